Context: an optimization exercise on an open-source flow, tuned for small area. The choices shown serve that exercise and are no tape-out recipe.
Where RTL was checked, it was by simulation tests only, not by an equivalence proof against the original.
The runs stand in the order in which they began. Some may have run side by side, so a run need not build on the results above it, and the first need not be the original design.
The series may have gaps, and a smaller design here may also do less where the tests do not look.
Only the layout flow was run in runs 2 and 3; the RTL was not checked for function there.
Power and IR drop assume default switching activity.

### design/flow/config.mk
export PLATFORM = sky130hd
export DESIGN_NAME = datapath
export DESIGN_NICKNAME = datapath
export VERILOG_FILES = /design/flow/design.v
export SDC_FILE = /design/flow/constraint.sdc
export NUM_CORES = 4
export LEC_CHECK = 0
export CAP_MARGIN = 20
export CORE_MARGIN = 2
export CORE_UTILIZATION = 40
export SLEW_MARGIN = 20
### design/flow/constraint.sdc
create_clock -name core_clock -period 11.5 [get_ports {clk}]
set_input_delay 2.3000 -clock core_clock [delete_from_list [all_inputs] [get_ports {clk}]]
set_output_delay 2.3000 -clock core_clock [all_outputs]
set_load 0.01 [all_outputs]
### design/flow/design.v
module mux2 #(parameter Width=8)
    (input wire [Width-1:0] d0,d1,
    input wire s,
    output wire [Width-1:0] y);
    assign y=s? d1:d0;
endmodule
module flop (
    input  wire clk, 
    input  wire reset,
    input  wire [31:0] d,
    output reg  [31:0] q  
);
    always @(posedge clk or posedge reset) begin
        if (reset) 
            q <= 32'b0;
        else 
            q <= d;
    end
endmodule
module Extender(
    input [23:0] Instruction, 
    input [1:0] ImmSrc,
    output reg [31:0] ExtImm  
);
always @(*) begin  
    case (ImmSrc)
        2'b00:ExtImm={24'b0 , Instruction[7:0]};  
        2'b01:ExtImm={20'b0 , Instruction[11:0]};  
        2'b10:ExtImm={{6{Instruction[23]}} , Instruction[23:0] , 2'b00};  
        default: ExtImm=32'bx;
    endcase
end
endmodule
module ALU (
    input [31:0] SrcA,
    input [31:0] SrcB,
    input [1:0] AluControl,
    output reg [31:0] AluOutput,
    output reg ZeroFlag,
    output reg CarryFlag,
    output reg OverflowFlag,
    output reg NegativeFlag
);
always @(*) begin
    AluOutput = 32'b0;
    CarryFlag = 0;
    OverflowFlag = 0;
    ZeroFlag = 0;
    NegativeFlag = 0;
    case (AluControl)
        2'b00: begin   
            AluOutput = SrcA & SrcB;
            CarryFlag = 0;
            OverflowFlag = 0;
        end
        2'b01: begin   
            AluOutput = SrcA | SrcB;
            CarryFlag = 0;
            OverflowFlag = 0;
        end
        2'b10: begin   
            {CarryFlag, AluOutput} = {1'b0, SrcA} + {1'b0, SrcB};
            OverflowFlag = (SrcA[31] == SrcB[31]) && (SrcA[31] != AluOutput[31]);
        end
        2'b11: begin   
            {CarryFlag, AluOutput} = {1'b0, SrcA} - {1'b0, SrcB};
            CarryFlag = (SrcA >= SrcB) ? 1 : 0;   
            OverflowFlag = (SrcA[31] != SrcB[31]) && (SrcA[31] != AluOutput[31]);
        end
        default: begin
            AluOutput = 32'b0;
            CarryFlag = 0;
            OverflowFlag = 0;
        end
    endcase
    ZeroFlag = (AluOutput == 32'b0);
    NegativeFlag = AluOutput[31];
end
endmodule
module adder (input [31:0] a,b,
    output [31:0] y);
    assign y = a + b;
endmodule
module GPR(
    input [31:0] R15, 
    input [3:0] A1,A2, 
    input clk,
    input [3:0] A3,  
    input [31:0] WD3,  
    output reg [31:0] RD1,RD2, 
    input WE3 
);
    reg [31:0] register[14:0];
    always@(*) begin  
        RD1=(A1==4'b1111)? R15 : register[A1];
        RD2=(A2==4'b1111)? R15 : register[A2];
    end
    always@(posedge clk) begin  
        if(WE3) begin
            register[A3]<=WD3; 
        end 
    end
endmodule
module datapath(
    input clk,
    input reset,
    input [1:0] RegSrc,
    input RegWrite,
    input [1:0] ImmSrc,
    input ALUSrc,
    input [1:0] ALUControl,
    input MemToReg,
    input PCSrc,
    output [3:0] ALUFlags,
    output [31:0] PC,
    input [31:0] Instr,
    output [31:0] ALUOutput, WriteData,
    input [31:0] ReadData
);
    wire [31:0] PCNext, PCReg, PCplus4, PCplus8;
    wire [31:0] ExtImm, SrcA, SrcB, Result;
    wire [3:0] A1, A2, A3;
    wire ZeroFlag, CarryFlag, OverflowFlag, NegativeFlag;
    assign ALUFlags = {NegativeFlag, ZeroFlag, CarryFlag, OverflowFlag};
    mux2 #(32) pcmux(
        .y(PCNext),
        .d0(PCplus4),
        .d1(Result),
        .s(PCSrc)
    );
    flop pcreg(
        .clk(clk),
        .reset(reset),
        .d(PCNext),
        .q(PCReg)
    );
    assign PC = PCReg;
    adder pcadd1(
        .a(PCReg),
        .b(32'b100),
        .y(PCplus4)
    );
    adder pcadd2(
        .a(PCplus4),
        .b(32'b100),
        .y(PCplus8)
    );
    mux2 #(4) ra1mux(
        .d0(Instr[19:16]),
        .d1(4'b1111),
        .s(RegSrc[0]),
        .y(A1)
    );
    mux2 #(4) ra2mux(
        .d0(Instr[3:0]),
        .d1(Instr[15:12]),
        .s(RegSrc[1]),
        .y(A2)
    );
    GPR rf(
        .clk(clk),
        .WE3(RegWrite),
        .A1(A1),
        .A2(A2),
        .A3(Instr[15:12]),
        .WD3(Result),
        .R15(PCplus8),
        .RD1(SrcA),
        .RD2(WriteData)
    );
    Extender ext(
        .Instruction(Instr[23:0]),
        .ImmSrc(ImmSrc),
        .ExtImm(ExtImm)
    );
    mux2 #(32) srcbmux(
        .d0(WriteData),
        .d1(ExtImm),
        .s(ALUSrc),
        .y(SrcB)
    );
    ALU alu(
        .SrcA(SrcA),
        .SrcB(SrcB),
        .AluControl(ALUControl),
        .AluOutput(ALUOutput),
        .ZeroFlag(ZeroFlag),
        .CarryFlag(CarryFlag),
        .OverflowFlag(OverflowFlag),
        .NegativeFlag(NegativeFlag)
    );
    mux2 #(32) resmux(
        .d0(ALUOutput),
        .d1(ReadData),
        .s(MemToReg),
        .y(Result)
    );
endmodule
### design/flow/run.sh
#!/bin/bash
# synth_recipe.tcl (not shown) runs the flow's synth.tcl, then flattens the netlist and writes it again
# the make line also repeats each setting of config.mk as NAME=value (left out here)
make -C /OpenROAD-flow-scripts/flow DESIGN_CONFIG=/design/flow/config.mk WORK_HOME=/design/flow/orfs CLKGATE_MAP_FILE= SYNTH_SCRIPT=/design/flow/synth_recipe.tcl finish
==> results of run 1 <==
[metal layers]
metal | vias up | GRT usage
met5 | - | 0
met2 | 1890 | 0.495
li1 | 13400 | -
met4 | 0 | 0.144
met1 | 15000 | 0.455
met3 | 318 | 0.0505
[cells by family (layout without fill, tap and decap cells)]
logic type | count (synthesis) | in the layout | synth area share
buffers and inverters | 390 | 857 | 0.0489
multiplexers | 170 | 170 | 0.0629
flip-flops | 512 | 512 | 0.471
AND/OR/NAND/NOR | 1328 | 1328 | 0.188
adder cells (fa/ha/maj) | 103 | 103 | 0.0403
XOR/XNOR | 76 | 76 | 0.0206
AO/OA/AOI/OAI | 846 | 846 | 0.168
[flip-flops by register name, indices dropped and copies added, names as in the netlist]
register	cells
pcreg.q	32
rf.register	480
[worst max-delay path, stage by stage]
cell,delay [ns]
clkdlybuf4s50_1,0.51
buf_12,0.15
mux2_8,0.44
nor3_2,0.26
nand2_1,0.14
buf_12,0.18
o22ai_1,0.17
a221oi_1,0.07
a21oi_1,0.40
o21ai_0,0.17
a21o_1,0.20
ha_1,0.35
nand2b_4,0.17
a221oi_4,0.34
nor2_2,0.10
a2111oi_4,0.54
o21ai_2,0.12
nor3b_2,0.18
o311a_1,0.35
or4_1,0.50
or4_1,0.46
or4_1,0.50
nor4_2,0.14
dlygate4sd1_1,0.30
[area by class of cell]
class	count	share of cell area
clock inverters	30	0.00819
flip-flops and latches	512	0.379
inverters	137	0.0128
repair buffers	619	0.137
clock buffers	71	0.0368
well taps	1060	0.0330
multi-input cells	2523	0.393
[where the power goes]
part | total [µW] | switching (µW) | internal [µW]
clock network | 1800 | 765 | 1040
registers | 2270 | 85.0 | 2190
logic | 2440 | 1450 | 997
[timing repair]
action | in CTS | in global routing
gates cloned | 1 | 0
resized for setup | 4 | 19
setup buffers | 3 | 1
pin swaps | 1 | 1
endpoints found under the setup margin | 1 | 1
endpoints found under the hold margin | 0 | 0
[synth_stat cells (all sizes together), types with 6 or more instances]
| library cell | number | area (µm²) |
|---|---|---|
| nand4 | 19 | 146 |
| xnor2 | 51 | 447 |
| and3 | 26 | 163 |
| or3 | 13 | 81.3 |
| a311oi | 26 | 228 |
| o21ai | 223 | 1120 |
| or4 | 8 | 63.8 |
| a22oi | 23 | 178 |
| nor2b | 26 | 163 |
| o31ai | 12 | 95.1 |
| mux2 | 103 | 1160 |
| or2 | 31 | 196 |
| a21oi | 211 | 1070 |
| edfxtp | 480 | 14400 |
| o21a | 19 | 143 |
| nand3b | 8 | 60.1 |
| o211ai | 13 | 97.6 |
| a31oi | 75 | 469 |
| a221oi | 47 | 429 |
| dfrtp | 32 | 801 |
| o21bai | 10 | 75.1 |
| xor2 | 25 | 219 |
| a32oi | 9 | 78.8 |
| mux2i | 51 | 510 |
| ha | 100 | 1250 |
| and4 | 6 | 55.1 |
| and2 | 13 | 81.3 |
| a21o | 36 | 270 |
| inv | 136 | 510 |
| nor2 | 174 | 656 |
| a211oi | 19 | 143 |
| o22ai | 37 | 231 |
| nor4 | 26 | 205 |
| o221ai | 6 | 52.6 |
| nand2b | 24 | 158 |
| nor3 | 42 | 210 |
| a31o | 7 | 61.3 |
| buf | 76 | 398 |
| nand2 | 664 | 2490 |
| o32ai | 20 | 175 |
| nand3 | 230 | 1150 |
| clkbuf | 177 | 666 |
| mux4 | 16 | 360 |
[worst max path at each step]
stage / start / to / cells past startpoint
after floorplan: RegSrc[1] / ALUFlags[2] / 23
after global placement: RegSrc[1] / ALUFlags[2] / 27
after detailed placement: RegSrc[1] / ALUFlags[2] / 27
after CTS: RegSrc[1] / ALUFlags[2] / 26
after global routing: RegSrc[1] / ALUFlags[2] / 27
final: RegSrc[1] / ALUFlags[2] / 24
[cell usage in the layout, fill, tap and decap left out, drive strengths merged, types with 9 or more instances in the layout]
cell type and count:
xnor2 51, a21oi 211, nand4 19, o21a 19, or3 13, buf 457, mux4 16, and2 13
a211oi 19, o32ai 20, clkdlybuf4s50 160, a221oi 47, o22ai 37, clkinv 23, nor2b 26, mux2i 51
a22oi 23, mux2 103, xor2 25, o211ai 13, a32oi 9, dfrtp 32, nand2 664, nand2b 24
o31ai 12, nand3 230, or2 31, a21o 36, nor3 42, ha 100, o21bai 10, a31oi 75
o21ai 223, inv 137, a311oi 26, nor4 26, edfxtp 480, clkbuf 71, nor2 174, and3 26
[metrics by stage]
step	setup WS [ns]	total power [µW]	utilization
6_report	0.144	6520	0.501
5_1_grt	0.00217	6750	0.501
4_1_cts	0.187	6460	0.500
3_5_place_dp	-0.216	4670	0.476
3_3_place_gp	-0.170	4660	0.476
2_1_floorplan	0.988	3470	-
==> results.ini, run 1 <==
[timing]
tightestPinTransition_ns=1.23
timing.hold.ws_ns=0.708
period_share=0.987
fin_tns_setup_ns=0
timing.slew.headroom=0.177
skew_ns=0.0391
layout_min_cycle_time_ns=11.36
rsz0062_at_grt=no
hold_viol_final=0
setup_viol=0
drv_slew=0
max_freq_mhz=88.1

[clocking]
clk_pin_slew_ns=0.06
clkLatencyLatePin_ns=0.64
cts_tree=built
cts_buffers=55
htreeDepth=2
clock-root-buffer=clkbuf_16
cts_sinks=512
ctsHoldBuffers=0
ctsLongestPathBuffers=3

[route]
viasPerCell=6.18
ant_nets=0
routed_wl_mm=137
wl_met1_mm=56.0
top_layer_used=met4
first_pass_iters=6
drc_errors=0
num_vias=30600
route.met2.wl_mm=60.0
wire_per_inst_um=27.6
drt_first_iter_violations=3585
wl_met3_mm=13.9

[hold_path]
holdPathEnd=pcreg.q[1]
hp-start=pcreg.q[1]
hp-class=reg2reg
holdPathStages=1

[critical_path]
r2r_end=rf.register[0][24]
crit_fanout=12
worstReg2RegStart=pcreg.q[3]
crit_path_start_kind=input pin
worstSetupPathType=in2out
cp-end-kind=output port
critPathArrivalTime_ns=9.06
crit_required_ns=9.20
worstRegToRegCells=28
r2r_slack_ns=3.17

[cells_and_area]
fin_cells=4952
drive_gt1_frac=0.197
diodes=0
multiInputGateArea_um2=15800
final_area_um2=40200
synthToLayoutAreaGrowth_pct=24.4
seq_area_um2=15200
final_net_count=4026
fill_cells=7552

[power_and_ir_drop]
vdd_ir_drop_max_v=0.000129
power_density_nw_per_um2=162
cellLeakagePower_uw=0.0154

[synth]
yosys.cell_types.count=102
syn_inst=3425
syn_area_per_cell_um2=9.42
synth.net_count=3603
synth-seq-area-share=0.471
synth_edf_count=480
syn_area_um2=32300
async_flop_share=0.0625
synth_seq_cells=512
ys_warn_count=4
ys.flop_type=edfxtp_1

[floorplanning]
dieArea_um2=83000
io_pins=176
dieHeight_um=288
start_util=0.403
core_um2=80200
rows=104
die_x_um=288

[grt]
grt_pass1_vias=29000
grt_pass1_wl_mm=197
grt_max_degree=58
antenna_found_initial=3
grtUsageTotal=0.324
overflow=0

[run_status]
status=complete, no violations

[place]
port-buffer-count=167
dp_hpwl_mm=98.2
place_area_um2=38200
dp.cells=4846
place.gp.congestion=0.979

[job]
drv_cap=0

==> inputs of run 2 (changes only) <==
==> design/flow/design.v (replaced) <==
module datapath(
    input clk,
    input reset,
    input [1:0] RegSrc,
    input RegWrite,
    input [1:0] ImmSrc,
    input ALUSrc,
    input [1:0] ALUControl,
    input MemToReg,
    input PCSrc,
    output [3:0] ALUFlags,
    output [31:0] PC,
    input [31:0] Instr,
    output [31:0] ALUOutput, WriteData,
    input [31:0] ReadData
);
    reg  [31:0] PCReg;
    wire [28:0] pc_inc = PCReg[31:3] + 29'd1;
    wire [31:0] PCplus8 = {pc_inc, PCReg[2:0]};
    wire [31:0] PCplus4 = PCReg[2] ? {pc_inc, 1'b0, PCReg[1:0]}
                                   : {PCReg[31:3], 1'b1, PCReg[1:0]};
    assign PC = PCReg;
    wire [31:0] Result = MemToReg ? ReadData : ALUOutput;
    always @(posedge clk or posedge reset) begin
        if (reset) PCReg <= 32'b0;
        else       PCReg <= PCSrc ? Result : PCplus4;
    end
    reg [31:0] r [0:14];
    wire [3:0] A3 = Instr[15:12];
    integer k;
    always @(posedge clk) begin
        for (k = 0; k < 15; k = k + 1)
            if (RegWrite && A3 == k) r[k] <= Result;
    end
    wire [3:0] A1 = RegSrc[0] ? 4'hF : Instr[19:16];
    wire [3:0] A2 = RegSrc[1] ? Instr[15:12] : Instr[3:0];
    reg [31:0] SrcA, RD2;
    integer j;
    always @(*) begin
        SrcA = {32{A1 == 4'hF}} & PCplus8;
        RD2  = {32{A2 == 4'hF}} & PCplus8;
        for (j = 0; j < 15; j = j + 1) begin
            SrcA = SrcA | ({32{A1 == j}} & r[j]);
            RD2  = RD2  | ({32{A2 == j}} & r[j]);
        end
    end
    assign WriteData = RD2;
    wire [31:0] ExtImm = ImmSrc[1] ? {{6{Instr[23]}}, Instr[23:0], 2'b00}
                       : ImmSrc[0] ? {20'b0, Instr[11:0]}
                       :             {24'b0, Instr[7:0]};
    wire [31:0] SrcB = ALUSrc ? ExtImm : RD2;
    wire sub = ALUControl[1] & ALUControl[0];
    wire [31:0] Bx = SrcB ^ {32{sub}};
    wire [32:0] sum = {1'b0, SrcA} + {1'b0, Bx} + {32'b0, sub};
    wire [31:0] logic_out = ALUControl[0] ? (SrcA | SrcB) : (SrcA & SrcB);
    assign ALUOutput = ALUControl[1] ? sum[31:0] : logic_out;
    wire N = ALUOutput[31];
    wire Z = ~|ALUOutput;
    wire C = ALUControl[1] & sum[32];
    wire V = ALUControl[1] & (SrcA[31] == Bx[31]) & (sum[31] != SrcA[31]);
    assign ALUFlags = {N, Z, C, V};
endmodule
==> run 2 against run 1 <==
Non-clock buffer count up 3. First-iteration DRC count up 44%. Via count down 10%. Utilization up 1.4 points. Setup slack better by 0.22 ns. Power down 6.5%. Largest power group is now registers.
==> results.ini, run 2 <==
[place]
port-buffer-count=167  ; unchanged
place.gp.congestion=1.00  ; +2.5%
dp_hpwl_mm=104  ; +5.8%

[synth]
synth_top_area_frac=0.509  ; +0.0623
syn_area_per_cell_um2=11.2  ; +19%
synth_area_leaders=edfxtp_1 (51%), a22oi_1 (5.5%), nand3_1 (2.9%)
synth_common_cells=edfxtp_1 (480), nand2_1 (213), a22oi_1 (207), nand3_1 (162), clkbuf_1 (138)
synth_fa_ha_area_frac=0.0212  ; -0.0191
synth_edf_count=480  ; unchanged
synth_seq_cells=512  ; unchanged
synth_compound_area_frac=0.219  ; +0.0509
ys_warn_count=2  ; -2
ys.flop_type=edfxtp_1
synth_top_family_by_area=compound AO/OA/AOI/OAI gates
synthXorXnorAreaFrac=0.0288  ; +0.00814
synth.most_common_cell=edfxtp_1
async_flop_share=0.0625  ; unchanged
synth.net_count=2633  ; -27%
syn_area_um2=28300  ; -12%
yosysTopAreaCell=edfxtp_1
yosys.area_share.simple=0.129  ; -0.0591
muxShareOfSynthArea=0.0292  ; -0.0338
yosys.cell_types.count=102  ; unchanged
syn_inst=2524  ; -26%
synth-seq-area-share=0.537  ; +0.0658

[critical_path]
cp-startpoint=RegSrc[1]
r2r_slack_ns=4.31  ; +1.14 ns
cp-endpoint=ALUFlags[2]
critPathArrivalTime_ns=8.84  ; -0.22 ns
crit_fanout=18  ; +6
r2r_end=PCReg[30]
cp-end-kind=output port
worstRegToRegCells=21  ; -25%
crit_path_start_kind=input pin
worstReg2RegStart=PCReg[3]
worstSetupPathType=in2out
crit_required_ns=9.20  ; about the same

[timing]
timing.hold.ws_ns=0.657  ; -0.0515 ns
timing.slew.headroom=0.283  ; +0.106
rsz0062_at_grt=no
drv_slew=0  ; unchanged
skew_ns=0.0311  ; -0.00798 ns
fin_tns_setup_ns=0  ; unchanged
hold_viol_final=0  ; unchanged
layout_min_cycle_time_ns=11.14  ; -0.215 ns
max_freq_mhz=89.8  ; +1.9%
setup_viol=0  ; unchanged
period_share=0.969  ; -0.0187
tightestPinTransition_ns=1.07  ; -0.157 ns

[cells_and_area]
drive_gt1_frac=0.222  ; +0.0252
final_net_count=3104  ; -23%
post-route-util=0.515  ; +0.0140
reg.largest.list=r x480, PCReg x32
mostFrequentLayoutCells=edfxtp_1 (480), buf_4 (430), nand2_1 (211)
final_common_cell=edfxtp_1
regMostFlops=r
synthToLayoutAreaGrowth_pct=27.3
largest_reg_flops=480  ; unchanged

[route]
ant_nets=0  ; unchanged
viasPerCell=6.92  ; +12%
routed_wl_mm=146  ; +6.5%
first_pass_iters=11  ; +5
drc_errors=0  ; unchanged
wire_per_inst_um=36.6  ; +33%
num_vias=27500  ; -10%
drt_first_iter_violations=5176  ; +44%

[power_and_ir_drop]
power_density_nw_per_um2=169  ; +4.1%
vdd_ir_drop_max_v=0.000119  ; -7.9%
cellLeakagePower_uw=0.0129  ; -16%

[job]
drv_cap=0  ; unchanged

[clocking]
clk_pin_slew_ns=0.06  ; about the same
ctsHoldBuffers=0  ; unchanged
clkLatencyLatePin_ns=0.64  ; about the same
htreeDepth=2  ; unchanged
cts_sinks=512  ; unchanged
ctsLongestPathBuffers=3  ; unchanged
cts_tree=built
cts_buffers=53  ; -3.6%
clock-root-buffer=clkbuf_16

[grt]
grtUsageTotal=0.385  ; +0.0603
grt_max_degree=50  ; -14%
grt_pass1_vias=26300  ; -9.2%
antenna_found_initial=3  ; unchanged
grt_pass1_wl_mm=200  ; +1.6%
overflow=0  ; unchanged

[floorplanning]
die_x_um=270  ; -6.2%
dieArea_um2=73000  ; -12%
core_um2=70000  ; -13%
start_util=0.404  ; +0.00178
io_pins=176  ; unchanged
rows=97  ; -6.7%
dieHeight_um=270  ; -6.2%

[hold_path]
hp-class=reg2reg

[run_status]
status=complete, no violations

==> run 2: cell type report <==
class	count	area [µm²]
Sequential cell	512	15200
Timing Repair Buffer	622	5380
Antenna cell	3	7.51
Fill cell	6172	34000
Multi-Input combinational cell	1772	12400
Clock buffer	63	1360
Inverter	34	128
Tap cell	940	1180
Clock inverter	32	370
==> run 2: worst min path at each step <==
stage	from	to	slack (ns)	cells past startpoint
after floorplan	PCReg[0]	PCReg[0]	0.59	1
after global placement	PCReg[31]	PCReg[31]	0.61	2
after detailed placement	PCReg[31]	PCReg[31]	0.64	2
after CTS	PCReg[31]	PCReg[31]	0.65	2
after global routing	PCReg[30]	PCReg[30]	0.71	2
final	PCReg[31]	PCReg[31]	0.66	2
==> run 2: repair_timing <==
action                     in CTS  in global routing
setup endpoints to repair       2                  1
pin swaps                       0                  7
setup buffers                   0                  3
gates resized for setup         7                 15
==> run 2: worst max-delay path, cell delays in order <==
cell             delay [ns]
clkdlybuf4s50_1        0.45
buf_12                 0.18
and3b_1                0.20
or2_2                  0.37
buf_4                  0.21
a22oi_1                0.20
o22ai_1                0.12
or4_1                  0.68
buf_4                  0.23
o21a_1                 0.19
xnor2_1                0.13
ha_1                   0.33
a21oi_1                0.15
o21ai_0                0.09
buf_4                  0.15
a211oi_2               0.38
buf_4                  0.23
a21oi_1                0.06
or2_2                  0.29
a31oi_1                0.32
o21ai_0                0.18
xnor2_1                0.15
o21ai_0                0.17
nor4_1                 0.40
nand4_1                0.23
nor4_2                 0.24
dlymetal6s2s_1         0.19
==> run 2: kinds of logic after synthesis <==
logic type,count (synthesis)
muxes,73
AOI/OAI and AO/OA,836
DFF,512
buffers and inverters,240
adders and majority gates,51
and+or+nand+nor,719
xor gates and xnor gates,93
==> run 2: layer usage <==
| metal | vias up | part of all wire | GRT usage | wire length, µm |
|---|---|---|---|---|
| met4 | 0 | 0.056 | 0.173 | 8190 |
| met2 | 2362 | 0.43 | 0.584 | 62500 |
| met5 | - | 0 | 0 | 0 |
| met3 | 522 | 0.15 | 0.138 | 21200 |
| met1 | 13500 | 0.37 | 0.492 | 53600 |
| li1 | 11100 | - | - | - |
==> run 2: power by group <==
part	internal (µW)	switching, µW
combinational	816	1190
sequential	2210	92.1
clock	1010	779
==> run 2: through the flow <==
| step | area (µm²) | cells | power, µW | setup WS, ns |
|---|---|---|---|---|
| 6_report | 36100 | 3978 | 6100 | 0.359 |
| 5_1_grt | 36100 | 3975 | 6240 | 0.171 |
| 4_1_cts | 36000 | 3972 | 6010 | 0.00249 |
| 3_5_place_dp | 34200 | 3877 | 4260 | -0.433 |
| 3_3_place_gp | 34200 | 3877 | 4250 | -0.468 |
| 2_1_floorplan | 28300 | 2524 | 3210 | 1.52 |
==> inputs of run 3 (changes only) <==
--- a/design/flow/config.mk
+++ b/design/flow/config.mk
@@ -9,3 +9,4 @@
 export CORE_MARGIN = 2
 export CORE_UTILIZATION = 40
+export GPL_TIMING_DRIVEN = 0
 export SLEW_MARGIN = 20
==> run 3 against run 2 <==
Now fails the layout checks on setup timing. Synthesized cell count unchanged. Worst hold slack improved by 0.016 ns. Routed wire length is 10% higher. Largest power group unchanged. Largest cell class unchanged. First-iteration DRC count up 7.6%. Register-to-register slack got worse by 0.86 ns. Cell area is 1.0% lower. Maximum frequency shrank 3.2%.
==> results.ini, run 3 <==
[clocking]
cts_sinks=512  ; unchanged
ctsHoldBuffers=0  ; unchanged
htreeDepth=2  ; unchanged
cts_buffers=54  ; +1.9%
clkLatencyLatePin_ns=0.65  ; about the same
clk_pin_slew_ns=0.07  ; about the same
cts_tree=built
clock-root-buffer=clkbuf_16
ctsLongestPathBuffers=3  ; unchanged

[job]
drv_cap=0  ; unchanged

[route]
routed_wl_mm=160  ; +10%
num_vias=27900  ; +1.5%
drc_errors=0  ; unchanged
first_pass_iters=8  ; -3
viasPerCell=7.29  ; +5.4%
wire_per_inst_um=41.8  ; +14%
drt_first_iter_violations=5570  ; +7.6%
ant_nets=0  ; unchanged

[place]
dp_hpwl_mm=117  ; +12%
place.gp.congestion=1.01  ; +0.73%
port-buffer-count=159  ; -4.8%
place_area_um2=32400  ; -5.4%

[synth]
yosys.cell_types.count=102  ; unchanged
synth-seq-area-share=0.537  ; unchanged
yosysTopAreaCell=edfxtp_1
syn_area_um2=28300  ; unchanged
ys.flop_type=edfxtp_1
synth_top_area_frac=0.509  ; unchanged
syn_inst=2524  ; unchanged
synth_area_leaders=edfxtp_1 (51%), a22oi_1 (5.5%), nand3_1 (2.9%)
async_flop_share=0.0625  ; unchanged
synth_edf_count=480  ; unchanged
synth_common_cells=edfxtp_1 (480), nand2_1 (213), a22oi_1 (207), nand3_1 (162), clkbuf_1 (138)
ys_warn_count=2  ; unchanged
synth.net_count=2633  ; unchanged
syn_area_per_cell_um2=11.2  ; unchanged
synth.most_common_cell=edfxtp_1
synth_seq_cells=512  ; unchanged

[power_and_ir_drop]
combPwrFrac=0.323  ; -0.006
clock_power_share=0.309  ; +0.016
seq_power_share=0.369  ; -0.009
switchingPower_uw=2180  ; +5.6%
p_sw_frac=0.349  ; +0.0111
p_total_uw=6240  ; +2.3%
p_int_uw=4060  ; +0.57%
cellLeakagePower_uw=0.0122  ; -5.6%
power_density_nw_per_um2=175  ; +3.3%
vdd_ir_drop_max_v=0.000113  ; -4.5%

[grt]
grt_pass1_wl_mm=215  ; +7.7%
busiest_layer=met2
use_met3=0.163  ; +0.0256
antenna_found_initial=7  ; +4
grtUsageTotal=0.424  ; +0.0397
grtUsageMet1=0.521  ; +0.0283
overflow=0  ; unchanged
grt_max_degree=33  ; -34%
grt_util_met2=0.626  ; +0.0423
grt_pass1_vias=26400  ; +0.32%

[critical_path]
cp-end-kind=output port
cp_num_buf_inv=5  ; -2
cp_slowest_stage_delay_ns=0.64  ; -0.04 ns
path_cells=clkdlybuf4s50_1 -> buf_6 -> and3b_1 -> buf_6 -> a22o_1 -> a22o_1 -> nor4_4 -> a41oi_1 -> xnor2_1 -> ha_1 -> and3_1 -> a221oi_2 -> o21ai_1 -> or3_1 -> a21oi_4 -> o31ai_1 -> nor4_4 -> nand4b_1 -> nor3_4 -> nand4_1 -> nor4_2 -> buf_4 -> clkbuf_2
crit_family=simple AND/OR/NAND/NOR gates
crit_fanout=8  ; -10
crit_path_start_kind=input pin
r2r_slack_ns=3.45  ; -0.86 ns
slowest_stage=a22o_1
crit_required_ns=9.20  ; about the same
worstSetupPathType=in2out
critPathArrivalTime_ns=9.21  ; +0.37 ns

[floorplanning]
io_pins=176  ; unchanged
die_x_um=270  ; unchanged
dieArea_um2=73000  ; unchanged
start_util=0.404  ; unchanged
core_um2=70000  ; unchanged
dieHeight_um=270  ; unchanged
rows=97  ; unchanged

[timing]
layout_min_cycle_time_ns=11.51  ; +0.372 ns
period_share=1.00  ; +0.0324
timing.slew.headroom=0.136  ; -0.147
skew_ns=0.0307  ; -0.000388 ns
setup_viol=1  ; +1
max_freq_mhz=86.9  ; -3.2%
worst_slack_ns=-0.0132  ; -0.372 ns
tightestPinTransition_ns=1.30  ; +0.227 ns
hold_viol_final=0  ; unchanged
drv_slew=0  ; unchanged

[cells_and_area]
reg.largest.list=r x480, PCReg x32
final_area_um2=35700  ; -1.0%
synthToLayoutAreaGrowth_pct=26.1
regMostFlops=r
largest_reg_flops=480  ; unchanged
mostFrequentLayoutCells=edfxtp_1 (480), nand2_1 (210), a22oi_1 (207)
drive_gt1_frac=0.189  ; -0.0326
final_net_count=2952  ; -4.9%
final_common_cell=edfxtp_1

[run_status]
status=finished with violations
check.faults=setup timing

[hold_path]
hp-class=reg2reg

run 3: final timing paths:
| path | startpoint | endpoint | cells past startpoint |
|---|---|---|---|
| setup / recovery | Instr[12] | ALUFlags[2] | 23 |
| setup reg to reg | PCReg[3] | r[13][31] | 18 |
| min in group asynchronous | reset | PCReg[23] | 2 |
| hold reg to reg | PCReg[31] | PCReg[31] | 2 |
| hold / removal | PCReg[31] | PCReg[31] | 2 |
| max in group asynchronous | reset | PCReg[3] | 2 |
run 3: layout make-up:
type                    count  area [µm²]
repair buffers            276        2930
diodes                      5        12.5
fillers                  6248       34300
flip-flops and latches    512       15200
well taps                 940        1180
plain buffers             193        1340
clock buffers              62        1400
clock inverters            38         499
inverters                  34         128
multi-input cells        1772       13000
run 3: timing repair:
item | 4_1_cts | 5_1_grt
setup buffers | 38 | 9
gates resized for setup | 332 | 31
pin swaps | 38 | 24
setup endpoints to repair | 32 | 4
cloned | 0 | 0
run 3: logic make-up (layout without fill, tap and decap cells):
family	after synthesis	in the layout	share of synthesized area
and+or+nand+nor	719	719	0.129
buffers and inverters	240	603	0.0360
DFF	512	512	0.537
adders and majority gates	51	51	0.0212
AOI/OAI and AO/OA	836	836	0.219
xor gates and xnor gates	93	93	0.0288
muxes	73	73	0.0292
other	0	5	0
run 3: metrics by stage:
step                hold slack [ns]  worst slack [ns]  setup TNS (ns)  cells   util
floorplan                     0.586              1.52               0   2524      -
global route                  0.699           -0.0916         -0.0916   3827  0.510
detailed placement            0.656             -3.21          -33.88   3693  0.462
finish                        0.673           -0.0132         -0.0132   3832  0.510
CTS                           0.676             0.151               0   3819  0.507
global placement              0.646             -3.72         -151.09   3623  0.444
run 3: routing by layer:
metal	routed length [µm]	share of wire
met1	55500	0.35
met2	67400	0.42
met3	24900	0.16
met4	12500	0.078
met5	19	0.00012
run 3: worst reg2reg max path: stages (launching register included):
cell and delay, ns:
dfrtp_1 0.63, nand4_1 0.44, or3_1 0.47, clkbuf_1 0.24, o21ai_0 0.89, a21oi_1 0.32
or4b_4 0.74, a21o_1 0.31, xnor2_1 0.16, ha_1 0.44, and3_1 0.31, and4_1 0.38
a221o_1 0.50, a22o_1 0.26, a211o_1 0.32, and4_1 0.25, a211oi_4 0.30, nor2_1 0.12
a21oi_2 0.66
run 3: power groups by stage:
stage | combinational (µW) | clock [µW] | sequential [µW]
floorplan | 899 | 0 | 2310
global placement | 1730 | 0 | 2340
detailed placement | 1770 | 0 | 2330
CTS | 1890 | 1910 | 2290
global route | 2060 | 1980 | 2300
finish | 2010 | 1920 | 2300
==> inputs of run 4 (changes only) <==
--- a/design/flow/design.v
+++ b/design/flow/design.v
@@ -52,11 +52,30 @@
     wire sub = ALUControl[1] & ALUControl[0];
     wire [31:0] Bx = SrcB ^ {32{sub}};
-    wire [32:0] sum = {1'b0, SrcA} + {1'b0, Bx} + {32'b0, sub};
-    wire [31:0] logic_out = ALUControl[0] ? (SrcA | SrcB) : (SrcA & SrcB);
-    assign ALUOutput = ALUControl[1] ? sum[31:0] : logic_out;
+    wire [31:0] p = SrcA ^ Bx;
+    wire [31:0] g = SrcA & Bx;
+    reg [31:0] G, P;
+    integer lvl, q;
+    always @(*) begin
+        G = {g[31:1], g[0] | (p[0] & sub)};
+        P = p;
+        for (lvl = 1; lvl < 32; lvl = lvl * 2)
+            for (q = 2 * lvl - 1; q < 32; q = q + 2 * lvl) begin
+                G[q] = G[q] | (P[q] & G[q - lvl]);
+                P[q] = P[q] & P[q - lvl];
+            end
+        for (lvl = 8; lvl >= 1; lvl = lvl / 2)
+            for (q = 3 * lvl - 1; q < 32; q = q + 2 * lvl) begin
+                G[q] = G[q] | (P[q] & G[q - lvl]);
+                P[q] = P[q] & P[q - lvl];
+            end
+    end
+    wire [32:0] c = {G, sub};
+    wire [31:0] s = p ^ c[31:0];
+    wire [31:0] logic_out = g | (p & {32{ALUControl[0]}});
+    assign ALUOutput = ALUControl[1] ? s : logic_out;
     wire N = ALUOutput[31];
     wire Z = ~|ALUOutput;
-    wire C = ALUControl[1] & sum[32];
-    wire V = ALUControl[1] & (SrcA[31] == Bx[31]) & (sum[31] != SrcA[31]);
+    wire C = ALUControl[1] & c[32];
+    wire V = ALUControl[1] & (SrcA[31] == Bx[31]) & (s[31] != SrcA[31]);
     assign ALUFlags = {N, Z, C, V};
 endmodule
==> design/flow/flow/run.sh (new file) <==
#!/bin/bash
# Own layout flow: the standard ORFS flow (standard.sh, unchanged synthesis script and
# register mapping), with these changes:
#  - ABC maps the combinational logic with an area-oriented script (flow/abc.script);
#    registers are mapped by dfflibmap before ABC, exactly as in the standard synthesis.
#  - port buffers use the smallest buffer cell (repair may still upsize them).
#  - CTS without dummy loads, with smaller sink clusters.
#
set -euo pipefail
W=$PWD
rm -rf "$W/own_scripts"
cp -r "$FLOW_HOME/scripts" "$W/own_scripts"
cp "$W/flow/abc.script" "$W/own_scripts/abc_area.script"
cp "$W/flow/abc.script" "$W/own_scripts/abc_speed.script"
CTS="-sink_clustering_enable -repair_clock_nets -dont_use_dummy_load"
CTS="$CTS -sink_clustering_size 12 -sink_clustering_max_diameter 60"
CTS="$CTS -buf_list sky130_fd_sc_hd__clkbuf_8"
bash "$W/standard.sh" \
  "SCRIPTS_DIR=$W/own_scripts" \
  "BUFFER_PORTS_ARGS=-buffer_cell sky130_fd_sc_hd__buf_1" \
  "CTS_ARGS=$CTS" \
  finish > "$W/own_flow_make.log" 2>&1
==> design/flow/flow/abc.script (new file) <==
&get -n
&st
&dch -f
&nf -a -p
&put
buffer -c
upsize -c
dnsize -c
topo
stime -c
==> design/flow/standard.sh (new file) <==
#!/bin/bash
# synth_recipe.tcl (not shown) runs the flow's synth.tcl, then flattens the netlist and writes it again
# the make line also repeats each setting of config.mk as NAME=value (left out here)
make -C /OpenROAD-flow-scripts/flow DESIGN_CONFIG=/design/flow/config.mk WORK_HOME=/design/flow/orfs CLKGATE_MAP_FILE= SYNTH_SCRIPT=/design/flow/synth_recipe.tcl "${@:-finish}"
--- a/design/flow/config.mk
+++ b/design/flow/config.mk
@@ -6,7 +6,9 @@
 export NUM_CORES = 4
 export LEC_CHECK = 0
-export CAP_MARGIN = 20
+export ABC_AREA = 1
+export CAP_MARGIN = 10
 export CORE_MARGIN = 2
-export CORE_UTILIZATION = 40
+export CORE_UTILIZATION = 50
 export GPL_TIMING_DRIVEN = 0
-export SLEW_MARGIN = 20
+export SETUP_SLACK_MARGIN = 0.2
+export SLEW_MARGIN = 10
removed: design/flow/run.sh
==> run 4 against run 3 <==
Now clean on timing, DRC and antenna. Die area shrank 29%. First-iteration DRC count shrank 6.5%. Register-to-register slack gained 1.1 ns. Sequential share of layout area grew 9.8 points. Final cell count shrank 24%. Global-route usage grew 4.2 points. Sequential cell count is the same. Routed wire length shrank 22%. Setup slack gained 0.16 ns. Utilization grew 7.3 points. Non-clock buffer count shrank 78. Clock power shrank 48%. Critical endpoint unchanged. Largest cell class unchanged. Largest power group unchanged.
==> results.ini, run 4 <==
[run_status]
status=complete, no violations

[synth]
yosys.cell_types.count=70  ; -31%
syn_area_um2=25100  ; -12%
synth.net_count=2062  ; -22%
syn_inst=1937  ; -23%
yosysTopAreaCell=edfxtp_1
synth_edf_count=480  ; unchanged
ys.flop_type=edfxtp_1
syn_area_per_cell_um2=12.9  ; +15%
synth_common_cells=edfxtp_1 (480), a22oi_1 (225), nand2_1 (188), a222oi_1 (126), clkbuf_1 (89)
synth_top_area_frac=0.575  ; +0.0662
synth_seq_cells=512  ; unchanged
ys_warn_count=2  ; unchanged
async_flop_share=0.0625  ; unchanged
synth.most_common_cell=edfxtp_1
synth_area_leaders=edfxtp_1 (58%), a22oi_1 (6.7%), a222oi_1 (5.0%)
synth-seq-area-share=0.607  ; +0.0698

[route]
drt_first_iter_violations=5206  ; -6.5%
drc_errors=0  ; unchanged
ant_nets=0  ; unchanged
num_vias=22600  ; -19%
first_pass_iters=11  ; +3
wire_per_inst_um=42.7  ; +2.0%
viasPerCell=7.75  ; +6.3%
routed_wl_mm=124  ; -22%

[grt]
use_met3=0.231  ; +0.0676
grt_pass1_wl_mm=166  ; -23%
grt_util_met2=0.657  ; +0.0309
antenna_found_initial=4  ; -3
grt_pass1_vias=21200  ; -20%
overflow=0  ; unchanged
grtUsageMet1=0.564  ; +0.0428
grtUsageTotal=0.466  ; +0.0416
grt_max_degree=33  ; unchanged
busiest_layer=met2

[cells_and_area]
mostFrequentLayoutCells=edfxtp_1 (480), a22oi_1 (225), nand2_1 (186)
fill_cells=4072  ; -35%
reg.largest.list=r x480, PCReg x32
synthToLayoutAreaGrowth_pct=15.9
final_common_cell=edfxtp_1
drive_gt1_frac=0.166  ; -0.0233
final_area_um2=29100  ; -19%
multiInputGateArea_um2=9650  ; -26%
final_net_count=2364  ; -20%
largest_reg_flops=480  ; unchanged
seq_area_um2=15200  ; unchanged
regMostFlops=r

[place]
port-buffer-count=161  ; +1.3%
dp_hpwl_mm=84.7  ; -27%
place_area_um2=27200  ; -16%
place.gp.congestion=1.09  ; +7.4%

[floorplanning]
die_x_um=228  ; -16%
rows=82  ; -15%
dieArea_um2=51900  ; -29%
dieHeight_um=228  ; -16%
core_um2=49900  ; -29%
start_util=0.503  ; +0.0982
io_pins=176  ; unchanged

[power_and_ir_drop]
vdd_ir_drop_max_v=0.0000928  ; -18%
p_total_uw=4780  ; -23%
cellLeakagePower_uw=0.00947  ; -22%
power_density_nw_per_um2=164  ; -5.8%

[critical_path]
crit_path_start_kind=input pin
worstSetupPathType=in2out
critPathArrivalTime_ns=9.05  ; -0.16 ns
cp-end-kind=output port
crit_required_ns=9.20  ; about the same
crit_fanout=10  ; +2

[clocking]
ctsLongestPathBuffers=3  ; unchanged
clock-root-buffer=clkbuf_8
cts_tree=built
cts_sinks=512  ; unchanged
clkLatencyLatePin_ns=0.68  ; +0.03 ns
htreeDepth=2  ; unchanged
clk_pin_slew_ns=0.09  ; +0.02 ns
cts_buffers=50  ; -7.4%

[timing]
skew_ns=0.0473  ; +0.0167 ns
layout_min_cycle_time_ns=11.35  ; -0.165 ns
timing.hold.ws_ns=0.613  ; -0.0599 ns
setup_viol=0  ; -1
tightestPinTransition_ns=1.42  ; +0.120 ns
max_freq_mhz=88.1  ; +1.5%
drv_slew=0  ; unchanged
rsz0062_at_grt=no
period_share=0.987  ; -0.0143
timing.slew.headroom=0.0492  ; -0.0868
hold_viol_final=0  ; unchanged

[hold_path]
hp-class=reg2reg

[job]
drv_cap=0  ; unchanged

-- run 4: changes by cell type after synthesis, moves of 25 or more --
| cell | previous run | this run |
|---|---|---|
| a222oi_1 | 49 | 126 |
| o21ai_0 | 125 | 46 |
| a21oi_1 | 87 | 62 |
| nor3_1 | 40 | 9 |
| nand3_1 | 162 | 44 |
| clkbuf_1 | 138 | 89 |
| nand2_1 | 213 | 188 |
| a221oi_1 | 22 | 47 |
-- run 4: cells by family (layout without fill, tap and decap cells) --
| kind of cell | Yosys count | in the layout | share of synthesized area |
|---|---|---|---|
| compound gates | 623 | 623 | 0.193 |
| flops | 512 | 512 | 0.607 |
| simple gates | 470 | 470 | 0.0955 |
| buf+inv | 164 | 462 | 0.0273 |
| xor+xnor | 80 | 80 | 0.0280 |
| fa+ha+maj | 49 | 49 | 0.0293 |
| mux | 39 | 41 | 0.0197 |
| other cells | 0 | 8 | 0 |
-- run 4: worst paths after layout --
path                            slack (ns)  depth (start not counted)  startpoint          end
worst min-delay path                  0.61                          2    PCReg[6]     PCReg[6]
worst max register to register        4.51                         20    PCReg[3]    PCReg[23]
worst max-delay path                  0.15                         24   Instr[16]  ALUFlags[2]
max in group asynchronous             9.23                          2       reset    PCReg[28]
worst min register to register        0.61                          2    PCReg[6]     PCReg[6]
min in group asynchronous             1.76                          2       reset    PCReg[19]
-- run 4: where the power goes --
group          switching [µW]  internal [µW]  total (µW)
Combinational            1050            421        1470
Clock                     616            386        1000
Sequential               80.3           2220        2300
Total                    1750           3030        4780
-- run 4: repair_timing --
| action | 4_1_cts | 5_1_grt |
|---|---|---|
| pin swaps | 17 | 13 |
| setup buffers | 44 | 8 |
| hold buffers | 0 | 0 |
| setup endpoints to repair | 21 | 1 |
| gates cloned | 2 | 0 |
| resized for setup | 209 | 33 |
-- run 4: metrics by stage --
step	util	setup TNS [ns]	setup slack, ns	instances
detailed placement	0.545	-15.06	-2.15	2805
CTS	0.579	0	0.257	2901
global route	0.582	0	0.175	2909
finish	0.583	0	0.151	2917
global placement	0.532	-37.41	-2.14	2770
floorplan	-	0	1.52	1937
-- run 4: layer usage --
layer | vias to the layer above | wire length, µm
met5 | - | 38
met4 | 6 | 10600
met3 | 603 | 22800
met2 | 2492 | 50300
met1 | 10900 | 40700
li1 | 8575 | -
-- run 4: final cells by class --
class                      instances  area share
sequential                       512       0.524
multi-input combinational       1263       0.332
timing repair buffer             248      0.0562
buffer                           143      0.0319
tap                              672      0.0289
clock buffer                      50      0.0237
inverter                          21     0.00271
antenna                            8    0.000689
-- run 4: worst max-delay path, cell delays in order --
cell and delay [ns]:
buf_1 0.33, or3b_2 0.55, nor2_1 0.45, clkdlybuf4s15_1 0.92
a22oi_1 0.21, nand3_1 0.13, nor2_1 0.14, o21ai_1 0.53
ha_1 0.43, a21oi_1 0.14, o21ai_0 0.12, a21oi_2 0.26
inv_2 0.13, a21oi_4 0.22, o31ai_4 0.12, a31o_2 0.29
fa_2 0.45, nand2_1 0.08, o21ai_0 0.16, nor4_1 0.41
nand4_1 0.25, nor2_1 0.16, buf_4 0.12, buf_1 0.14
==> inputs of run 5 (changes only) <==
--- a/design/flow/config.mk
+++ b/design/flow/config.mk
@@ -7,8 +7,8 @@
 export LEC_CHECK = 0
 export ABC_AREA = 1
-export CAP_MARGIN = 10
+export CAP_MARGIN = 0
 export CORE_MARGIN = 2
 export CORE_UTILIZATION = 50
 export GPL_TIMING_DRIVEN = 0
 export SETUP_SLACK_MARGIN = 0.2
-export SLEW_MARGIN = 10
+export SLEW_MARGIN = 0
==> run 5 against run 4 <==
Critical path depth grew 3. Via count is 0.73% higher. Die area stayed put. Area after synthesis unchanged. Count of clock-buffer cells in the layout is the same.
==> results.ini, run 5 <==
[power_and_ir_drop]
clock_power_share=0.210  ; about the same
seq_power_share=0.483  ; about the same
p_sw_frac=0.367  ; +0.000800
switchingPower_uw=1750  ; about the same
cellLeakagePower_uw=0.00938  ; -1.0%
power_density_nw_per_um2=165  ; +0.42%
p_int_uw=3020  ; -0.31%
vdd_ir_drop_max_v=0.000109  ; +17%
combPwrFrac=0.307  ; about the same

[cells_and_area]
drive_gt1_frac=0.158  ; -0.00750
mostFrequentLayoutCells=edfxtp_1 (480), a22oi_1 (225), nand2_1 (186)
fill_cells=4104  ; +0.79%
final_common_cell=edfxtp_1
regMostFlops=r
final_net_count=2350  ; -0.59%
reg.largest.list=r x480, PCReg x32
largest_reg_flops=480  ; unchanged
synthToLayoutAreaGrowth_pct=15.2

[synth]
synth_seq_cells=512  ; unchanged
muxShareOfSynthArea=0.0197  ; unchanged
async_flop_share=0.0625  ; unchanged
synth_edf_count=480  ; unchanged
synth_top_area_frac=0.575  ; unchanged
syn_inst=1937  ; unchanged
ys.flop_type=edfxtp_1
synth_compound_area_frac=0.193  ; unchanged
yosys.cell_types.count=70  ; unchanged
synth_area_leaders=edfxtp_1 (58%), a22oi_1 (6.7%), a222oi_1 (5.0%)
synth_common_cells=edfxtp_1 (480), a22oi_1 (225), nand2_1 (188), a222oi_1 (126), clkbuf_1 (89)
syn_area_per_cell_um2=12.9  ; unchanged
synth.most_common_cell=edfxtp_1
synth.net_count=2062  ; unchanged
synthXorXnorAreaFrac=0.0280  ; unchanged
yosysTopAreaCell=edfxtp_1
ys_warn_count=2  ; unchanged
synth_fa_ha_area_frac=0.0293  ; unchanged
syn_area_um2=25100  ; unchanged
synth_top_family_by_area=compound AO/OA/AOI/OAI gates
synth-seq-area-share=0.607  ; unchanged
yosys.area_share.simple=0.0955  ; unchanged

[grt]
grt_pass1_wl_mm=167  ; +0.14%
antenna_found_initial=10  ; +6
grt_max_degree=33  ; unchanged
overflow=0  ; unchanged
grtUsageTotal=0.466  ; about the same
grt_pass1_vias=21000  ; -0.92%

[timing]
worst_slack_ns=0.199  ; +0.0475 ns
fin_tns_setup_ns=0  ; unchanged
skew_ns=0.0550  ; +0.00764 ns
setup_viol=0  ; unchanged
tightestPinTransition_ns=1.41  ; -0.00236 ns
timing.slew.headroom=0.0508  ; +0.00159
rsz0062_at_grt=no
hold_viol_final=0  ; unchanged
drv_slew=0  ; unchanged
period_share=0.983  ; -0.00413
max_freq_mhz=88.5  ; +0.42%
layout_min_cycle_time_ns=11.30  ; -0.0475 ns

[clocking]
cts_tree=built
clkLatencyLatePin_ns=0.68  ; about the same
clk_pin_slew_ns=0.09  ; about the same
clock-root-buffer=clkbuf_8
ctsHoldBuffers=0  ; unchanged
ctsLongestPathBuffers=3  ; unchanged
cts_buffers=50  ; unchanged
htreeDepth=2  ; unchanged
cts_sinks=512  ; unchanged

[floorplanning]
io_pins=176  ; unchanged
start_util=0.503  ; unchanged
rows=82  ; unchanged
dieArea_um2=51900  ; unchanged
dieHeight_um=228  ; unchanged
die_x_um=228  ; unchanged
core_um2=49900  ; unchanged

[place]
place.gp.congestion=1.09  ; unchanged
pre_cts_slack_ns=-2.05  ; +0.0982 ns
port-buffer-count=161  ; unchanged
dp_hpwl_mm=84.5  ; -0.15%

[route]
ant_nets=0  ; unchanged
drc_errors=0  ; unchanged
first_pass_iters=11  ; unchanged
drt_first_iter_violations=5453  ; +4.7%
viasPerCell=7.83  ; +1.1%
wire_per_inst_um=42.9  ; +0.53%
num_vias=22800  ; +0.73%
routed_wl_mm=125  ; +0.18%

[critical_path]
worstRegToRegCells=19  ; -5.0%
crit_fanout=10  ; unchanged
crit_path_start_kind=input pin
worstSetupPathType=in2out
r2r_slack_ns=4.35  ; -0.16 ns
r2r_end=r[6][31]
worstReg2RegStart=PCReg[3]
crit_required_ns=9.20  ; about the same
cp-end-kind=output port
critPathArrivalTime_ns=9.00  ; -0.05 ns

[hold_path]
hp-start=PCReg[6]
holdPathStages=2  ; unchanged
holdPathEnd=PCReg[6]
hp-class=reg2reg

[run_status]
status=complete, no violations

[job]
drv_cap=0  ; unchanged

## run 5: cell counts after synthesis
No cell type changed its count.
## run 5: worst max-delay path, cell delays in order
cell	delay, ns
buf_1	0.33
or3b_2	0.57
nor2_2	0.35
clkdlybuf4s15_1	0.90
a22oi_1	0.22
nand2_1	0.17
nor3_4	0.10
o21ai_2	0.22
ha_1	0.38
nand2_1	0.15
nor2_1	0.08
a211oi_2	0.28
o31ai_4	0.15
a21oi_2	0.29
inv_2	0.12
a21oi_4	0.22
o31ai_4	0.12
a31o_2	0.30
fa_2	0.49
xor2_1	0.20
a21oi_2	0.23
inv_1	0.13
nor4_4	0.18
nand4_1	0.12
nor2_1	0.14
buf_4	0.11
buf_1	0.14
## run 5: cell type report
| class | count | area, µm² | area share |
|---|---|---|---|
| Multi-Input combinational cell | 1265 | 9650 | 0.334 |
| Timing Repair Buffer | 232 | 1470 | 0.0508 |
| Tap cell | 672 | 841 | 0.0291 |
| Clock buffer | 50 | 688 | 0.0238 |
| Buffer | 143 | 907 | 0.0314 |
| Sequential cell | 512 | 15200 | 0.527 |
| Antenna cell | 12 | 30.0 | 0.00104 |
| Inverter | 21 | 78.8 | 0.00273 |
## run 5: timing repair
item / 4_1_cts / 5_1_grt
setup buffers: 36 / 6
gates cloned: 4 / 0
pin swaps: 16 / 9
endpoints found under the setup margin: 21 / 1
gates resized for setup: 203 / 40
## run 5: kinds of logic after synthesis
group	after synthesis
DFF	512
buffers and inverters	164
muxes	39
and+or+nand+nor	470
xor gates and xnor gates	80
AOI/OAI and AO/OA	623
adders and majority gates	49
## run 5: how the worst max path moves through the flow
stage	start	end	cells past startpoint	slack, ns
3_5_place_dp	Instr[15]	ALUFlags[2]	30	-2.05
2_1_floorplan	RegSrc[1]	ALUFlags[2]	28	1.52
6_report	Instr[19]	ALUFlags[2]	27	0.20
4_1_cts	Instr[17]	ALUFlags[2]	28	0.20
3_3_place_gp	Instr[15]	ALUFlags[2]	28	-2.14
5_1_grt	Instr[13]	ALUFlags[2]	32	0.17
## run 5: power groups by stage
| stage | registers (µW) | clock network [µW] | logic, µW |
|---|---|---|---|
| finish | 2300 | 1000 | 1460 |
| global route | 2310 | 1050 | 1500 |
| CTS | 2300 | 989 | 1360 |
| detailed placement | 2340 | 0 | 1300 |
| global placement | 2340 | 0 | 1270 |
| floorplan | 2330 | 0 | 711 |
## run 5: per-stage QoR
stage	hold WS, ns	util	power (µW)	cell area (µm²)	std cells
3_3_place_gp	0.554	0.532	3610	26500	2770
3_5_place_dp	0.577	0.543	3640	27100	2799
2_1_floorplan	0.566	-	3040	25100	1937
6_report	0.611	0.579	4770	28900	2907
4_1_cts	0.598	0.576	4650	28700	2889
5_1_grt	0.632	0.579	4870	28900	2896
## run 5: per-layer routing
metal / GRT usage / up-vias / share of wire / wire, µm
li1: - / 8561 / - / -
met1: 0.568 / 11100 / 0.33 / 41100
met2: 0.660 / 2520 / 0.41 / 50800
met3: 0.221 / 632 / 0.18 / 22200
met4: 0.308 / 8 / 0.084 / 10500
met5: 0 / - / 0.00042 / 52
==> inputs of run 6 (changes only) <==
--- a/design/flow/design.v
+++ b/design/flow/design.v
@@ -34,13 +34,19 @@
     end
     wire [3:0] A1 = RegSrc[0] ? 4'hF : Instr[19:16];
-    wire [3:0] A2 = RegSrc[1] ? Instr[15:12] : Instr[3:0];
-    reg [31:0] SrcA, RD2;
+    reg [15:0] s1, s2;
     integer j;
     always @(*) begin
-        SrcA = {32{A1 == 4'hF}} & PCplus8;
-        RD2  = {32{A2 == 4'hF}} & PCplus8;
+        for (j = 0; j < 16; j = j + 1) begin
+            s1[j] = (A1 == j);
+            s2[j] = RegSrc[1] ? (Instr[15:12] == j) : (Instr[3:0] == j);
+        end
+    end
+    reg [31:0] SrcA, RD2;
+    always @(*) begin
+        SrcA = {32{s1[15]}} & PCplus8;
+        RD2  = {32{s2[15]}} & PCplus8;
         for (j = 0; j < 15; j = j + 1) begin
-            SrcA = SrcA | ({32{A1 == j}} & r[j]);
-            RD2  = RD2  | ({32{A2 == j}} & r[j]);
+            SrcA = SrcA | ({32{s1[j]}} & r[j]);
+            RD2  = RD2  | ({32{s2[j]}} & r[j]);
         end
     end
==> run 6 against run 5 <==
Still clean on timing, DRC and antenna. Power is 2.2% lower. Area after synthesis is 0.20% lower. Critical path depth is 1 higher. Register-to-register slack worse by 0.38 ns. Count of clock-buffer cells in the layout stayed put. Clock skew hardly changed. Clock power hardly changed. Synthesized cell count is 0.31% higher. Sequential power hardly changed. Critical endpoint unchanged. Largest cell class unchanged.
==> results.ini, run 6 <==
[timing]
skew_ns=0.0554  ; +0.000367 ns
setup_viol=0  ; unchanged
drv_slew=0  ; unchanged
hold_viol_final=0  ; unchanged
rsz0062_at_grt=no
worst_slack_ns=0.250  ; +0.0510 ns
timing.slew.headroom=0.0647  ; +0.0139
fin_tns_setup_ns=0  ; unchanged
layout_min_cycle_time_ns=11.25  ; -0.0510 ns
tightestPinTransition_ns=1.39  ; -0.0207 ns
max_freq_mhz=88.9  ; +0.45%
period_share=0.978  ; -0.00443

[floorplanning]
die_x_um=228  ; about the same
dieHeight_um=228  ; about the same
start_util=0.509  ; +0.00624
rows=81  ; -1.2%
core_um2=49200  ; -1.4%
io_pins=176  ; unchanged
dieArea_um2=51800  ; -0.20%

[route]
num_vias=22400  ; -1.5%
ant_nets=0  ; unchanged
first_pass_iters=16  ; +5
viasPerCell=7.84  ; about the same
routed_wl_mm=121  ; -2.8%
wire_per_inst_um=42.4  ; -1.2%
drc_errors=0  ; unchanged
drt_first_iter_violations=5644  ; +3.5%

[critical_path]
cp_slowest_stage_delay_ns=0.58  ; -0.32 ns
crit_fanout=10  ; unchanged
cpMostUsedCell=buf_4
cp_num_buf_inv=9  ; +3
crit_path_start_kind=input pin
cp-end-kind=output port
crit_family=compound AO/OA/AOI/OAI gates
worstSetupPathType=in2out
crit_required_ns=9.20  ; about the same
worstRegToRegCells=24  ; +5
cp.depth=28  ; +3.7%
slowest_stage=nor4_2
critPathArrivalTime_ns=8.95  ; -0.05 ns

[synth]
synth_area_leaders=edfxtp_1 (58%), a222oi_1 (6.6%), a22oi_1 (5.7%)
synth_fa_ha_area_frac=0.0293  ; +0.0000585
yosys.cell_types.count=69  ; -1.4%
syn_area_um2=25000  ; -0.20%
ys_warn_count=2  ; unchanged
muxShareOfSynthArea=0.0153  ; -0.00446
synth.net_count=2068  ; +0.29%
syn_area_per_cell_um2=12.9  ; -0.51%
ys.flop_type=edfxtp_1
async_flop_share=0.0625  ; unchanged
synth_top_family_by_area=compound AO/OA/AOI/OAI gates
synth_top_area_frac=0.576  ; +0.00115
synth_compound_area_frac=0.193  ; -0.000514
yosysTopAreaCell=edfxtp_1
synthXorXnorAreaFrac=0.0287  ; +0.000706
synth_common_cells=edfxtp_1 (480), nand2_1 (207), a22oi_1 (189), a222oi_1 (165), clkbuf_1 (111)
yosys.area_share.simple=0.0997  ; +0.00424
synth_edf_count=480  ; unchanged
synth_seq_cells=512  ; unchanged
syn_inst=1943  ; +0.31%
synth.most_common_cell=edfxtp_1
synth-seq-area-share=0.608  ; +0.00121

[cells_and_area]
synthToLayoutAreaGrowth_pct=13.3
drive_gt1_frac=0.154  ; -0.00408
largest_reg_flops=480  ; unchanged
fin_cells=2862  ; -1.5%
fill_cells=4039  ; -1.6%
post-route-util=0.577  ; -0.00261
reg.largest.list=r x480, PCReg x32
mostFrequentLayoutCells=edfxtp_1 (480), nand2_1 (205), a22oi_1 (187)
final_net_count=2318  ; -1.4%
regMostFlops=r
final_common_cell=edfxtp_1

[clocking]
cts_buffers=50  ; unchanged
ctsLongestPathBuffers=3  ; unchanged
htreeDepth=2  ; unchanged
clkLatencyLatePin_ns=0.68  ; about the same
cts_sinks=512  ; unchanged
clk_pin_slew_ns=0.09  ; about the same
cts_tree=built
clock-root-buffer=clkbuf_8

[grt]
grt_pass1_wl_mm=160  ; -4.1%
grtUsageTotal=0.460  ; -0.00619
overflow=0  ; unchanged
grt_pass1_vias=20200  ; -3.8%
grt_max_degree=33  ; unchanged
antenna_found_initial=13  ; +3

[place]
dp_hpwl_mm=83.2  ; -1.6%
pre_cts_slack_ns=-2.35  ; -0.301 ns
place.gp.congestion=1.04  ; -4.0%
dp.cells=2787  ; -0.43%
port-buffer-count=162  ; +0.62%

[power_and_ir_drop]
power_density_nw_per_um2=165  ; -0.32%
vdd_ir_drop_max_v=0.0000995  ; -8.7%
cellLeakagePower_uw=0.00938  ; about the same

[hold_path]
holdPathStages=2  ; unchanged
hp-class=reg2reg

[run_status]
status=complete, no violations

[job]
drv_cap=0  ; unchanged

-- run 6: cell types whose count changed after synthesis, moves of 16 or more --
cell / change
a221oi_1: -16
a222oi_1: +39
a22oi_1: -36
buf_2: -23
clkbuf_1: +22
nand2_1: +19
nor2_1: -21
xnor2_1: +19
xor2_1: -19
-- run 6: repair_timing --
| item | CTS | global route |
|---|---|---|
| resized for setup | 217 | 101 |
| endpoints found under the setup margin | 23 | 5 |
| buffers inserted | 11 | 6 |
| pin swaps | 12 | 20 |
| hold buffers | 0 | 0 |
-- run 6: tightest hold or removal path: cells and delay by family (launching register included) --
family	cells	cell delay, ns
and+or+nand+nor	2	0.12
DFF	1	0.44
-- run 6: worst paths after layout --
| path | to | slack [ns] | startpoint |
|---|---|---|---|
| min in group asynchronous | PCReg[20] | 1.55 | reset |
| max in group asynchronous | PCReg[9] | 9.49 | reset |
| worst max register to register | PCReg[31] | 3.97 | PCReg[3] |
| worst min-delay path | PCReg[30] | 0.59 | PCReg[30] |
| worst min register to register | PCReg[30] | 0.59 | PCReg[30] |
| worst max-delay path | ALUFlags[2] | 0.25 | Instr[1] |
-- run 6: logic make-up after synthesis --
kind of cell | Yosys count
AOI/OAI and AO/OA | 611
xor gates and xnor gates | 81
adders and majority gates | 49
buffers and inverters | 164
DFF | 512
muxes | 34
and+or+nand+nor | 492
-- run 6: where the power goes --
part	total [µW]	internal (µW)	switching (µW)	leakage (µW)
Sequential	2310	2220	87.6	0.00473
Clock	998	386	612	0.000360
Combinational	1360	382	977	0.00428
Total	4660	2990	1680	0.00938
-- run 6: final cells by class --
type,instances,area [µm²],share of cell area
antenna,7,17.5,0.000618
buffer,143,902,0.0318
clock buffer,50,688,0.0243
inverter,21,78.8,0.00278
multi-input combinational,1267,9500,0.335
sequential,512,15200,0.537
tap,664,831,0.0293
timing repair buffer,198,1110,0.0391
-- run 6: through the flow --
step	power [µW]	hold WS (ns)	instance area, µm²
floorplan	3000	0.592	25000
global placement	3540	0.563	26500
detailed placement	3570	0.569	26800
CTS	4540	0.591	28100
global route	4750	0.633	28300
finish	4660	0.591	28300
-- run 6: per-layer routing --
metal / share of wire / vias to the layer above / global-route usage / wire, µm
met5: 0.0015 / - / 0 / 183
met4: 0.080 / 10 / 0.295 / 9720
met3: 0.19 / 584 / 0.239 / 22500
met2: 0.40 / 2502 / 0.645 / 48800
met1: 0.33 / 10800 / 0.555 / 40100
li1: - / 8521 / - / -
==> inputs of run 7 (changes only) <==
--- a/design/flow/flow/run.sh
+++ b/design/flow/flow/run.sh
@@ -14,5 +14,5 @@
 cp "$W/flow/abc.script" "$W/own_scripts/abc_speed.script"
 CTS="-sink_clustering_enable -repair_clock_nets -dont_use_dummy_load"
-CTS="$CTS -sink_clustering_size 12 -sink_clustering_max_diameter 60"
+CTS="$CTS -sink_clustering_size 14 -sink_clustering_max_diameter 60"
 CTS="$CTS -buf_list sky130_fd_sc_hd__clkbuf_8"
 bash "$W/standard.sh" \
==> design/flow/flow/abc.script (replaced) <==
&get -n
&st
&synch2
&dch -f
&nf -a -p
&put
buffer -c
upsize -c
dnsize -c
topo
stime -c
--- a/design/flow/config.mk
+++ b/design/flow/config.mk
@@ -9,5 +9,5 @@
 export CAP_MARGIN = 0
 export CORE_MARGIN = 2
-export CORE_UTILIZATION = 50
+export CORE_UTILIZATION = 55
 export GPL_TIMING_DRIVEN = 0
 export SETUP_SLACK_MARGIN = 0.2
==> run 7 against run 6 <==
Synthesized cell count down 2.6%. Global-route usage is 2.5 points higher. Maximum frequency about the same. Sequential power about the same. Sequential cell count stayed put. Critical path depth fell by 2. Die area is 10% lower. Area after synthesis is 1.3% lower. Critical path type unchanged. Critical endpoint unchanged. Largest cell class unchanged.
==> results.ini, run 7 <==
[run_status]
status=complete, no violations

[power_and_ir_drop]
clock_power_share=0.206  ; -0.008
power_density_nw_per_um2=161  ; -2.4%
switchingPower_uw=1560  ; -7.0%
p_sw_frac=0.347  ; -0.0119
seq_power_share=0.514  ; +0.019
vdd_ir_drop_max_v=0.000112  ; +12%
p_int_uw=2930  ; -2.0%
combPwrFrac=0.280  ; -0.011
cellLeakagePower_uw=0.00886  ; -5.5%

[synth]
synth-seq-area-share=0.616  ; +0.00770
yosys.cell_types.count=66  ; -4.3%
synth_top_area_frac=0.583  ; +0.00730
synth_area_leaders=edfxtp_1 (58%), a222oi_1 (6.2%), a22oi_1 (6.0%)
yosysTopAreaCell=edfxtp_1
synth_edf_count=480  ; unchanged
synth_common_cells=edfxtp_1 (480), a22oi_1 (198), a222oi_1 (153), clkbuf_1 (108), nand2_1 (107)
synth_seq_cells=512  ; unchanged
synth.net_count=2017  ; -2.5%
synth.most_common_cell=edfxtp_1
ys_warn_count=2  ; unchanged
syn_area_um2=24700  ; -1.3%
async_flop_share=0.0625  ; unchanged
syn_area_per_cell_um2=13.1  ; +1.4%
ys.flop_type=edfxtp_1
syn_inst=1892  ; -2.6%

[critical_path]
cp_num_buf_inv=5  ; -4
critPathArrivalTime_ns=8.95  ; about the same
crit_path_start_kind=input pin
slowest_stage=clkbuf_2
crit_required_ns=9.20  ; about the same
crit_family=simple AND/OR/NAND/NOR gates
crit_fanout=10  ; unchanged
cp_slowest_stage_delay_ns=0.59  ; about the same
cp-end-kind=output port
worstSetupPathType=in2out

[place]
pre_cts_slack_ns=-1.51  ; +0.846 ns
place.gp.congestion=1.01  ; -3.0%
port-buffer-count=161  ; -0.62%
place_area_um2=26600  ; -0.74%
dp_hpwl_mm=78.8  ; -5.2%
dp.cells=2669  ; -4.2%

[hold_path]
hp-class=reg2reg

[clocking]
ctsHoldBuffers=0  ; unchanged
clk_pin_slew_ns=0.09  ; about the same
clkLatencyLatePin_ns=0.63  ; -0.05 ns
cts_sinks=512  ; unchanged
htreeDepth=2  ; unchanged
ctsLongestPathBuffers=3  ; unchanged
cts_tree=built
cts_buffers=43  ; -14%
clock-root-buffer=clkbuf_8

[route]
viasPerCell=8.18  ; +4.3%
routed_wl_mm=116  ; -3.9%
drt_first_iter_violations=6390  ; +13%
first_pass_iters=14  ; -2
wire_per_inst_um=42.7  ; +0.81%
num_vias=22300  ; -0.57%
drc_errors=0  ; unchanged
ant_nets=0  ; unchanged

[grt]
grt_pass1_vias=20100  ; -0.64%
grtUsageTotal=0.485  ; +0.0249
antenna_found_initial=9  ; -4
overflow=0  ; unchanged
grt_max_degree=33  ; unchanged
grt_pass1_wl_mm=155  ; -3.0%

[timing]
setup_viol=0  ; unchanged
hold_viol_final=0  ; unchanged
timing.slew.headroom=0.100  ; +0.0355
period_share=0.978  ; about the same
timing.hold.ws_ns=0.606  ; +0.0153 ns
max_freq_mhz=88.9  ; about the same
drv_slew=0  ; unchanged
worst_slack_ns=0.248  ; -0.00216 ns
layout_min_cycle_time_ns=11.25  ; +0.00216 ns
rsz0062_at_grt=no
skew_ns=0.0416  ; -0.0138 ns
tightestPinTransition_ns=1.35  ; -0.0432 ns

[floorplanning]
dieHeight_um=216  ; -5.2%
die_x_um=216  ; -5.2%
io_pins=176  ; unchanged
start_util=0.557  ; +0.0485
dieArea_um2=46600  ; -10%
core_um2=44300  ; -9.8%
rows=77  ; -4.9%

[cells_and_area]
final_net_count=2252  ; -2.8%
final_area_um2=27900  ; -1.4%
fill_cells=3486  ; -14%
fin_cells=2728  ; -4.7%
drive_gt1_frac=0.128  ; -0.0258
reg.largest.list=r x480, PCReg x32
synthToLayoutAreaGrowth_pct=13.1
final_common_cell=edfxtp_1
largest_reg_flops=480  ; unchanged
mostFrequentLayoutCells=edfxtp_1 (480), a22oi_1 (197), buf_1 (160)
regMostFlops=r

[job]
drv_cap=0  ; unchanged

run 7: cell types whose count changed in the layout (fill, tap and decap cells not counted), sizes merged, moves of 15 or more:
cell   delta
buf      -24
nand3    +19
xor2     +15
and3     +15
xnor2    -17
o21ai    +23
nand4    -20
nand2   -100
nor2     +41
run 7: worst paths after layout:
path	start	end	slack, ns	cells past startpoint
min in group asynchronous	reset	PCReg[27]	1.57	2
max	Instr[17]	ALUFlags[2]	0.25	26
max reg2reg	PCReg[3]	PCReg[31]	4.25	25
min	PCReg[24]	PCReg[24]	0.61	2
max in group asynchronous	reset	PCReg[0]	9.48	3
min reg2reg	PCReg[24]	PCReg[24]	0.61	2
run 7: area by class of cell:
cell class | count | area (µm²) | area share
diodes | 11 | 27.5 | 0.000985
well taps | 592 | 741 | 0.0265
clock buffers | 43 | 592 | 0.0212
inverters | 26 | 97.6 | 0.00349
plain buffers | 139 | 828 | 0.0296
multi-input cells | 1215 | 9300 | 0.333
repair buffers | 190 | 1140 | 0.0407
flip-flops and latches | 512 | 15200 | 0.545
run 7: power groups by stage:
stage                     sequential (µW)  combinational [µW]  clock (µW)
final                                2310                1260         923
after global routing                 2310                1310         961
after CTS                            2300                1170         900
after detailed placement             2340                1150           0
after global placement               2350                1110           0
after floorplan                      2330                 665           0
run 7: timing repair:
item	in CTS	in global routing
gates resized for setup	158	48
setup buffers	0	4
pin swaps	3	7
setup endpoints to repair	17	3
run 7: cell families after synthesis:
family / Yosys count / share of synthesized area
multiplexers: 29 / 0.0132
XOR/XNOR: 79 / 0.0280
adder cells (fa/ha/maj): 49 / 0.0297
flip-flops: 512 / 0.616
AO/OA/AOI/OAI: 655 / 0.207
AND/OR/NAND/NOR: 403 / 0.0799
buffers and inverters: 165 / 0.0267
run 7: per-stage QoR:
stage,setup TNS [ns],total power (µW),utilization
4_1_cts,0,4370,0.625
5_1_grt,0,4580,0.630
6_report,0,4490,0.630
2_1_floorplan,0,2990,-
3_3_place_gp,-3.90,3460,0.588
3_5_place_dp,-5.48,3490,0.601
run 7: tightest hold or removal path: stages (launching register included):
cell     delay [ns]
dfrtp_1        0.41
a22oi_1        0.10
o21ai_0        0.07
run 7: metal layers:
layer | up-vias | global-route usage | share of wire
met5 | - | 0.0125 | 0.0029
met4 | 14 | 0.283 | 0.078
li1 | 8350 | - | -
met3 | 628 | 0.255 | 0.19
met2 | 2670 | 0.681 | 0.41
met1 | 10600 | 0.594 | 0.32
==> inputs of run 8 (changes only) <==
--- a/design/flow/flow/run.sh
+++ b/design/flow/flow/run.sh
@@ -6,4 +6,6 @@
 #  - port buffers use the smallest buffer cell (repair may still upsize them).
 #  - CTS without dummy loads, with smaller sink clusters.
+#  - after placement repair, the slew/cap buffers it inserted are shrunk to the
+#    smallest size that keeps every max-slew and max-capacitance limit (flow/post_resize.tcl).
 #
 set -euo pipefail
@@ -20,3 +22,4 @@
   "BUFFER_PORTS_ARGS=-buffer_cell sky130_fd_sc_hd__buf_1" \
   "CTS_ARGS=$CTS" \
+  "POST_RESIZE_TCL=$W/flow/post_resize.tcl" \
   finish > "$W/own_flow_make.log" 2>&1
==> design/flow/flow/post_resize.tcl (new file) <==
# repair_design sizes the buffers it inserts for slew and capacitance generously;
# give each the smallest buffer that still leaves no max-slew or max-capacitance
# violation (setup repair later upsizes any that timing needs)
proc own_downsize_repair_buffers {} {
  set sizes {sky130_fd_sc_hd__buf_1 sky130_fd_sc_hd__buf_2 sky130_fd_sc_hd__buf_4
    sky130_fd_sc_hd__buf_6 sky130_fd_sc_hd__buf_8 sky130_fd_sc_hd__buf_12
    sky130_fd_sc_hd__buf_16}
  estimate_parasitics -placement
  if {[sta::max_slew_violation_count] != 0 || [sta::max_capacitance_violation_count] != 0} {
    puts "own_downsize: violations before, skipped"
    return
  }
  foreach inst [get_cells -quiet {load_slew* max_cap* wire*}] {
    set orig [get_property $inst ref_name]
    set oi [lsearch $sizes $orig]
    if {$oi <= 0} continue
    for {set i 0} {$i < $oi} {incr i} {
      replace_cell $inst [lindex $sizes $i]
      estimate_parasitics -placement
      if {[sta::max_slew_violation_count] == 0 && [sta::max_capacitance_violation_count] == 0} { break }
    }
    if {$i == $oi} {
      replace_cell $inst $orig
      estimate_parasitics -placement
    } else {
      puts "own_downsize: [get_full_name $inst] $orig -> [lindex $sizes $i]"
    }
  }
  report_design_area
}
own_downsize_repair_buffers
==> run 8 against run 7 <==
Now fails the layout checks on capacitance limit, slew limit. Die area is the same. Combinational power is essentially flat. Cell area shrank 1.1%.
==> results.ini, run 8 <==
[critical_path]
worstSetupPathType=in2out
r2r_slack_ns=4.43  ; +0.18 ns
crit_required_ns=9.20  ; about the same
crit_path_start_kind=input pin
cp-end-kind=output port
critPathArrivalTime_ns=8.93  ; -0.02 ns
crit_fanout=10  ; unchanged

[cells_and_area]
synthToLayoutAreaGrowth_pct=11.9
fill_cells=3488  ; +0.057%
mostFrequentLayoutCells=edfxtp_1 (480), a22oi_1 (197), buf_1 (171)
regMostFlops=r
reg.largest.list=r x480, PCReg x32
largest_reg_flops=480  ; unchanged
post-route-util=0.624  ; -0.00692
drive_gt1_frac=0.125  ; -0.00318
final_common_cell=edfxtp_1
final_net_count=2258  ; +0.27%

[synth]
yosys.cell_types.count=66  ; unchanged
synth.net_count=2017  ; unchanged
synth_edf_count=480  ; unchanged
syn_area_per_cell_um2=13.1  ; unchanged
syn_area_um2=24700  ; unchanged
synth-seq-area-share=0.616  ; unchanged
synth_common_cells=edfxtp_1 (480), a22oi_1 (198), a222oi_1 (153), clkbuf_1 (108), nand2_1 (107)
syn_inst=1892  ; unchanged
synth_area_leaders=edfxtp_1 (58%), a222oi_1 (6.2%), a22oi_1 (6.0%)
async_flop_share=0.0625  ; unchanged
ys_warn_count=2  ; unchanged
yosysTopAreaCell=edfxtp_1
synth_seq_cells=512  ; unchanged
synth.most_common_cell=edfxtp_1
synth_top_area_frac=0.583  ; unchanged
ys.flop_type=edfxtp_1

[grt]
grt_max_degree=33  ; unchanged
antenna_found_initial=9  ; unchanged
grt_pass1_vias=19900  ; -0.65%
grt_pass1_wl_mm=154  ; -0.47%
grtUsageTotal=0.483  ; -0.00194
overflow=0  ; unchanged

[clocking]
cts_buffers=43  ; unchanged
clock-root-buffer=clkbuf_8
cts_sinks=512  ; unchanged
htreeDepth=2  ; unchanged
clkLatencyLatePin_ns=0.64  ; about the same
ctsLongestPathBuffers=3  ; unchanged
cts_tree=built
ctsHoldBuffers=0  ; unchanged
clk_pin_slew_ns=0.07  ; -0.02 ns

[place]
dp_hpwl_mm=78.7  ; -0.11%
port-buffer-count=161  ; unchanged
place.gp.congestion=1.01  ; unchanged

[job]
drv_cap=1  ; +1

[floorplanning]
start_util=0.557  ; unchanged
io_pins=176  ; unchanged
dieArea_um2=46600  ; unchanged
core_um2=44300  ; unchanged
die_x_um=216  ; unchanged
dieHeight_um=216  ; unchanged
rows=77  ; unchanged

[route]
ant_nets=0  ; unchanged
drc_errors=0  ; unchanged
drt_first_iter_violations=6561  ; +2.7%
first_pass_iters=15  ; +1
viasPerCell=8.07  ; -1.3%
num_vias=22100  ; -1.1%
routed_wl_mm=116  ; -0.55%
wire_per_inst_um=42.4  ; -0.73%

[timing]
hold_viol_final=0  ; unchanged
max_freq_mhz=89.0  ; +0.19%
tightestPinTransition_ns=1.52  ; +0.166 ns
timing.hold.ws_ns=0.625  ; +0.0187 ns
setup_viol=0  ; unchanged
period_share=0.977  ; -0.00184
fin_tns_setup_ns=0  ; unchanged
rsz0062_at_grt=no
timing.slew.headroom=-0.0105  ; -0.111
skew_ns=0.0628  ; +0.0212 ns
layout_min_cycle_time_ns=11.23  ; -0.0212 ns
drv_slew=16  ; +16

[run_status]
check.faults=capacitance limit, slew limit
status=finished with violations

[hold_path]
hp-class=reg2reg

[power_and_ir_drop]
p_total_uw=4460  ; -0.55%
vdd_ir_drop_max_v=0.000131  ; +17%
cellLeakagePower_uw=0.00879  ; -0.85%
power_density_nw_per_um2=162  ; +0.55%

-- run 8: worst paths after layout --
path | from | end | depth (start not counted)
max in group asynchronous | reset | PCReg[5] | 3
setup reg to reg | PCReg[3] | PCReg[31] | 25
hold / removal | PCReg[26] | PCReg[26] | 2
setup / recovery | Instr[19] | ALUFlags[2] | 26
min in group asynchronous | reset | PCReg[28] | 2
hold reg to reg | PCReg[26] | PCReg[26] | 2
-- run 8: cells by family after synthesis --
| kind of cell | count (synthesis) | share of synthesized area |
|---|---|---|
| compound gates | 655 | 0.207 |
| flops | 512 | 0.616 |
| simple gates | 403 | 0.0799 |
| buf+inv | 165 | 0.0267 |
| xor+xnor | 79 | 0.0280 |
| fa+ha+maj | 49 | 0.0297 |
| mux | 29 | 0.0132 |
-- run 8: routing by layer --
layer | routed length [µm] | GRT usage | up-vias
met5 | 93 | 0 | -
met4 | 9350 | 0.297 | 8
met3 | 22400 | 0.259 | 616
met2 | 46300 | 0.670 | 2527
met1 | 37700 | 0.591 | 10600
li1 | - | - | 8347
-- run 8: layout make-up --
class | instances | area [µm²] | area share
inverter | 26 | 97.6 | 0.00353
antenna | 10 | 25.0 | 0.000906
buffer | 139 | 843 | 0.0305
sequential | 512 | 15200 | 0.551
multi-input combinational | 1215 | 9290 | 0.336
clock buffer | 43 | 592 | 0.0214
timing repair buffer | 196 | 833 | 0.0302
tap | 592 | 741 | 0.0268
-- run 8: timing repair --
action | CTS | global route
pin swaps | 1 | 11
resized for setup | 166 | 43
gates cloned | 0 | 0
endpoints found under the setup margin | 16 | 3
setup buffers | 1 | 9
-- run 8: metrics by stage --
stage,instances,cell area [µm²],worst slack (ns)
after floorplan,1892,24700,1.73
after global placement,2645,26000,-1.34
after detailed placement,2669,26300,-1.49
after CTS,2713,27400,0.202
after global routing,2723,27600,0.198
final,2733,27600,0.269
-- run 8: worst max-delay path: stages --
cell      delay [ns]
clkbuf_2        0.23
or3_1           0.49
nor2_2          0.55
clkbuf_4        0.48
clkbuf_2        0.49
a222oi_1        0.13
nand3_1         0.13
nor2_1          0.10
o21ai_0         0.28
ha_1            0.42
a21oi_1         0.18
o21ai_0         0.10
a21oi_1         0.27
o31ai_4         0.18
a31oi_2         0.29
nor3_2          0.09
nor3_2          0.20
o21ai_1         0.14
fa_1            0.50
nand2_1         0.07
o21ai_0         0.16
nor4_2          0.45
nand4_1         0.24
nor3_2          0.16
buf_4           0.12
buf_1           0.13
-- run 8: power by group --
part           total (µW)  internal, µW  switching (µW)  leakage, µW
Clock                 915           335             580     0.000309
Sequential           2310          2220            85.4      0.00474
Combinational        1240           365             875      0.00374
Total                4460          2920            1540      0.00879
==> inputs of run 9 (changes only) <==
--- a/design/flow/flow/run.sh
+++ b/design/flow/flow/run.sh
@@ -7,5 +7,5 @@
 #  - CTS without dummy loads, with smaller sink clusters.
 #  - after placement repair, the slew/cap buffers it inserted are shrunk to the
-#    smallest size that keeps every max-slew and max-capacitance limit (flow/post_resize.tcl).
+#    smallest size that keeps their nets' slews within 75% of the limit (flow/post_resize.tcl).
 #
 set -euo pipefail
--- a/design/flow/flow/post_resize.tcl
+++ b/design/flow/flow/post_resize.tcl
@@ -1,9 +1,22 @@
 # repair_design sizes the buffers it inserts for slew and capacitance generously;
-# give each the smallest buffer that still leaves no max-slew or max-capacitance
-# violation (setup repair later upsizes any that timing needs)
+# give each the smallest buffer that keeps the slews on its nets at most 75% of the
+# limit and leaves no max-slew or max-capacitance violation (setup repair later
+# upsizes any that timing needs)
+proc own_net_slew_ok {inst limit} {
+  foreach p [get_pins -of_objects $inst] {
+    set net [get_nets -quiet -of_objects $p]
+    if {$net eq ""} continue
+    foreach q [get_pins -quiet -of_objects $net] {
+      set s [get_property $q slew_max]
+      if {$s ne "" && $s > $limit} { return 0 }
+    }
+  }
+  return 1
+}
 proc own_downsize_repair_buffers {} {
   set sizes {sky130_fd_sc_hd__buf_1 sky130_fd_sc_hd__buf_2 sky130_fd_sc_hd__buf_4
     sky130_fd_sc_hd__buf_6 sky130_fd_sc_hd__buf_8 sky130_fd_sc_hd__buf_12
     sky130_fd_sc_hd__buf_16}
+  set limit [expr {0.75 * 1.5}]
   estimate_parasitics -placement
   if {[sta::max_slew_violation_count] != 0 || [sta::max_capacitance_violation_count] != 0} {
@@ -18,5 +31,6 @@
       replace_cell $inst [lindex $sizes $i]
       estimate_parasitics -placement
-      if {[sta::max_slew_violation_count] == 0 && [sta::max_capacitance_violation_count] == 0} { break }
+      if {[sta::max_slew_violation_count] == 0 && [sta::max_capacitance_violation_count] == 0
+          && [own_net_slew_ok $inst $limit]} { break }
     }
     if {$i == $oi} {
==> run 9 against run 8 <==
Now clean on timing, DRC and antenna. Clock skew decreased by 0.017 ns. Final cell count decreased by 0.11%. Area after synthesis unchanged. Power increased by 0.43%. Utilization decreased by 0.073 points. Critical path type unchanged. Largest power group unchanged.
==> results.ini, run 9 <==
[critical_path]
crit_required_ns=9.20  ; about the same
worstReg2RegStart=PCReg[3]
path_cells=buf_2 -> or3b_2 -> nor2_4 -> clkbuf_2 -> clkdlybuf4s15_2 -> a222oi_1 -> nand3_1 -> ha_1 -> a21oi_2 -> o21a_1 -> o21a_2 -> o31ai_4 -> a31oi_4 -> nor3_2 -> nor3_2 -> o21ai_0 -> fa_1 -> nand2_1 -> o21ai_0 -> nor4_2 -> nand4_1 -> nor3_1 -> buf_4 -> buf_1
critPathArrivalTime_ns=8.96  ; +0.03 ns
r2r_end=PCReg[31]
worstSetupPathType=in2out
crit_path_start_kind=input pin
cp-startpoint=Instr[16]
cp_slowest_stage_delay_ns=0.65  ; +0.10 ns
crit_fanout=10  ; unchanged
cp-end-kind=output port
slowest_stage=clkdlybuf4s15_2
cp-endpoint=ALUFlags[2]
r2r_slack_ns=4.27  ; -0.16 ns
worstRegToRegCells=25  ; unchanged

[synth]
yosysTopAreaCell=edfxtp_1
yosys.cell_types.count=66  ; unchanged
ys_warn_count=2  ; unchanged
syn_area_um2=24700  ; unchanged
async_flop_share=0.0625  ; unchanged
synth_top_area_frac=0.583  ; unchanged
synth_seq_cells=512  ; unchanged
synth.net_count=2017  ; unchanged
synth-seq-area-share=0.616  ; unchanged
synth_area_leaders=edfxtp_1 (58%), a222oi_1 (6.2%), a22oi_1 (6.0%)
syn_area_per_cell_um2=13.1  ; unchanged
ys.flop_type=edfxtp_1
synth_common_cells=edfxtp_1 (480), a22oi_1 (198), a222oi_1 (153), clkbuf_1 (108), nand2_1 (107)
synth_edf_count=480  ; unchanged
synth.most_common_cell=edfxtp_1
syn_inst=1892  ; unchanged

[cells_and_area]
drive_gt1_frac=0.125  ; -0.000646
fill_cells=3502  ; +0.40%
final_net_count=2253  ; -0.22%
largest_reg_flops=480  ; unchanged
regMostFlops=r
synthToLayoutAreaGrowth_pct=11.7
final_common_cell=edfxtp_1
mostFrequentLayoutCells=edfxtp_1 (480), a22oi_1 (197), buf_1 (167)
reg.largest.list=r x480, PCReg x32
fin_cells=2730  ; -0.11%

[grt]
grt_pass1_vias=20000  ; +0.40%
overflow=0  ; unchanged
grt_pass1_wl_mm=155  ; +0.38%
grt_max_degree=33  ; unchanged
antenna_found_initial=10  ; +1
grtUsageTotal=0.484  ; +0.00124

[route]
ant_nets=0  ; unchanged
num_vias=22000  ; -0.31%
wire_per_inst_um=42.5  ; +0.17%
drt_first_iter_violations=5809  ; -11%
first_pass_iters=10  ; -5
drc_errors=0  ; unchanged
routed_wl_mm=116  ; about the same
viasPerCell=8.06  ; -0.20%

[timing]
fin_tns_setup_ns=0  ; unchanged
period_share=0.979  ; +0.00221
timing.slew.headroom=0.0238  ; +0.0343
setup_viol=0  ; unchanged
layout_min_cycle_time_ns=11.26  ; +0.0254 ns
tightestPinTransition_ns=1.46  ; -0.0515 ns
skew_ns=0.0460  ; -0.0169 ns
rsz0062_at_grt=no
max_freq_mhz=88.8  ; -0.23%
hold_viol_final=0  ; unchanged
drv_slew=0  ; -16

[clocking]
cts_sinks=512  ; unchanged
cts_tree=built
htreeDepth=2  ; unchanged
ctsHoldBuffers=0  ; unchanged
ctsLongestPathBuffers=3  ; unchanged
cts_buffers=43  ; unchanged
clkLatencyLatePin_ns=0.65  ; about the same
clk_pin_slew_ns=0.10  ; +0.03 ns
clock-root-buffer=clkbuf_8

[floorplanning]
start_util=0.557  ; unchanged
rows=77  ; unchanged
io_pins=176  ; unchanged
dieHeight_um=216  ; unchanged
core_um2=44300  ; unchanged
die_x_um=216  ; unchanged
dieArea_um2=46600  ; unchanged

[power_and_ir_drop]
power_density_nw_per_um2=162  ; +0.54%
cellLeakagePower_uw=0.00877  ; -0.14%
vdd_ir_drop_max_v=0.000101  ; -23%

[hold_path]
hp-class=reg2reg

[place]
place.gp.congestion=1.01  ; unchanged
dp.cells=2669  ; unchanged
port-buffer-count=161  ; unchanged
dp_hpwl_mm=78.7  ; about the same

[job]
drv_cap=0  ; -1

[run_status]
status=complete, no violations

## run 9: changes by cell type in the layout (fill, tap and decap cells not counted), sizes merged
cell / change
clkdlybuf4s15: -1
diode: +2
clkbuf: +4
buf: -8
## run 9: cell type report
cell class	count	area [µm²]	share of cell area
clock buffer	43	592	0.0214
multi-input combinational	1215	9290	0.337
sequential	512	15200	0.551
buffer	139	832	0.0301
tap	592	741	0.0268
inverter	26	97.6	0.00354
timing repair buffer	191	803	0.0291
antenna	12	30.0	0.00109
## run 9: timing repair
action                                 4_1_cts  5_1_grt
cloned                                       0        0
resized for setup                          167       32
endpoints found under the hold margin        0        0
buffers inserted                             1        4
setup endpoints to repair                   19        3
pin swaps                                    1        5
## run 9: logic make-up after synthesis
kind of cell               after synthesis  synth area share
adders and majority gates               49            0.0297
xor gates and xnor gates                79            0.0280
muxes                                   29            0.0132
and+or+nand+nor                        403            0.0799
AOI/OAI and AO/OA                      655             0.207
DFF                                    512             0.616
buffers and inverters                  165            0.0267
## run 9: worst min-delay path by stage
stage               from        end  slack, ns  depth (start not counted)
2_1_floorplan   PCReg[4]   PCReg[4]       0.59                          2
3_3_place_gp   PCReg[24]  PCReg[24]       0.57                          2
3_5_place_dp   PCReg[24]  PCReg[24]       0.61                          2
4_1_cts        PCReg[24]  PCReg[24]       0.62                          2
5_1_grt        PCReg[26]  PCReg[26]       0.66                          2
6_report       PCReg[26]  PCReg[26]       0.63                          2
## run 9: report_power, final
group | switching (µW) | internal [µW]
clock network | 594 | 335
logic | 880 | 366
registers | 85.5 | 2220
total | 1560 | 2920
## run 9: per-stage QoR
stage	cell area [µm²]	hold slack (ns)	setup WS (ns)	power, µW	util
finish	27600	0.630	0.243	4480	0.623
global route	27600	0.665	0.237	4580	0.622
CTS	27400	0.625	0.207	4370	0.618
detailed placement	26300	0.605	-1.54	3480	0.593
global placement	26000	0.570	-1.34	3460	0.588
floorplan	24700	0.591	1.73	2990	-
## run 9: layer usage
layer	wire, µm	track usage	vias to the layer above
met5	187	0	-
met4	9510	0.303	10
met3	22600	0.253	622
met2	46400	0.676	2613
met1	37300	0.591	10400
li1	-	-	8333
## run 9: worst max-delay path: cells and delay by family
kind            cells  cell delay [ns]
fa+ha+maj           2             0.71
simple gates        9             2.47
compound gates      8             1.75
buf+inv             5             1.68

[afterwards: timing with drivers on the ports]
In the flow no input, the clock included, has a driving cell. The finished layouts below were timed again as built, in two steps. Step 1 assumes that a clkbuf_16 drives the clock port and a buf_2 every other input. Step 2, shift: input delay + t, output delay - t, t = (earliest + latest rising clock arrival at the registers) / 2. This alone moves slack from input paths to output paths. a / b / c = ideal ports / drivers / drivers and shift; a / b = the first two.
run | t, ns | setup slack, ns | hold slack, ns | slew at the worst register clock pin (ns) | cell pins on the clock port's net
run 1 | 0.689 | 0.144 / 0.117 / 0.117 | 0.708 / 0.708 / 0.708 | 0.07 / 0.07 | 1
run 2 | 0.678 | 0.359 / 0.337 / 0.337 | 0.657 / 0.657 / 0.657 | 0.07 / 0.07 | 1
run 3 | 0.696 | -0.013 / -0.038 / -0.038 | 0.673 / 0.673 / 0.673 | 0.08 / 0.08 | 1
run 4 | 0.715 | 0.151 / 0.064 / 0.064 | 0.613 / 0.613 / 0.613 | 0.09 / 0.09 | 1
run 5 | 0.705 | 0.199 / 0.127 / 0.127 | 0.611 / 0.611 / 0.611 | 0.09 / 0.09 | 1
run 6 | 0.715 | 0.250 / 0.217 / 0.217 | 0.591 / 0.591 / 0.591 | 0.09 / 0.09 | 1
run 7 | 0.659 | 0.248 / 0.223 / 0.223 | 0.606 / 0.606 / 0.606 | 0.10 / 0.10 | 1
run 8 | 0.667 | 0.269 / 0.236 / 0.236 | 0.625 / 0.625 / 0.625 | 0.10 / 0.10 | 1
run 9 | 0.679 | 0.243 / 0.214 / 0.214 | 0.630 / 0.630 / 0.630 | 0.10 / 0.10 | 1
For run 4, which loses most, drivers alone change the setup slack by -0.087 ns; drivers and shift together by -0.087 ns.
